What follows belongs to an exercise in optimizing a design on an open flow for a short achievable clock period and few clock cycles; a production flow would make more cautious choices. The RTL was checked by simulation tests, not by an equivalence proof against the original design. Order is by start time. A run may have started before the one above it ended, and the first run may already hold edits. Some runs may be left out. An edit can pass the tests and still lose a function that they never use. Power figures rest on the tool's default switching activity, not on a simulated workload.

$ cat flow/run.sh
#!/bin/bash
# synth_recipe.tcl (not shown) runs the flow's synth.tcl, then flattens the netlist and writes it again
# the make line also repeats each setting of config.mk as NAME=value (left out here)
make -C /OpenROAD-flow-scripts/flow DESIGN_CONFIG=/design/flow/config.mk WORK_HOME=/design/flow/orfs CLKGATE_MAP_FILE= SYNTH_SCRIPT=/design/flow/synth_recipe.tcl finish
$ cat flow/config.mk
export PLATFORM = sky130hd
export DESIGN_NAME = RV32ICore
export DESIGN_NICKNAME = RV32ICore
export VERILOG_FILES = /design/flow/design.v
export SDC_FILE = /design/flow/constraint.sdc
export NUM_CORES = 4
export LEC_CHECK = 0
export CAP_MARGIN = 20
export CORE_MARGIN = 2
export CORE_UTILIZATION = 40
export SLEW_MARGIN = 20
$ cat flow/constraint.sdc
create_clock -name core_clock -period 10.0 [get_ports {CPU_CLK}]
set_input_delay 2.0000 -clock core_clock [delete_from_list [all_inputs] [get_ports {CPU_CLK}]]
set_output_delay 2.0000 -clock core_clock [all_outputs]
set_load 0.01 [all_outputs]
$ cat flow/design.v
`timescale 1ns / 1ps
`timescale 1ns / 1ps
 `timescale 1ns / 1ps
module ALU(
    input wire [31:0] op1,
    input wire [31:0] op2,
    input wire [3:0] ALU_func,
    output reg [31:0] ALU_out
    );
    always @ (*)
        begin
            case (ALU_func)
                4'd0:   ALU_out <= op1 << op2[4:0];
                4'd1:   ALU_out <= op1 >> op2[4:0];
                4'd2:   ALU_out <= $signed(op1) >>> op2[4:0];
                4'd3:   ALU_out <= op1 + op2;
                4'd4:   ALU_out <= op1 - op2;
                4'd5:   ALU_out <= op1 ^ op2;
                4'd6:    ALU_out <= op1 | op2;
                4'd7:   ALU_out <= op1 & op2;
                4'd8:   ALU_out <= $signed(op1) < $signed(op2) ? 32'd1 : 32'd0;
                4'd9:  ALU_out <= $unsigned(op1) < $unsigned(op2) ? 32'd1 : 32'd0;
                4'd10:   ALU_out <= {op2[31:12], 12'd0};
                default:    ALU_out <= 32'd0;
            endcase
        end
endmodule
`timescale 1ns / 1ps
 `timescale 1ns / 1ps
module BranchDecision(
    input wire [31:0] reg1, reg2,
    input wire [2:0] br_type,
    output reg br
    );
    always @ (*)
        begin
            case(br_type)
                3'd0:  br <= 1'b0;
                3'd1:       br <= (reg1 == reg2);
                3'd2:       br <= (reg1 != reg2);
                3'd3:       br <= ($signed(reg1) < $signed(reg2));
                3'd4:      br <= ($unsigned(reg1) < $unsigned(reg2));
                3'd5:       br <= ($signed(reg1) >= $signed(reg2));
                3'd6:      br <= ($unsigned(reg1) >= $unsigned(reg2));
                default:    br <= 1'b0;
            endcase
        end
endmodule
`timescale 1ns / 1ps
 `timescale 1ns / 1ps
module ControllerDecoder(
    input wire [31:0] inst,
    output wire jal,
    output wire jalr,
    output wire op2_src,
    output reg [3:0] ALU_func,
    output reg [2:0] br_type,
    output wire load_npc,
    output wire wb_select,
    output reg [2:0] load_type,
    output reg [1:0] src_reg_en,
    output reg reg_write_en,
    output reg [3:0] cache_write_en,
    output wire alu_src1,
    output wire [1:0] alu_src2,
    output reg [2:0] imm_type, 
    output reg csrreg_write_en, 
    output reg [2:0] csrALU_func, 
    output wire csrwb_select
    );
    wire [6:0] Op, Fn7;
    wire [2:0] Fn3;
    wire [4:0] Rs2, Rs1, RD;
    assign {Fn7, Rs2, Rs1, Fn3, RD, Op} = inst;
    localparam ALUR_OP = 7'b011_0011; 
    localparam ALUI_OP = 7'b001_0011; 
    localparam LUI_OP = 7'b011_0111; 
    localparam AUIPC_OP = 7'b001_0111; 
    localparam JALR_OP = 7'b110_0111; 
    localparam JAL_OP = 7'b110_1111; 
    localparam BR_OP = 7'b110_0011; 
    localparam LOAD_OP = 7'b000_0011; 
    localparam STORE_OP = 7'b010_0011; 
    localparam CSR_OP = 7'b111_0011;
    wire SLLI, SRLI, SRAI, SLL;
    assign SLLI = (Op == ALUI_OP) && (Fn3 == 3'b001) && (Fn7 == 7'b000_0000);
    assign SRLI = (Op == ALUI_OP) && (Fn3 == 3'b101) && (Fn7 == 7'b000_0000);
    assign SRAI = (Op == ALUI_OP) && (Fn3 == 3'b101) && (Fn7 == 7'b010_0000);
    assign SLL = (Op == ALUR_OP) && (Fn3 == 3'b001) && (Fn7 == 7'b000_0000);
    assign SRL = (Op == ALUR_OP) && (Fn3 == 3'b101) && (Fn7 == 7'b000_0000);
    assign SRA = (Op == ALUR_OP) && (Fn3 == 3'b101) && (Fn7 == 7'b010_0000);
    wire ADD, SUB, ADDI;
    assign ADD = (Op == ALUR_OP) && (Fn3 == 3'b000) && (Fn7 == 7'b000_0000);
    assign SUB = (Op == ALUR_OP) && (Fn3 == 3'b000) && (Fn7 == 7'b010_0000);
    assign ADDI = (Op == ALUI_OP) && (Fn3 == 3'b000);
    wire SLT, SLTU, SLTI, SLTIU;
    assign SLT = (Op == ALUR_OP) && (Fn3 == 3'b010) && (Fn7 == 7'b000_0000);
    assign SLTU = (Op == ALUR_OP) && (Fn3 == 3'b011) && (Fn7 == 7'b000_0000);
    assign SLTI = (Op == ALUI_OP) && (Fn3 == 3'b010);
    assign SLTIU = (Op == ALUI_OP) && (Fn3 == 3'b011);
    wire XOR, OR, AND, XORI, ORI, ANDI;
    assign XOR = (Op == ALUR_OP) && (Fn3 == 3'b100) && (Fn7 == 7'b000_0000);
    assign OR = (Op == ALUR_OP) && (Fn3 == 3'b110) && (Fn7 == 7'b000_0000);
    assign AND = (Op == ALUR_OP) && (Fn3 == 3'b111) && (Fn7 == 7'b000_0000);
    assign XORI = (Op == ALUI_OP) && (Fn3 == 3'b100);
    assign ORI = (Op == ALUI_OP) && (Fn3 == 3'b110);
    assign ANDI = (Op == ALUI_OP) && (Fn3 == 3'b111);
    wire LUI, AUIPC;
    assign LUI = (Op == LUI_OP);
    assign AUIPC = (Op == AUIPC_OP);
    wire JALR, JAL, BEQ, BNE, BLT, BGE, BLTU, BGEU;
    assign JALR = (Op == JALR_OP);
    assign JAL = (Op == JAL_OP);
    assign BEQ = (Op == BR_OP) && (Fn3 == 3'b000);
    assign BNE = (Op == BR_OP) && (Fn3 == 3'b001);
    assign BLT = (Op == BR_OP) && (Fn3 == 3'b100);
    assign BGE = (Op == BR_OP) && (Fn3 == 3'b101);
    assign BLTU = (Op == BR_OP) && (Fn3 == 3'b110);
    assign BGEU = (Op == BR_OP) && (Fn3 == 3'b111);
    wire LB, LH, LW, LBU, LHU;
    assign LB = (Op == LOAD_OP) && (Fn3 == 3'b000);
    assign LH = (Op == LOAD_OP) && (Fn3 == 3'b001);
    assign LW = (Op == LOAD_OP) && (Fn3 == 3'b010);
    assign LBU = (Op == LOAD_OP) && (Fn3 == 3'b100);
    assign LHU = (Op == LOAD_OP) && (Fn3 == 3'b101);
    wire SB, SH, SW;
    assign SB = (Op == STORE_OP) && (Fn3 == 3'b000);
    assign SH = (Op == STORE_OP) && (Fn3 == 3'b001);
    assign SW = (Op == STORE_OP) && (Fn3 == 3'b010);
    wire CSRW, CSRS, CSRC, CSRWI, CSRSI, CSRCI; 
    assign CSRW = (Op == CSR_OP) && (Fn3 == 3'b001); 
    assign CSRS = (Op == CSR_OP) && (Fn3 == 3'b010); 
    assign CSRC = (Op == CSR_OP) && (Fn3 == 3'b011); 
    assign CSRWI = (Op == CSR_OP) && (Fn3 == 3'b101); 
    assign CSRSI = (Op == CSR_OP) && (Fn3 == 3'b110); 
    assign CSRCI = (Op == CSR_OP) && (Fn3 == 3'b111);
    assign jal = JAL;
    assign jalr = JALR;
    assign op2_src = SLLI || SRLI || SRAI || ADDI || SLTI || SLTIU || XORI || ORI || ANDI || LUI || AUIPC || JALR || JAL || BEQ || BNE || BLT || BGE || BLTU || BGEU || LB || LH || LW || LBU || LHU || SB || SH || SW;
    always @ (*)
        begin
            if (SLL || SLLI)        ALU_func <= 4'd0;
            else if (SRL || SRLI)   ALU_func <= 4'd1;
            else if (SRA || SRAI)   ALU_func <= 4'd2;
            else if (ADD || ADDI || AUIPC || JALR || Op == LOAD_OP || Op == STORE_OP)   
                                    ALU_func <= 4'd3;
            else if (SUB)           ALU_func <= 4'd4;
            else if (XOR || XORI)   ALU_func <= 4'd5;
            else if (OR || ORI)     ALU_func <= 4'd6;
            else if (AND || ANDI)   ALU_func <= 4'd7;
            else if (SLT || SLTI)   ALU_func <= 4'd8;
            else if (SLTU || SLTIU) ALU_func <= 4'd9;
            else if (LUI)           ALU_func <= 4'd10;
            else                    ALU_func <= 4'b1111;
        end
    always @ (*)
        begin
            if (BEQ)        br_type <= 3'd1;
            else if (BNE)   br_type <= 3'd2;
            else if (BLT)   br_type <= 3'd3;
            else if (BLTU)  br_type <= 3'd4;
            else if (BGE)   br_type <= 3'd5;
            else if (BGEU)  br_type <= 3'd6;
            else            br_type <= 3'd0;  
        end
    assign load_npc = JAL || JALR;
    wire RegWD_NL = LUI || AUIPC || (Op == ALUR_OP) || (Op == ALUI_OP) || JAL || JALR;
    wire RegWD_L = LB || LH || LW || LBU || LHU;
    assign wb_select = RegWD_NL ? 1'b0 : (RegWD_L ? 1'b1 : 1'b0);
    always @ (*)
        begin
            if (LB)         load_type <= 3'd1;
            else if (LH)    load_type <= 3'd2;
            else if (LW)    load_type <= 3'd3;
            else if (LBU)   load_type <= 3'd4;
            else if (LHU)   load_type <= 3'd5;
            else            load_type <= 3'b0;
        end
    always @ (*)
        begin
            src_reg_en[0] <= (Op == ALUR_OP) || (Op == BR_OP) || (Op == STORE_OP);
            src_reg_en[1] <= (Op == ALUI_OP) || (Op == ALUR_OP) || (Op == LOAD_OP) || (Op == STORE_OP) || (Op == BR_OP) || JALR;
        end
    always @ (*)
        begin 
            if(RegWD_NL || RegWD_L || CSRW || CSRS || CSRC || CSRWI || CSRSI || CSRCI) reg_write_en <= 1'b1;
            else reg_write_en <= 1'b0; 
        end
    always @ (*)
        begin
            if (SB)         cache_write_en <= 4'b0001;
            else if (SH)    cache_write_en <= 4'b0011;
            else if (SW)    cache_write_en <= 4'b1111;
            else            cache_write_en <= 4'b0000;
        end
    always @ (*)
        begin
            if (Op == ALUR_OP)          imm_type <= 3'd0;
            else if (Op == ALUI_OP || Op == LOAD_OP || JALR)   imm_type <= 3'd1;
            else if (LUI || AUIPC)      imm_type <= 3'd4;
            else if (JAL)               imm_type <= 3'd5;
            else if (Op == BR_OP)       imm_type <= 3'd3;
            else if (Op == STORE_OP)    imm_type <= 3'd2;
            else                        imm_type <= 3'b111;
        end
    assign alu_src1 = AUIPC;
    assign alu_src2 = (SLLI || SRLI || SRAI) ? 2'b01 : ((Op == ALUR_OP || Op == BR_OP) ? 2'b00 : 2'b10);
    always @ (*)
        begin 
            if(CSRW || CSRS || CSRC || CSRWI || CSRCI || CSRSI ) csrreg_write_en <= 1'b1;
            else csrreg_write_en <= 1'b0; 
        end
    always @ (*)
        begin
            if (CSRW)       csrALU_func <= 3'd0;
            else if (CSRS)  csrALU_func <= 3'd1;
            else if (CSRC)  csrALU_func <= 3'd2; 
            else if (CSRWI) csrALU_func <= 3'd3;
            else if (CSRSI) csrALU_func <= 3'd4;
            else if (CSRCI) csrALU_func <= 3'd5;
            else            csrALU_func <= 3'b111;
        end
    assign csrwb_select = (CSRW || CSRS || CSRC || CSRWI || CSRSI || CSRCI) ? 1'b1 : 1'b0;
endmodule
`timescale 1ns / 1ps
 `timescale 1ns / 1ps
module csrALU(
    input wire [31:0] op1,
    input wire [31:0] op2,
    input wire [4:0] op3,
    input wire [2:0] csrALU_func,
    output reg [31:0] ALU_out
    );
    always @ (*)
        begin
            case (csrALU_func)
                3'd0:     ALU_out <= op1 ;
                3'd1:     ALU_out <= op1 | op2;
                3'd2:     ALU_out <= (~op1) & op2;
                3'd3:    ALU_out <= {27'd0, op3};
                3'd4:    ALU_out <= op2 | {27'd0, op3};
                3'd5:    ALU_out <= op2 & ~{27'd0, op3};
                default:    ALU_out <= 32'd0;
            endcase
        end
endmodule
`timescale 1ns / 1ps
module CSRRegisterFile(
    input wire clk, 
    input wire rst, 
    input wire write_en, 
    input wire [11:0] addr, wb_addr, 
    input wire [31:0] wb_data, 
    output wire [31:0] csrreg
);
reg [31:0] csr_reg_file[3:0];
integer i;
    always@(posedge clk) 
    begin 
        if (rst)
            for (i = 0; i < 4; i = i + 1) 
                csr_reg_file[i][31:0] <= 32'b0;
        else if(write_en)
            csr_reg_file[wb_addr[1:0]] <= wb_data;   
    end
    assign csrreg = (write_en && (wb_addr[1:0] == addr[1:0])) ? wb_data : csr_reg_file[addr[1:0]];
endmodule
`timescale 1ns / 1ps
 `timescale 1ns / 1ps
module DataExtend(
    input wire [31:0] data,
    input wire [1:0] addr,
    input wire [2:0] load_type,
    output reg [31:0] dealt_data
    );
    always @ (*)
        begin
            case (load_type)
                3'b0:    dealt_data <= 32'b0;
                3'd1:    
                    begin
                        case(addr)
                            2'b00:  dealt_data <= {{24{data[7]}}, data[7:0]};
                            2'b01:  dealt_data <= {{24{data[15]}}, data[15:8]};
                            2'b10:  dealt_data <= {{24{data[23]}}, data[23:16]};
                            2'b11:  dealt_data <= {{24{data[31]}}, data[31:24]};
                            default:    dealt_data <= 32'b0;
                        endcase
                    end
                3'd2:
                    begin
                        casex(addr)
                            2'b00:  dealt_data <= {{16{data[15]}}, data[15:0]};
                            2'b01:  dealt_data <= {{16{data[23]}}, data[23:8]};
                            2'b10:  dealt_data <= {{16{data[31]}}, data[31:16]};
                            default:    dealt_data <= 32'b0;
                        endcase
                    end
                3'd3:    dealt_data <= data;
                3'd4:   
                    begin
                        case(addr)
                            2'b00:  dealt_data <= {24'b0, data[7:0]};
                            2'b01:  dealt_data <= {24'b0, data[15:8]};
                            2'b10:  dealt_data <= {24'b0, data[23:16]};
                            2'b11:  dealt_data <= {24'b0, data[31:24]};
                            default: dealt_data <= 32'b0;
                        endcase
                    end
                3'd5:
                    begin
                        casex(addr)
                            2'b00:  dealt_data <= {16'b0, data[15:0]};
                            2'b01:  dealt_data <= {16'b0, data[23:8]};
                            2'b10:  dealt_data <= {16'b0, data[31:16]};
                            default:    dealt_data <= 32'b0;
                        endcase
                    end
                default:    dealt_data <= 32'b0;
            endcase
        end
endmodule
`timescale 1ns / 1ps
module RegisterFile(
    input wire clk,
    input wire rst,
    input wire write_en,
    input wire [4:0] addr1, addr2, wb_addr,
    input wire [31:0] wb_data,
    output wire [31:0] reg1, reg2
    );
    reg [31:0] reg_file[31:1];
    integer i;
    always@(posedge clk) 
    begin 
        if (rst)
            for (i = 1; i < 32; i = i + 1) 
                reg_file[i][31:0] <= 32'b0;
        else if(write_en && (wb_addr != 5'h0))
            reg_file[wb_addr] <= wb_data;   
    end
    assign reg1 = (addr1 == 5'b0) ? 32'h0 :
                  (write_en && (wb_addr == addr1)) ? wb_data : reg_file[addr1];
    assign reg2 = (addr2 == 5'b0) ? 32'h0 :
                  (write_en && (wb_addr == addr2)) ? wb_data : reg_file[addr2];
endmodule
`timescale 1ns / 1ps
module HarzardUnit(
    input wire rst,
    input wire [4:0] reg1_srcD, reg2_srcD, reg1_srcE, reg2_srcE, reg_dstE, reg_dstM, reg_dstW,
    input wire br, jalr, jal,
    input wire [1:0] src_reg_en,
    input wire wb_select,
    input wire reg_write_en_EX,
    input wire reg_write_en_MEM,
    input wire reg_write_en_WB,
    input wire cache_write_en_EX,
    input wire alu_src1,
    input wire [1:0] alu_src2,
    output reg flushF, bubbleF, flushD, bubbleD, flushE, bubbleE, flushM, bubbleM, flushW, bubbleW,
    output reg [1:0] op1_sel, op2_sel, reg2_sel
    );
    always @ (*)
        begin
            if(rst)
                begin
                    flushF <= 1'b1; bubbleF <= 1'b0;
                    flushD <= 1'b1; bubbleD <= 1'b0;
                    flushE <= 1'b1; bubbleE <= 1'b0;
                    flushM <= 1'b1; bubbleM <= 1'b0;
                    flushW <= 1'b1; bubbleW <= 1'b0;
                end
            else if (wb_select && ((reg_dstE == reg1_srcD) || (reg_dstE == reg2_srcD) && reg_dstE != 5'b0 ))
                begin
                    flushF <= 1'b0; bubbleF <= 1'b1;
                    flushD <= 1'b0; bubbleD <= 1'b1;
                    flushE <= 1'b1; bubbleE <= 1'b0;
                    flushM <= 1'b0; bubbleM <= 1'b0;
                    flushW <= 1'b0; bubbleW <= 1'b0;
                end
            else if (br || jalr)
                begin
                    flushF <= 1'b0; bubbleF <= 1'b0;
                    flushD <= 1'b1; bubbleD <= 1'b0;
                    flushE <= 1'b1; bubbleE <= 1'b0;
                    flushM <= 1'b0; bubbleM <= 1'b0;
                    flushW <= 1'b0; bubbleW <= 1'b0;                    
                end
            else if (jal)
                begin
                    flushF <= 1'b0; bubbleF <= 1'b0;
                    flushD <= 1'b1; bubbleD <= 1'b0;
                    flushE <= 1'b0; bubbleE <= 1'b0;
                    flushM <= 1'b0; bubbleM <= 1'b0;
                    flushW <= 1'b0; bubbleW <= 1'b0;                    
                end
            else 
                begin
                    flushF <= 1'b0; bubbleF <= 1'b0;
                    flushD <= 1'b0; bubbleD <= 1'b0;
                    flushE <= 1'b0; bubbleE <= 1'b0;
                    flushM <= 1'b0; bubbleM <= 1'b0;
                    flushW <= 1'b0; bubbleW <= 1'b0;                    
                end
        end
    always @ (*)
        begin
            if ((src_reg_en[1] == 1'b1) && (reg_write_en_MEM) && (reg_dstM != 5'b0) && (reg1_srcE == reg_dstM))
                op1_sel <= 2'b00;
            else if ((src_reg_en[1] == 1'b1) && (reg_write_en_WB) && (reg_dstW != 5'b0) && (reg1_srcE == reg_dstW) )
                op1_sel <= 2'b01;
            else if (alu_src1 == 1'b0)
                op1_sel <= 2'b11;
            else
                op1_sel <= 2'b10;
        end
    always @ (*)
        begin
            if ((src_reg_en[0] == 1'b1) && (reg_write_en_MEM) && (reg_dstM != 5'b0) && (reg2_srcE == reg_dstM) && !cache_write_en_EX)
                op2_sel <= 2'b00;
            else if ((src_reg_en[0] == 1'b1) && (reg_write_en_WB) && (reg_dstW != 5'b0) && (reg2_srcE == reg_dstW) && !cache_write_en_EX)
                op2_sel <= 2'b01;
            else if (alu_src2 == 2'b00 || alu_src2 == 2'b10)
                op2_sel <= 2'b11;
            else
                op2_sel <= 2'b10;
        end
    always @ (*)
        begin
            if ((src_reg_en[0] == 1'b1) && (reg_write_en_MEM) && (reg_dstM != 5'b0) && (reg2_srcE == reg_dstM))
                reg2_sel <= 2'b00;
            else if ((src_reg_en[0] == 1'b1) && (reg_write_en_WB) && (reg_dstW != 5'b0) && (reg2_srcE == reg_dstW))
                reg2_sel <= 2'b01;
            else 
                reg2_sel <= 2'b10;
        end
endmodule
`timescale 1ns / 1ps
 `timescale 1ns / 1ps
module ImmExtend(
    input wire [31:7] inst,
    input wire [2:0] imm_type,
    output reg [31:0] imm
    );
    always@(*)
    begin
        case(imm_type)
            3'd1: imm <= {{21{inst[31]}}, inst[30:20]};
            3'd0: imm <= 32'b0;
            3'd2: imm <= {{21{inst[31]}}, inst[30:25], inst[11:7]};
            3'd3: imm <= {{20{inst[31]}}, inst[7], inst[30:25], inst[11:8], 1'b0};
            3'd4: imm <= {inst[31:12], 12'b0};
            3'd5: imm <= {{12{inst[31]}}, inst[19:12], inst[20], inst[30:21], 1'b0};
            default: imm <= 32'h00000000;
        endcase
    end
endmodule
`timescale 1ns / 1ps
module NPC_Generator(
    input wire [31:0] PC, jal_target, jalr_target, br_target,
    input wire jal, jalr, br,
    output reg [31:0] NPC
    );
    always@(*)
        begin
            if(jalr) NPC <= jalr_target;
            else if(br) NPC <= br_target;
            else if(jal) NPC <= jal_target;
            else NPC <= PC;
        end
endmodule
`timescale 1ns / 1ps
module PC_IF(
    input wire clk, bubbleF, flushF,
    input wire [31:0] NPC,
    output reg [31:0] PC
    );
    always@(posedge clk)
        if (!bubbleF) 
        begin
            if (flushF)
                PC <= 0;
            else 
                PC <= NPC;
        end
endmodule
`timescale 1ns / 1ps
module PC_ID(
    input wire clk, bubbleD, flushD,
    input wire [31:0] PC_IF,
    output reg [31:0] PC_ID
    );
    always@(posedge clk)
        if (!bubbleD) 
        begin
            if (flushD)
                PC_ID <= 0;
            else 
                PC_ID <= PC_IF;
        end
endmodule
`timescale 1ns / 1ps
module IR_ID(
    input wire clk, bubbleD, flushD,
    input wire [31:0] inst_ID_raw,
    output wire [31:0] inst_ID
    );
    reg bubble_ff;
    reg flush_ff;
    reg [31:0] inst_ID_old;
    always@(posedge clk)
    begin
        bubble_ff <= bubbleD;
        flush_ff <= flushD;
        inst_ID_old <= inst_ID_raw;
    end
    assign inst_ID = bubble_ff ? inst_ID_old : (flush_ff ? 32'b0 : inst_ID_raw);
endmodule
`timescale 1ns / 1ps
module Addr_EX(
    input wire clk, bubbleE, flushE,
    input wire [4:0] reg1_src_ID, reg2_src_ID, reg_dest_ID,
    output reg [4:0] reg1_src_EX, reg2_src_EX, reg_dest_EX
    );
    always@(posedge clk)
        if (!bubbleE) 
        begin
            if (flushE)
            begin
                reg1_src_EX <= 0;
                reg2_src_EX <= 0;
                reg_dest_EX <= 0;
            end
            else
            begin
                reg1_src_EX <= reg1_src_ID;
                reg2_src_EX <= reg2_src_ID;
                reg_dest_EX <= reg_dest_ID;
            end
        end
endmodule
`timescale 1ns / 1ps
module BR_Target_EX(
    input wire clk, bubbleE, flushE,
    input wire [31:0] address,
    output reg [31:0] address_EX
    );
    always@(posedge clk)
        if (!bubbleE) 
        begin
            if (flushE)
                address_EX <= 0;
            else 
                address_EX <= address;
        end
endmodule
`timescale 1ns / 1ps
module Ctrl_EX(
    input wire clk, bubbleE, flushE,
    input wire jalr_ID,
    input wire [3:0] ALU_func_ID,
    input wire [2:0] br_type_ID,
    input wire load_npc_ID,
    input wire wb_select_ID,
    input wire [2:0] load_type_ID,
    input wire [1:0] src_reg_en_ID,
    input wire reg_write_en_ID,
    input wire [3:0] cache_write_en_ID,
    input wire alu_src1_ID,
    input wire [1:0] alu_src2_ID,
    input wire csrreg_write_en_ID,
    input wire [2:0] csrALU_func_ID, 
    input wire csrwb_select_ID, 
    output reg jalr_EX,
    output reg [3:0] ALU_func_EX,
    output reg [2:0] br_type_EX,
    output reg load_npc_EX,
    output reg wb_select_EX,
    output reg [2:0] load_type_EX,
    output reg [2:0] src_reg_en_EX,
    output reg reg_write_en_EX,
    output reg [3:0] cache_write_en_EX,
    output reg alu_src1_EX,
    output reg [1:0] alu_src2_EX, 
    output reg csrreg_write_en_EX, 
    output reg [2:0] csrALU_func_EX, 
    output reg csrwb_select_EX
    );
    always@(posedge clk)
        if (!bubbleE) 
        begin
            if (flushE)
            begin
                jalr_EX <= 0;
                ALU_func_EX <= 4'h0;
                br_type_EX <= 3'h0;
                load_npc_EX <= 0;
                wb_select_EX <= 0;
                load_type_EX <= 2'h0;
                src_reg_en_EX <= 2'h0;
                reg_write_en_EX <= 0;
                cache_write_en_EX <= 3'h0;
                alu_src1_EX <= 0;
                alu_src2_EX <= 2'b0;
                csrreg_write_en_EX = 0;
                csrALU_func_EX = 3'b0;
                csrwb_select_EX = 0;
            end
            else
            begin
                jalr_EX <= jalr_ID;
                ALU_func_EX <= ALU_func_ID;
                br_type_EX <= br_type_ID;
                load_npc_EX <= load_npc_ID;
                wb_select_EX <= wb_select_ID;
                load_type_EX <= load_type_ID;
                src_reg_en_EX <= src_reg_en_ID;
                reg_write_en_EX <= reg_write_en_ID;
                cache_write_en_EX <= cache_write_en_ID;
                alu_src1_EX <= alu_src1_ID;
                alu_src2_EX <= alu_src2_ID;
                csrreg_write_en_EX <= csrreg_write_en_ID;
                csrALU_func_EX <= csrALU_func_ID;
                csrwb_select_EX <= csrwb_select_ID;
            end
        end
endmodule
`timescale 1ns / 1ps
module Op1_EX(
    input wire clk, bubbleE, flushE,
    input wire [31:0] reg1,
    output reg [31:0] reg1_EX
    );
    always@(posedge clk)
        if (!bubbleE) 
        begin
            if (flushE)
                reg1_EX <= 0;
            else 
                reg1_EX <= reg1;
        end
endmodule
`timescale 1ns / 1ps
module Op2_EX(
    input wire clk, bubbleE, flushE,
    input wire [31:0] op2,
    output reg [31:0] reg_or_imm
    );
    always@(posedge clk)
        if (!bubbleE) 
        begin
            if (flushE)
                reg_or_imm <= 0;
            else 
                reg_or_imm <= op2;
        end
endmodule
`timescale 1ns / 1ps
module PC_EX(
    input wire clk, bubbleE, flushE,
    input wire [31:0] PC_ID,
    output reg [31:0] PC_EX
    );
    always@(posedge clk)
        if (!bubbleE) 
        begin
            if (flushE)
                PC_EX <= 0;
            else 
                PC_EX <= PC_ID;
        end
endmodule
`timescale 1ns / 1ps
module Reg2_EX(
    input wire clk, bubbleE, flushE,
    input wire [31:0] reg2,
    output reg [31:0] reg2_EX
    );
    always@(posedge clk)
        if (!bubbleE) 
        begin
            if (flushE)
                reg2_EX <= 0;
            else 
                reg2_EX <= reg2;
        end
endmodule
`timescale 1ns / 1ps
module csrAddrid(
    input wire clk, bubbleE, flushE, 
    input wire [11:0] csrAid, 
    output reg [11:0] csrAex    
);
always @ (posedge clk)
    if(!bubbleE)
    begin
        if(flushE)
            csrAex <= 0;
        else 
            csrAex <= csrAid;
    end
endmodule
`timescale 1ns / 1ps
module csrDid(
    input wire clk, bubbleE, flushE, 
    input wire [31:0] csrRegid, 
    output reg [31:0] csrRegex    
);
always @ (posedge clk)
    if(!bubbleE)
    begin
        if(flushE)
            csrRegex <= 0;
        else 
            csrRegex <= csrRegid;
    end
endmodule
`timescale 1ns / 1ps
module Addr_MEM(
    input wire clk, bubbleM, flushM,
    input wire [4:0] reg_dest_EX,
    output reg [4:0] reg_dest_MEM
    );
    always@(posedge clk)
        if (!bubbleM) 
        begin
            if (flushM)
                reg_dest_MEM <= 0;
            else 
                reg_dest_MEM <= reg_dest_EX;
        end
endmodule
`timescale 1ns / 1ps
module Ctrl_MEM(
    input wire clk, bubbleM, flushM,
    input wire wb_select_EX,
    input wire [2:0] load_type_EX,
    input wire reg_write_en_EX,
    input wire [3:0] cache_write_en_EX,
    input wire csrwb_select_EX, 
    input wire csrreg_write_en_EX,
    output reg wb_select_MEM,
    output reg [2:0] load_type_MEM,
    output reg reg_write_en_MEM,
    output reg [3:0] cache_write_en_MEM,
    output reg csrwb_select_MEM, 
    output reg csrreg_write_en_MEM
    );
    always@(posedge clk)
        if (!bubbleM) 
        begin
            if (flushM)
            begin
                wb_select_MEM <= 0;
                load_type_MEM <= 2'h0;
                reg_write_en_MEM <= 0;
                cache_write_en_MEM <= 3'h0;
                csrwb_select_MEM = 0;
                csrreg_write_en_MEM = 0;
            end
            else
            begin
                wb_select_MEM <= wb_select_EX;
                load_type_MEM <= load_type_EX;
                reg_write_en_MEM <= reg_write_en_EX;
                cache_write_en_MEM <= cache_write_en_EX;
                csrwb_select_MEM <= csrwb_select_EX; 
                csrreg_write_en_MEM <= csrreg_write_en_EX;
            end
        end
endmodule
`timescale 1ns / 1ps
module Reg2_MEM(
    input wire clk, bubbleM, flushM,
    input wire [31:0] reg2_EX,
    output reg [31:0] reg2_MEM
    );
    always@(posedge clk)
        if (!bubbleM) 
        begin
            if (flushM)
                reg2_MEM <= 0;
            else 
                reg2_MEM <= reg2_EX;
        end
endmodule
`timescale 1ns / 1ps
module Result_MEM(
    input wire clk, bubbleM, flushM,
    input wire [31:0] result,
    output reg [31:0] result_MEM
    );
    always@(posedge clk)
        if (!bubbleM) 
        begin
            if (flushM)
                result_MEM <= 32'h0;
            else 
                result_MEM <= result;
        end
endmodule
`timescale 1ns / 1ps
module csrAddrex(
    input wire clk, bubbleM, flushM,
    input wire [11:0] csrAex,
    output reg [11:0] csrAmem
    );
    always@(posedge clk)
        if (!bubbleM) 
        begin
            if (flushM)
                csrAmem <= 0;
            else 
                csrAmem <= csrAex;
        end
endmodule
`timescale 1ns / 1ps
module csrDex(
    input wire clk, bubbleM, flushM,
    input wire [31:0] csrALU_out,
    output reg [31:0] csrRegmem2
    );
    always@(posedge clk)
        if (!bubbleM) 
        begin
            if (flushM)
                csrRegmem2 <= 0;
            else 
                csrRegmem2 <= csrALU_out;
        end
endmodule
`timescale 1ns / 1ps
module csrex(
    input wire clk, bubbleM, flushM,
    input wire [31:0] csrRegex,
    output reg [31:0] csrRegmem1
    );
    always@(posedge clk)
        if (!bubbleM) 
        begin
            if (flushM)
                csrRegmem1 <= 0;
            else 
                csrRegmem1 <= csrRegex;
        end
endmodule
`timescale 1ns / 1ps
module Addr_WB(
    input wire clk, bubbleW, flushW,
    input wire [4:0] reg_dest_MEM,
    output reg [4:0] reg_dest_WB
    );
    always@(posedge clk)
        if (!bubbleW) 
        begin
            if (flushW)
                reg_dest_WB <= 4'h0;
            else 
                reg_dest_WB <= reg_dest_MEM;
        end
endmodule
`timescale 1ns / 1ps
module Ctrl_WB(
    input wire clk, bubbleW, flushW,
    input wire reg_write_en_MEM,
    input wire csrreg_write_en_MEM,
    output reg reg_write_en_WB,
    output reg csrreg_write_en_WB
    );
    always@(posedge clk)
        if (!bubbleW) 
        begin
            if (flushW)
                begin
                reg_write_en_WB <= 0;
                csrreg_write_en_WB <= 0;
                end
            else
                begin
                reg_write_en_WB <= reg_write_en_MEM;
                csrreg_write_en_WB <= csrreg_write_en_MEM;
                end
        end
endmodule
`timescale 1ns / 1ps
module WB_Data_WB(
    input wire clk, bubbleW, flushW,
    input wire wb_select, csrwb_select,
    input wire [2:0] load_type,
    input  [3:0] write_en,
    input  [31:0] addr,
    input  [31:0] in_data,
    input [31:0] csrRegmem1,
    input wire [31:0] data_raw,
    output wire [3:0] mem_write_en,
    output wire [31:0] mem_in_data,
    output wire [31:0] data_WB
    );
    wire [31:0] data_WB_raw;
    assign mem_write_en = write_en << addr[1:0];
    assign mem_in_data = in_data << (8 * addr[1:0]);
    reg bubble_ff;
    reg flush_ff;
    reg wb_select_old;
    reg csrwb_select_old;
    reg [31:0] data_WB_old;
    reg [31:0] csrRegmem1_old;
    reg [31:0] addr_old;
    reg [2:0] load_type_old;
    DataExtend DataExtend1(
        .data(data_raw),
        .addr(addr_old[1:0]),
        .load_type(load_type_old),
        .dealt_data(data_WB_raw)
    );
    always@(posedge clk)
    begin
        bubble_ff <= bubbleW;
        flush_ff <= flushW;
        data_WB_old <= data_WB;
        addr_old <= addr;
        wb_select_old <= wb_select;
        csrwb_select_old <= csrwb_select;
        load_type_old <= load_type;
        csrRegmem1_old <= csrRegmem1;
    end
    wire [31:0] data_WB_first;
    assign data_WB_first = bubble_ff ? data_WB_old :
                                 (flush_ff ? 32'b0 : 
                                             (wb_select_old ? data_WB_raw :
                                                          addr_old));
    assign data_WB = csrwb_select_old ? csrRegmem1_old : data_WB_first;
endmodule
`timescale 1ns / 1ps
module csrAddrwb(
    input wire clk, bubbleW, flushW,
    input wire [31:0] csrAmem,
    output reg [31:0] csrAwb
    );
    always@(posedge clk)
        if (!bubbleW) 
        begin
            if (flushW)
                csrAwb <= 0;
            else 
                csrAwb <= csrAmem;
        end
endmodule
`timescale 1ns / 1ps
module csrDwb(
    input wire clk, bubbleW, flushW,
    input wire [31:0] csrRegmem2,
    output reg [31:0] csrRegwb
    );
    always@(posedge clk)
        if (!bubbleW) 
        begin
            if (flushW)
                csrRegwb <= 0;
            else 
                csrRegwb <= csrRegmem2;
        end
endmodule
`timescale 1ns / 1ps
module RV32ICore(
    input wire CPU_CLK,
    input wire CPU_RST,
    output wire [31:0] imem_addr,
    input wire [31:0] imem_rdata,
    output wire [31:0] dmem_addr,
    output wire [3:0] dmem_we,
    output wire [31:0] dmem_wdata,
    input wire [31:0] dmem_rdata
    );
    wire bubbleF, flushF, bubbleD, flushD, bubbleE, flushE, bubbleM, flushM, bubbleW, flushW;
    wire [31:0] jal_target, br_target;
    wire jal, br;
    wire jalr_ID, jalr_EX;
    wire [31:0] NPC, PC_IF, PC_4, PC_ID, PC_EX;
    wire [31:0] inst_ID;
    wire reg_write_en_ID, reg_write_en_EX, reg_write_en_MEM, reg_write_en_WB;
    wire [4:0] reg1_src_EX;
    wire [4:0] reg2_src_EX;
    wire [4:0] reg_dest_EX, reg_dest_MEM, reg_dest_WB;
    wire [31:0] data_WB;
    wire [31:0] reg1, reg1_EX;
    wire [31:0] reg2, reg2_EX, reg2_MEM;
    wire [31:0] op2;
    wire [31:0] reg_or_imm;
    wire op2_src;
    wire [3:0] ALU_func_ID, ALU_func_EX;
    wire [2:0] br_type_ID, br_type_EX;
    wire load_npc_ID, load_npc_EX;
    wire wb_select_ID, wb_select_EX, wb_select_MEM;
    wire [2:0] load_type_ID, load_type_EX, load_type_MEM;
    wire [1:0] src_reg_en_ID, src_reg_en_EX;
    wire [3:0] cache_write_en_ID, cache_write_en_EX, cache_write_en_MEM;
    wire alu_src1_ID, alu_src1_EX;
    wire [1:0] alu_src2_ID, alu_src2_EX;
    wire [2:0] imm_type;
    wire [31:0] imm;
    wire [31:0] ALU_op1, ALU_op2, ALU_out;
    wire [31:0] dealt_reg2;
    wire [31:0] result, result_MEM;
    wire [1:0] op1_sel, op2_sel, reg2_sel;
    wire csrreg_write_en_ID, csrreg_write_en_EX, csrreg_write_en_MEM, csrreg_write_en_WB;
    wire [2:0] csrALU_func_ID, csrALU_func_EX;
    wire csrwb_select_ID, csrwb_select_EX, csrwb_select_MEM;
    wire [31:0] csrRegid, csrRegex, csrRegmem1, csrRegmem2, csrRegwb, csrALU_out; 
    wire [11:0] csrAex, csrAmem, csrAwb;
    assign imem_addr = PC_IF;
    assign dmem_addr = result_MEM;
    assign PC_4 = PC_IF + 4;
    assign op2 = op2_src ? imm : reg2;
    assign jal_target = PC_ID + op2 - 4;
    assign ALU_op1 = (op1_sel == 2'h0) ? result_MEM :
                                         ((op1_sel == 2'h1) ? data_WB :
                                                              (op1_sel == 2'h2) ? (PC_EX - 4) :
                                                                                  reg1_EX);
    assign ALU_op2 = (op2_sel == 2'h0) ? result_MEM :
                                         ((op2_sel == 2'h1) ? data_WB :
                                                              ((op2_sel == 2'h2) ? reg2_src_EX :
                                                                                   reg_or_imm));
    assign dealt_reg2 = (reg2_sel == 2'h0) ? result_MEM :
                                            ((reg2_sel == 2'h1) ? data_WB : reg2_EX);
    assign result = load_npc_EX ? PC_EX : ALU_out;
    NPC_Generator NPC_Generator1(
        .PC(PC_4),
        .jal_target(jal_target),
        .jalr_target(ALU_out),
        .br_target(br_target),
        .jal(jal),
        .jalr(jalr_EX),
        .br(br),
        .NPC(NPC)
    );
    PC_IF PC_IF1(
        .clk(CPU_CLK),
        .bubbleF(bubbleF),
        .flushF(flushF),
        .NPC(NPC),
        .PC(PC_IF)
    );
    PC_ID PC_ID1(
        .clk(CPU_CLK),
        .bubbleD(bubbleD),
        .flushD(flushD),
        .PC_IF(PC_4),
        .PC_ID(PC_ID)
    );
    IR_ID IR_ID1(
        .clk(CPU_CLK),
        .bubbleD(bubbleD),
        .flushD(flushD),
        .inst_ID_raw(imem_rdata),
        .inst_ID(inst_ID)
    );
    RegisterFile RegisterFile1(
        .clk(CPU_CLK),
        .rst(CPU_RST),
        .write_en(reg_write_en_WB),
        .addr1(inst_ID[19:15]),
        .addr2(inst_ID[24:20]),
        .wb_addr(reg_dest_WB),
        .wb_data(data_WB),
        .reg1(reg1),
        .reg2(reg2)
    );
    CSRRegisterFile CSRRegisterFile1(
        .clk(CPU_CLK), 
        .rst(CPU_RST), 
        .write_en(csrreg_write_en_WB), 
        .addr(inst_ID[31:20]), 
        .wb_addr(csrAwb),
        .wb_data(csrRegwb), 
        .csrreg(csrRegid) 
    );
    ControllerDecoder ControllerDecoder1(
        .inst(inst_ID),
        .jal(jal),
        .jalr(jalr_ID),
        .op2_src(op2_src),
        .ALU_func(ALU_func_ID),
        .br_type(br_type_ID),
        .load_npc(load_npc_ID),
        .wb_select(wb_select_ID),
        .load_type(load_type_ID),
        .src_reg_en(src_reg_en_ID),
        .reg_write_en(reg_write_en_ID),
        .cache_write_en(cache_write_en_ID),
        .alu_src1(alu_src1_ID),
        .alu_src2(alu_src2_ID),
        .imm_type(imm_type), 
        .csrreg_write_en(csrreg_write_en_ID), 
        .csrALU_func(csrALU_func_ID), 
        .csrwb_select(csrwb_select_ID)
    );
    ImmExtend ImmExtend1(
        .inst(inst_ID[31:7]),
        .imm_type(imm_type),
        .imm(imm)
    );
    PC_EX PC_EX1(
        .clk(CPU_CLK),
        .bubbleE(bubbleE),
        .flushE(flushE),
        .PC_ID(PC_ID),
        .PC_EX(PC_EX)
    );
    BR_Target_EX BR_Target_EX1(
        .clk(CPU_CLK),
        .bubbleE(bubbleE),
        .flushE(flushE),
        .address(jal_target),
        .address_EX(br_target)
    );
    Op1_EX Op1_EX1(
        .clk(CPU_CLK),
        .bubbleE(bubbleE),
        .flushE(flushE),
        .reg1(reg1),
        .reg1_EX(reg1_EX)
    );
    Op2_EX Op2_EX1(
        .clk(CPU_CLK),
        .bubbleE(bubbleE),
        .flushE(flushE),
        .op2(op2),
        .reg_or_imm(reg_or_imm)
    );
    Reg2_EX Reg2_EX1(
        .clk(CPU_CLK),
        .bubbleE(bubbleE),
        .flushE(flushE),
        .reg2(reg2),
        .reg2_EX(reg2_EX)
    );
    Addr_EX Addr_EX1(
        .clk(CPU_CLK),
        .bubbleE(bubbleE),
        .flushE(flushE),
        .reg1_src_ID(inst_ID[19:15]),
        .reg2_src_ID(inst_ID[24:20]),
        .reg_dest_ID(inst_ID[11:7]),
        .reg1_src_EX(reg1_src_EX),
        .reg2_src_EX(reg2_src_EX),
        .reg_dest_EX(reg_dest_EX)
    );
    csrDid csrDid1(
        .clk(CPU_CLK), 
        .bubbleE(bubbleE), 
        .flushE(flushE), 
        .csrRegid(csrRegid), 
        .csrRegex(csrRegex)
    );
    csrAddrid csrAddrid1(
        .clk(CPU_CLK), 
        .bubbleE(bubbleE), 
        .flushE(flushE), 
        .csrAid(inst_ID[31:20]), 
        .csrAex(csrAex)
    );
    Ctrl_EX Ctrl_EX1(
        .clk(CPU_CLK),
        .bubbleE(bubbleE),
        .flushE(flushE),
        .jalr_ID(jalr_ID),
        .ALU_func_ID(ALU_func_ID),
        .br_type_ID(br_type_ID),
        .load_npc_ID(load_npc_ID),
        .wb_select_ID(wb_select_ID),
        .load_type_ID(load_type_ID),
        .src_reg_en_ID(src_reg_en_ID),
        .reg_write_en_ID(reg_write_en_ID),
        .cache_write_en_ID(cache_write_en_ID),
        .alu_src1_ID(alu_src1_ID),
        .alu_src2_ID(alu_src2_ID),
        .csrreg_write_en_ID(csrreg_write_en_ID),
        .csrALU_func_ID(csrALU_func_ID),
        .csrwb_select_ID(csrwb_select_ID),
        .jalr_EX(jalr_EX),
        .ALU_func_EX(ALU_func_EX),
        .br_type_EX(br_type_EX),
        .load_npc_EX(load_npc_EX),
        .wb_select_EX(wb_select_EX),
        .load_type_EX(load_type_EX),
        .src_reg_en_EX(src_reg_en_EX),
        .reg_write_en_EX(reg_write_en_EX),
        .cache_write_en_EX(cache_write_en_EX),
        .alu_src1_EX(alu_src1_EX),
        .alu_src2_EX(alu_src2_EX), 
        .csrreg_write_en_EX(csrreg_write_en_EX),
        .csrALU_func_EX(csrALU_func_EX), 
        .csrwb_select_EX(csrwb_select_EX)
    );
    ALU ALU1(
        .op1(ALU_op1),
        .op2(ALU_op2),
        .ALU_func(ALU_func_EX),
        .ALU_out(ALU_out)
    );
    csrALU csrALU1(
        .op1(reg1_EX), 
        .op2(csrRegex), 
        .op3(reg1_src_EX), 
        .csrALU_func(csrALU_func_EX), 
        .ALU_out(csrALU_out)
    );
    BranchDecision BranchDecision1(
        .reg1(ALU_op1),
        .reg2(dealt_reg2),
        .br_type(br_type_EX),
        .br(br)
    );
    Result_MEM Result_MEM1(
        .clk(CPU_CLK),
        .bubbleM(bubbleM),
        .flushM(flushM),
        .result(result),
        .result_MEM(result_MEM)
    );
    Reg2_MEM Reg2_MEM1(
        .clk(CPU_CLK),
        .bubbleM(bubbleM),
        .flushM(flushM),
        .reg2_EX(dealt_reg2),
        .reg2_MEM(reg2_MEM)
    );
    Addr_MEM Addr_MEM1(
        .clk(CPU_CLK),
        .bubbleM(bubbleM),
        .flushM(flushM),
        .reg_dest_EX(reg_dest_EX),
        .reg_dest_MEM(reg_dest_MEM)
    );
    csrex csrex1(
        .clk(CPU_CLK), 
        .bubbleM(bubbleM), 
        .flushM(flushM), 
        .csrRegex(csrRegex), 
        .csrRegmem1(csrRegmem1)
    );
    csrDex csrDex1(
        .clk(CPU_CLK), 
        .bubbleM(bubbleM), 
        .flushM(flushM), 
        .csrALU_out(csrALU_out),
        .csrRegmem2(csrRegmem2) 
    );
    csrAddrex csrAddrex1(
        .clk(CPU_CLK), 
        .bubbleM(bubbleM), 
        .flushM(flushM), 
        .csrAex(csrAex), 
        .csrAmem(csrAmem)
    );
    Ctrl_MEM Ctrl_MEM1(
        .clk(CPU_CLK),
        .bubbleM(bubbleM),
        .flushM(flushM),
        .wb_select_EX(wb_select_EX),
        .load_type_EX(load_type_EX),
        .reg_write_en_EX(reg_write_en_EX),
        .cache_write_en_EX(cache_write_en_EX),
        .csrwb_select_EX(csrwb_select_EX), 
        .csrreg_write_en_EX(csrreg_write_en_EX),
        .wb_select_MEM(wb_select_MEM),
        .load_type_MEM(load_type_MEM),
        .reg_write_en_MEM(reg_write_en_MEM),
        .cache_write_en_MEM(cache_write_en_MEM),
        .csrwb_select_MEM(csrwb_select_MEM),
        .csrreg_write_en_MEM(csrreg_write_en_MEM)
    );
    WB_Data_WB WB_Data_WB1(
        .clk(CPU_CLK),
        .bubbleW(bubbleW),
        .flushW(flushW),
        .wb_select(wb_select_MEM),
        .csrwb_select(csrwb_select_MEM),
        .load_type(load_type_MEM),
        .write_en(cache_write_en_MEM),
        .addr(result_MEM),
        .in_data(reg2_MEM),
        .csrRegmem1(csrRegmem1),
        .data_raw(dmem_rdata),
        .mem_write_en(dmem_we),
        .mem_in_data(dmem_wdata),
        .data_WB(data_WB)
    );
    Addr_WB Addr_WB1(
        .clk(CPU_CLK),
        .bubbleW(bubbleW),
        .flushW(flushW),
        .reg_dest_MEM(reg_dest_MEM),
        .reg_dest_WB(reg_dest_WB)
    );
    csrDwb csrDwb1(
        .clk(CPU_CLK), 
        .bubbleW(bubbleW), 
        .flushW(flushW), 
        .csrRegmem2(csrRegmem2), 
        .csrRegwb(csrRegwb)
    );
    csrAddrwb csrAddrwb1(
        .clk(CPU_CLK), 
        .bubbleW(bubbleW), 
        .flushW(flushW), 
        .csrAmem(csrAmem),
        .csrAwb(csrAwb)
    );
    Ctrl_WB Ctrl_WB1(
        .clk(CPU_CLK),
        .bubbleW(bubbleW),
        .flushW(flushW),
        .reg_write_en_MEM(reg_write_en_MEM),
        .csrreg_write_en_MEM(csrreg_write_en_MEM),
        .reg_write_en_WB(reg_write_en_WB),
        .csrreg_write_en_WB(csrreg_write_en_WB)
    );
    HarzardUnit HarzardUnit1(
        .rst(CPU_RST),
        .reg1_srcD(inst_ID[19:15]),
        .reg2_srcD(inst_ID[24:20]),
        .reg1_srcE(reg1_src_EX),
        .reg2_srcE(reg2_src_EX),
        .reg_dstE(reg_dest_EX),
        .reg_dstM(reg_dest_MEM),
        .reg_dstW(reg_dest_WB),
        .br(br),
        .jalr(jalr_EX),
        .jal(jal),
        .src_reg_en(src_reg_en_EX),
        .wb_select(wb_select_EX),
        .reg_write_en_EX(reg_write_en_EX),
        .reg_write_en_MEM(reg_write_en_MEM),
        .reg_write_en_WB(reg_write_en_WB),
        .cache_write_en_EX(cache_write_en_EX),
        .alu_src1(alu_src1_EX),
        .alu_src2(alu_src2_EX),
        .flushF(flushF),
        .bubbleF(bubbleF),
        .flushD(flushD),
        .bubbleD(bubbleD),
        .flushE(flushE),
        .bubbleE(bubbleE),
        .flushM(flushM),
        .bubbleM(bubbleM),
        .flushW(flushW),
        .bubbleW(bubbleW),
        .op1_sel(op1_sel),
        .op2_sel(op2_sel),
        .reg2_sel(reg2_sel)
    );  
endmodule
==> flow_metrics.env, run 1 <==
export IMPL_routed_wirelength_mm=449
export IMPL_synth_top_area_cell="edfxtp_1"
export IMPL_area_growth_pct=12.6
export IMPL_rsz0062_at_grt="false"
export IMPL_dr_first_iter_drc_count=13500
export IMPL_grt_usage=0.347
export IMPL_initial_utilization=0.403
export IMPL_synth_edf_count=1216
export IMPL_die_area_sq_um=249000
export IMPL_worst_slack_ns=1.20
export IMPL_synth_cell_types=115
export IMPL_synth_area_sq_um=98100
export IMPL_maxSlewViolCount=0
export IMPL_final_core_util=0.453
export IMPL_drtAntennaViolNets=0
export IMPL_drt_first_pass_iters=7
export IMPL_tightest_slew_ns=1.32
export IMPL_ioPinCount=166
export IMPL_hold_violations=0
export IMPL_dieWidth_um=499
export IMPL_hpwl_mm=300
export IMPL_finalCritPeriodShare=0.880
export IMPL_end_kind="flip-flop"
export IMPL_finalCriticalPeriod_ns=8.80
export IMPL_cts_max_level=4
export IMPL_grt_pass1_vias=87200
export IMPL_clock_latency_ns=0.88
export IMPL_holdBufCountCts=0
export IMPL_post_cts_buffers=0
export IMPL_grt_max_degree=132
export IMPL_layout_drive_gt1_share=0.0844
export IMPL_die_h_um=499
export IMPL_fin_worst_skew_ns=0.0699
export IMPL_clock_sinks=1739
export IMPL_grt_first_pass_wirelength_mm=635
export IMPL_antenna_found_initial=15
export IMPL_synthFlopType="edfxtp_1"
export IMPL_port_buffers=165
export IMPL_synthesis_instances=11400
export IMPL_vias=92900
export IMPL_async_flop_share=0
export IMPL_critPathKind="in2reg"
export IMPL_regMostFlops="RegisterFile1.reg_file"
export IMPL_wire_per_inst_um=30.7
export IMPL_final_area_sq_um=110000
export IMPL_worstSetupStartpointType="input port"
export IMPL_ys_seq_elements=1739
export IMPL_via_per_inst=6.37
export IMPL_place_ws_ns=0.701
export IMPL_cts_buffers=187
export IMPL_overflow=0
export IMPL_cts_root_buf="clkbuf_16"
export IMPL_avgSynthCellArea_sq_um=8.59
export IMPL_placed_cell_area_sq_um=104000
export IMPL_synth_area_top_cells="edfxtp_1, dfxtp_1, nand2_1, nor2_1, nand3_1"
export IMPL_powerDensity_nw_per_um2=173
export IMPL_cp_arrival_ns=9.60
export IMPL_worst_hold_path_type="reg2reg"
export IMPL_total_power_mw=19.2
export IMPL_cts_tree="done"
export IMPL_yosys_top_cells_count="nand2_1, nor2_1, edfxtp_1"
export IMPL_clockBufferDepth=3
export IMPL_place_inst=14200
export IMPL_synth_seq_area_share=0.479
export IMPL_yosys_warnings=40
export IMPL_leakagePower_nw=40.8
export IMPL_synth_top_area_frac=0.372
export IMPL_fin_tns_setup_ns=0
export IMPL_clk_pin_slew_ns=0.06
export IMPL_largest_reg_flops=1024
export IMPL_maxSlewHeadroom=0.117
export IMPL_setup_viol=0
export IMPL_finalNetCount=11500
export IMPL_cp_data_required_time_ns=10.81
export IMPL_reg_top3="RegisterFile1.reg_file (1024), CSRRegisterFile1.csr_reg_file (128)"
export IMPL_route_detailed_drc=0
export IMPL_max_vdd_ir_drop_mv=0.158
export IMPL_cts_resized=0
export IMPL_fmax_ghz=0.114
export IMPL_drv_cap=0
export IMPL_final_cell_count_no_fill=14600
export IMPL_worstPathMaxFanout=33
export IMPL_hold_ws_ns=0.326
export IMPL_place_gp_congestion=1.06
export IMPL_status="no timing/DRC/antenna violations"
export IMPL_coreArea_sq_um=244000
export IMPL_synth_most_common_cell="nand2_1"
export IMPL_num_rows=181
-- path summary, 6_finish.rpt --
path | startpoint | slack, ns | cells after the start | to
worst max-delay path | dmem_rdata[23] | 1.20 | 23 | Ctrl_EX1.cache_write_en_EX[2]
worst min-delay path | csrex1.csrRegmem1[19] | 0.33 | 0 | WB_Data_WB1.csrRegmem1_old[19]
worst max register to register | Addr_WB1.reg_dest_WB[2] | 1.39 | 20 | PC_IF1.PC[12]
worst min register to register | csrex1.csrRegmem1[19] | 0.33 | 0 | WB_Data_WB1.csrRegmem1_old[19]
-- logic make-up (layout without fill, tap and decap cells) --
group | count (synthesis) | in the layout | synth area share
flip-flops | 1739 | 1739 | 0.479
adder cells (fa/ha/maj) | 195 | 195 | 0.0251
XOR/XNOR | 112 | 112 | 0.00999
buffers and inverters | 1264 | 1187 | 0.0496
multiplexers | 280 | 280 | 0.0306
AND/OR/NAND/NOR | 5755 | 5755 | 0.255
AO/OA/AOI/OAI | 2080 | 2080 | 0.151
other | 1 | 44 | 0.0000382
-- critical path, cell delays in order --
cell and delay [ns]:
clkdlybuf4s50_1 0.60, mux4_2 0.28, or3b_1 0.41, nor2_1 0.43, a221o_1 0.34, a221oi_4 0.10, buf_4 0.30, a211oi_1 0.65
a21oi_1 0.25, ha_1 0.40, a211oi_1 0.23, o21ai_0 0.12, a211oi_1 0.29, o211ai_1 0.33, or4b_2 0.69, a21oi_1 0.20
a2111oi_2 0.10, buf_12 0.19, a211oi_4 0.37, buf_4 0.24, nand2_1 0.11, nor4_1 0.72, buf_4 0.24
-- cell type report --
cell class              instances  area [sq um]
fillers                     23200        133000
multi-input cells            8454         47100
flip-flops and latches       1739         47000
clock buffers                 245          5170
repair buffers                571          5130
well taps                    3202          4010
clock inverters               103          1060
inverters                     268          1010
diodes                         12          30.0
-- metal layers --
metal	track usage	share of wire
met5	0	0.000047
met4	0.207	0.069
met3	0.0769	0.12
met2	0.531	0.43
met1	0.448	0.38
-- cell usage in the layout (no fill, tap or decap), drive strengths merged, types with 24 or more instances in the layout --
cell and n:
a211o 30, a211oi 236, a21o 45, a21oi 362, a221o 24, a221oi 48
a22o 32, a22oi 94, a311o 35, a311oi 255, a31oi 281, and2 208
and3 282, buf 406, clkbuf 246, clkdlybuf4s50 164, clkinv 71, conb 32
dfxtp 523, edfxtp 1216, ha 192, inv 279, mux2 58, mux2i 213
nand2 2530, nand2b 68, nand3 637, nand4 32, nor2 1576, nor2b 129
nor3 122, nor4 46, o211ai 102, o21a 31, o21ai 190, o22ai 52
o31ai 31, or2 25, xnor2 66, xor2 46
-- where the power goes --
| part | internal, mW | total (mW) | switching (mW) |
|---|---|---|---|
| clock | 4.01 | 7.14 | 3.13 |
| combinational | 1.18 | 3.70 | 2.51 |
| sequential | 8.02 | 8.32 | 0.298 |
Testbench counts, summed over its fixed seeds: cycles 134,879.
==> run 2: changes to the inputs <==
==> flow/design.v (replaced) <==
`timescale 1ns / 1ps
module RV32ICore(
    input wire CPU_CLK,
    input wire CPU_RST,
    output wire [31:0] imem_addr,
    input wire [31:0] imem_rdata,
    output wire [31:0] dmem_addr,
    output wire [3:0] dmem_we,
    output wire [31:0] dmem_wdata,
    input wire [31:0] dmem_rdata
    );
    localparam BTB_BITS = 5;
    localparam BTB_N = 1 << BTB_BITS;
    localparam TAG_LO = BTB_BITS + 2;
    localparam TAG_HI = 13;
    localparam OP_LUI = 7'b0110111, OP_AUIPC = 7'b0010111, OP_JAL = 7'b1101111,
               OP_JALR = 7'b1100111, OP_BR = 7'b1100011, OP_LOAD = 7'b0000011,
               OP_STORE = 7'b0100011, OP_IMM = 7'b0010011, OP_REG = 7'b0110011,
               OP_SYS = 7'b1110011;
    localparam A_ADD = 4'd0, A_SUB = 4'd1, A_SLL = 4'd2, A_SLT = 4'd3, A_SLTU = 4'd4,
               A_XOR = 4'd5, A_SRL = 4'd6, A_SRA = 4'd7, A_OR = 4'd8, A_AND = 4'd9,
               A_LINK = 4'd10, A_CSR = 4'd11;
    wire rst = CPU_RST;
    wire clk = CPU_CLK;
    reg [31:0] pc_f;
    reg        d_valid, d_use_hold;
    reg [31:0] d_pc, d_hold, d_pred_tgt, d_btb_tgt;
    reg        d_pred_taken, d_hit;
    reg [1:0]  d_ctr;
    reg        r_valid;
    reg [31:0] r_pc, r_inst, r_pred_tgt, r_btb_tgt;
    reg        r_pred_taken, r_hit;
    reg [1:0]  r_ctr;
    reg        e_valid;
    reg [31:0] e_pc, e_pc4, e_av, e_bv, e_sd, e_br_target, e_jcmp, e_pred_tgt, e_btb_tgt;
    reg        e_pred_taken, e_hit;
    reg [1:0]  e_ctr;
    reg [2:0]  e_fa, e_fb, e_fs;        
    reg [3:0]  e_alu;
    reg        e_rwe, e_load, e_store, e_br, e_jal, e_jalr, e_csr;
    reg [4:0]  e_rd, e_zimm;
    reg [2:0]  e_f3;
    reg [1:0]  e_csr_idx;
    reg [31:0] m_result, m_wdata;
    reg [3:0]  m_we;
    reg        m_rwe, m_load;
    reg [4:0]  m_rd;
    reg [2:0]  m_f3;
    reg [31:0] w_result;
    reg        w_rwe, w_load;
    reg [4:0]  w_rd;
    reg [2:0]  w_f3;
    reg [31:0] x_value;
    reg        x_rwe;
    reg [4:0]  x_rd;
    reg [31:0] rf [1:31];
    reg [31:0] csr [0:3];
    reg              btb_v   [0:BTB_N-1];
    reg              btb_unc [0:BTB_N-1];
    reg [1:0]        btb_ctr [0:BTB_N-1];
    reg [TAG_HI:TAG_LO] btb_tag [0:BTB_N-1];
    reg [31:0]       btb_tgt [0:BTB_N-1];
    reg        u_en, u_v, u_unc;
    reg [1:0]  u_ctr;
    reg [BTB_BITS-1:0] u_idx;
    reg [TAG_HI:TAG_LO] u_tag;
    reg [31:0] u_tgt;
    assign imem_addr = pc_f;
    assign dmem_addr = m_result;
    assign dmem_we = m_we;
    assign dmem_wdata = m_wdata;
    wire [BTB_BITS-1:0] f_idx = pc_f[BTB_BITS+1:2];
    wire        f_hit = btb_v[f_idx] && (btb_tag[f_idx] == pc_f[TAG_HI:TAG_LO]);
    wire [1:0]  f_ctr = btb_ctr[f_idx];
    wire [31:0] f_tgt = btb_tgt[f_idx];
    wire        f_pred = f_hit && (btb_unc[f_idx] || f_ctr[1]);
    wire [31:0] f_npc = f_pred ? f_tgt : (pc_f + 32'd4);
    wire [31:0] d_inst = d_use_hold ? d_hold : imem_rdata;
    wire [6:0] r_op = r_inst[6:0];
    wire [2:0] r_f3 = r_inst[14:12];
    wire [4:0] r_rd = r_inst[11:7];
    wire [4:0] r_rs1 = r_inst[19:15];
    wire [4:0] r_rs2 = r_inst[24:20];
    wire r_lui = r_op == OP_LUI;
    wire r_auipc = r_op == OP_AUIPC;
    wire r_jal = r_op == OP_JAL;
    wire r_jalr = r_op == OP_JALR;
    wire r_brn = r_op == OP_BR;
    wire r_load = r_op == OP_LOAD;
    wire r_store = r_op == OP_STORE;
    wire r_opimm = r_op == OP_IMM;
    wire r_opreg = r_op == OP_REG;
    wire r_csr = (r_op == OP_SYS) && (r_f3[1:0] != 2'b00);
    wire r_use1 = r_jalr | r_brn | r_load | r_store | r_opimm | r_opreg | (r_csr & ~r_f3[2]);
    wire r_use2 = r_brn | r_store | r_opreg;
    wire r_wr = (r_lui | r_auipc | r_jal | r_jalr | r_load | r_opimm | r_opreg | r_csr) && (r_rd != 5'd0);
    wire [31:0] r_imm_i = {{20{r_inst[31]}}, r_inst[31:20]};
    wire [31:0] r_imm_s = {{20{r_inst[31]}}, r_inst[31:25], r_inst[11:7]};
    wire [31:0] r_imm_u = {r_inst[31:12], 12'b0};
    wire [31:0] r_imm_b = {{20{r_inst[31]}}, r_inst[7], r_inst[30:25], r_inst[11:8], 1'b0};
    wire [31:0] r_imm_j = {{12{r_inst[31]}}, r_inst[19:12], r_inst[20], r_inst[30:21], 1'b0};
    wire [31:0] r_imm = r_store ? r_imm_s : ((r_lui | r_auipc) ? r_imm_u : r_imm_i);
    reg [3:0] r_alu;
    always @(*) begin
        if (r_jal | r_jalr) r_alu = A_LINK;
        else if (r_csr) r_alu = A_CSR;
        else if (r_opimm | r_opreg)
            case (r_f3)
                3'd0: r_alu = (r_opreg & r_inst[30]) ? A_SUB : A_ADD;
                3'd1: r_alu = A_SLL;
                3'd2: r_alu = A_SLT;
                3'd3: r_alu = A_SLTU;
                3'd4: r_alu = A_XOR;
                3'd5: r_alu = r_inst[30] ? A_SRA : A_SRL;
                3'd6: r_alu = A_OR;
                default: r_alu = A_AND;
            endcase
        else r_alu = A_ADD;
    end
    wire [31:0] r_rv1 = (r_rs1 == 5'd0) ? 32'd0 :
                        (x_rwe && x_rd == r_rs1) ? x_value : rf[r_rs1];
    wire [31:0] r_rv2 = (r_rs2 == 5'd0) ? 32'd0 :
                        (x_rwe && x_rd == r_rs2) ? x_value : rf[r_rs2];
    wire h1e = e_valid && e_rwe && e_rd == r_rs1;
    wire h1m = m_rwe && m_rd == r_rs1;
    wire h1w = w_rwe && w_rd == r_rs1;
    wire h2e = e_valid && e_rwe && e_rd == r_rs2;
    wire h2m = m_rwe && m_rd == r_rs2;
    wire h2w = w_rwe && w_rd == r_rs2;
    wire [2:0] fsel1 = h1e ? 3'b001 : h1m ? 3'b010 : h1w ? 3'b100 : 3'b000;
    wire [2:0] fsel2 = h2e ? 3'b001 : h2m ? 3'b010 : h2w ? 3'b100 : 3'b000;
    wire stall = r_valid && ((r_use1 && ((h1e && e_load) || (!h1e && h1m && m_load))) ||
                             (r_use2 && ((h2e && e_load) || (!h2e && h2m && m_load))));
    wire [31:0] a = e_fa[0] ? m_result : e_fa[1] ? w_result : e_fa[2] ? x_value : e_av;
    wire [31:0] b = e_fb[0] ? m_result : e_fb[1] ? w_result : e_fb[2] ? x_value : e_bv;
    wire [31:0] sd = e_fs[0] ? m_result : e_fs[1] ? w_result : e_fs[2] ? x_value : e_sd;
    wire [31:0] sum = a + b;
    wire [31:0] diff = a - b;
    wire lt = $signed(a) < $signed(b);
    wire ltu = a < b;
    wire eq = a == b;
    wire [31:0] csr_old = csr[e_csr_idx];
    wire [31:0] csr_src = e_f3[2] ? {27'd0, e_zimm} : a;
    reg  [31:0] csr_new;
    always @(*) begin
        case (e_f3[1:0])
            2'b01: csr_new = csr_src;
            2'b10: csr_new = csr_old | csr_src;
            default: csr_new = csr_old & ~csr_src;
        endcase
    end
    reg [31:0] e_res;
    always @(*) begin
        case (e_alu)
            A_ADD:  e_res = sum;
            A_SUB:  e_res = diff;
            A_SLL:  e_res = a << b[4:0];
            A_SLT:  e_res = {31'd0, lt};
            A_SLTU: e_res = {31'd0, ltu};
            A_XOR:  e_res = a ^ b;
            A_SRL:  e_res = a >> b[4:0];
            A_SRA:  e_res = $signed(a) >>> b[4:0];
            A_OR:   e_res = a | b;
            A_AND:  e_res = a & b;
            A_LINK: e_res = e_pc4;
            default: e_res = csr_old;
        endcase
    end
    reg cond;
    always @(*) begin
        case (e_f3)
            3'b000: cond = eq;
            3'b001: cond = ~eq;
            3'b100: cond = lt;
            3'b101: cond = ~lt;
            3'b110: cond = ltu;
            3'b111: cond = ~ltu;
            default: cond = 1'b0;
        endcase
    end
    wire taken = e_jal | e_jalr | (e_br & cond);
    wire tgt_ok = e_jalr ? (a == e_jcmp) : (e_pred_tgt == e_br_target);
    wire redir = e_valid && (taken ? !(e_pred_taken && tgt_ok) : e_pred_taken);
    wire [31:0] act_tgt = e_jalr ? sum : e_br_target;
    wire [31:0] redir_tgt = taken ? act_tgt : e_pc4;
    wire [1:0] lo = sum[1:0];
    reg [3:0] be;
    always @(*) begin
        case (e_f3[1:0])
            2'b00: be = 4'b0001 << lo;
            2'b01: be = lo[1] ? 4'b1100 : 4'b0011;
            default: be = 4'b1111;
        endcase
    end
    wire [31:0] wdata = (e_f3[1:0] == 2'b00) ? {4{sd[7:0]}} :
                        (e_f3[1:0] == 2'b01) ? {2{sd[15:0]}} : sd;
    wire [1:0] w_lo = w_result[1:0];
    wire [7:0] ld_b = w_lo[1] ? (w_lo[0] ? dmem_rdata[31:24] : dmem_rdata[23:16])
                              : (w_lo[0] ? dmem_rdata[15:8] : dmem_rdata[7:0]);
    wire [15:0] ld_h = w_lo[1] ? dmem_rdata[31:16] : dmem_rdata[15:0];
    reg [31:0] ld_val;
    always @(*) begin
        case (w_f3)
            3'b000: ld_val = {{24{ld_b[7]}}, ld_b};
            3'b001: ld_val = {{16{ld_h[15]}}, ld_h};
            3'b100: ld_val = {24'd0, ld_b};
            3'b101: ld_val = {16'd0, ld_h};
            default: ld_val = dmem_rdata;
        endcase
    end
    integer i;
    always @(posedge clk) begin
        if (rst) pc_f <= 32'd0;
        else if (redir) pc_f <= redir_tgt;
        else if (!stall) pc_f <= f_npc;
        if (rst || redir) begin
            d_valid <= 1'b0;
            d_use_hold <= 1'b0;
        end else if (stall) begin
            d_use_hold <= 1'b1;
            d_hold <= d_inst;
        end else begin
            d_valid <= 1'b1;
            d_use_hold <= 1'b0;
            d_pc <= pc_f;
            d_pred_taken <= f_pred;
            d_pred_tgt <= f_npc;
            d_hit <= f_hit;
            d_ctr <= f_ctr;
            d_btb_tgt <= f_tgt;
        end
        if (rst || redir) r_valid <= 1'b0;
        else if (!stall) begin
            r_valid <= d_valid;
            r_inst <= d_inst;
            r_pc <= d_pc;
            r_pred_taken <= d_pred_taken;
            r_pred_tgt <= d_pred_tgt;
            r_hit <= d_hit;
            r_ctr <= d_ctr;
            r_btb_tgt <= d_btb_tgt;
        end
        if (rst || redir || stall || !r_valid) begin
            e_valid <= 1'b0;
            e_rwe <= 1'b0;
            e_load <= 1'b0;
            e_store <= 1'b0;
            e_br <= 1'b0;
            e_jal <= 1'b0;
            e_jalr <= 1'b0;
            e_csr <= 1'b0;
            e_pred_taken <= 1'b0;
            e_hit <= 1'b0;
        end else begin
            e_valid <= 1'b1;
            e_rwe <= r_wr;
            e_load <= r_load;
            e_store <= r_store;
            e_br <= r_brn;
            e_jal <= r_jal;
            e_jalr <= r_jalr;
            e_csr <= r_csr;
            e_pred_taken <= r_pred_taken;
            e_hit <= r_hit;
        end
        e_pc <= r_pc;
        e_pc4 <= r_pc + 32'd4;
        e_br_target <= r_pc + (r_jal ? r_imm_j : r_imm_b);
        e_jcmp <= r_pred_tgt - r_imm_i;
        e_pred_tgt <= r_pred_tgt;
        e_btb_tgt <= r_btb_tgt;
        e_ctr <= r_ctr;
        e_alu <= r_alu;
        e_rd <= r_rd;
        e_zimm <= r_rs1;
        e_f3 <= r_f3;
        e_csr_idx <= r_inst[21:20];
        e_av <= r_lui ? 32'd0 : (r_auipc ? r_pc : r_rv1);
        e_bv <= (r_opreg | r_brn) ? r_rv2 : r_imm;
        e_sd <= r_rv2;
        e_fa <= (r_lui | r_auipc) ? 3'b000 : fsel1;
        e_fb <= (r_opreg | r_brn) ? fsel2 : 3'b000;
        e_fs <= fsel2;
        m_result <= e_res;
        m_wdata <= wdata;
        if (rst) begin
            m_we <= 4'd0;
            m_rwe <= 1'b0;
            m_load <= 1'b0;
        end else begin
            m_we <= e_store ? be : 4'd0;
            m_rwe <= e_rwe;
            m_load <= e_load;
        end
        m_rd <= e_rd;
        m_f3 <= e_f3;
        w_result <= m_result;
        w_rwe <= rst ? 1'b0 : m_rwe;
        w_load <= m_load;
        w_rd <= m_rd;
        w_f3 <= m_f3;
        x_value <= w_load ? ld_val : w_result;
        x_rwe <= rst ? 1'b0 : w_rwe;
        x_rd <= w_rd;
        if (rst) begin
            for (i = 1; i < 32; i = i + 1) rf[i] <= 32'd0;
        end else if (x_rwe) begin
            rf[x_rd] <= x_value;
        end
        if (rst) begin
            for (i = 0; i < 4; i = i + 1) csr[i] <= 32'd0;
        end else if (e_csr) begin
            csr[e_csr_idx] <= csr_new;
        end
        if (rst) u_en <= 1'b0;
        else u_en <= e_valid && ((e_br && (taken || e_hit)) || e_jal || e_jalr || (e_hit && !(e_br || e_jal || e_jalr)));
        u_v <= e_br | e_jal | e_jalr;
        u_unc <= e_jal | e_jalr;
        u_idx <= e_pc[BTB_BITS+1:2];
        u_tag <= e_pc[TAG_HI:TAG_LO];
        u_tgt <= taken ? act_tgt : e_btb_tgt;
        u_ctr <= !e_hit ? 2'b11 :
                 taken ? ((e_ctr == 2'b11) ? 2'b11 : e_ctr + 2'b01)
                       : ((e_ctr == 2'b00) ? 2'b00 : e_ctr - 2'b01);
        if (rst) begin
            for (i = 0; i < BTB_N; i = i + 1) btb_v[i] <= 1'b0;
        end else if (u_en) begin
            btb_v[u_idx] <= u_v;
            btb_unc[u_idx] <= u_unc;
            btb_ctr[u_idx] <= u_ctr;
            btb_tag[u_idx] <= u_tag;
            btb_tgt[u_idx] <= u_tgt;
        end
    end
endmodule
==> flow_metrics.env, run 2 <==
export IMPL_status="no timing/DRC/antenna violations"
export IMPL_maxSlewViolCount=0
export IMPL_area_growth_pct=12.7
export IMPL_grt_max_degree=139
export IMPL_reg_top3="btb_tgt (1024), rf (1024), btb_tag (224)"
export IMPL_fillers=34000
export IMPL_fin_worst_skew_ns=0.0915
export IMPL_async_flop_share=0
export IMPL_seq_area_sq_um=95200
export IMPL_cts_buffers=362
export IMPL_clock_latency_ns=1.00
export IMPL_place_gp_congestion=0.999
export IMPL_slowest_stage="and2_4"
export IMPL_synth_seq_area_share=0.610
export IMPL_via_per_inst=6.19
export IMPL_cp_arrival_ns=7.95
export IMPL_yosys_area_share_xor_xnor=0.0147
export IMPL_worst_hold_path_type="reg2reg"
export IMPL_grt_pass1_vias=98100
export IMPL_synth_most_common_cell="edfxtp_1"
export IMPL_antenna_found_initial=65
export IMPL_end_kind="flip-flop"
export IMPL_holdBufCountCts=0
export IMPL_synth_area_top_cells="edfxtp_1, mux4_2, dfxtp_1, and2_1, mux2i_1"
export IMPL_total_power_mw=36.2
export IMPL_ys_seq_elements=3356
export IMPL_maxSlewHeadroom=0.0881
export IMPL_synth_top_family_by_area="multiplexers"
export IMPL_setup_viol=0
export IMPL_synth_top_area_frac=0.537
export IMPL_synth_top_area_cell="edfxtp_1"
export IMPL_port_buffers=165
export IMPL_fin_tns_setup_ns=0
export IMPL_synthFlopType="edfxtp_1"
export IMPL_worst_slack_ns=2.65
export IMPL_die_h_um=629
export IMPL_dr_first_iter_drc_count=14700
export IMPL_cts_tree="done"
export IMPL_hold_violations=0
export IMPL_worstSetupStartpointType="flip-flop"
export IMPL_cp_num_buf_inv=4
export IMPL_ioPinCount=166
export IMPL_crit_path_frequent_cell="buf_4"
export IMPL_worstPathMaxFanout=88
export IMPL_cts_root_buf="clkbuf_16"
export IMPL_cts_max_level=5
export IMPL_final_cell_count_no_fill=16000
export IMPL_yosys_top_cells_count="edfxtp_1, mux4_2, and2_1"
export IMPL_drt_first_pass_iters=25
export IMPL_clockBufferDepth=4
export IMPL_placed_cell_area_sq_um=164000
export IMPL_clock_sinks=3356
export IMPL_synth_area_sq_um=156000
export IMPL_final_common_cell="edfxtp_1"
export IMPL_routed_wirelength_mm=594
export IMPL_synth_fa_ha_area_frac=0.0137
export IMPL_fmax_ghz=0.136
export IMPL_post_cts_buffers=0
export IMPL_final_core_util=0.452
export IMPL_layout_common_cells="edfxtp_1, mux4_2, and2_1, nor2_1, dfxtp_1"
export IMPL_hold_ws_ns=0.325
export IMPL_place_inst=15300
export IMPL_synth_compound_area_frac=0.0585
export IMPL_layout_drive_gt1_share=0.210
export IMPL_avgSynthCellArea_sq_um=14.9
export IMPL_grt_usage=0.295
export IMPL_final_area_sq_um=176000
export IMPL_coreArea_sq_um=389000
export IMPL_wire_per_inst_um=37.1
export IMPL_finalNetCount=10700
export IMPL_vias=99200
export IMPL_max_vdd_ir_drop_mv=0.162
export IMPL_multi_input_area_sq_um=57300
export IMPL_yosys_mux_area_fraction=0.183
export IMPL_hpwl_mm=384
export IMPL_initial_utilization=0.401
export IMPL_dieWidth_um=629
export IMPL_cp_slowest_stage_delay_ns=0.73
export IMPL_drv_cap=0
export IMPL_yosys_warnings=1
export IMPL_critPathKind="reg2reg"
export IMPL_synth_cell_types=98
export IMPL_cts_resized=0
export IMPL_clk_pin_slew_ns=0.06
export IMPL_finalCritPeriodShare=0.735
export IMPL_yosys_area_share_simple=0.0930
export IMPL_route_detailed_drc=0
export IMPL_grt_first_pass_wirelength_mm=809
export IMPL_synth_edf_count=2792
export IMPL_place_ws_ns=2.66
export IMPL_die_area_sq_um=395000
export IMPL_tightest_slew_ns=1.37
export IMPL_drtAntennaViolNets=0
export IMPL_finalCriticalPeriod_ns=7.35
export IMPL_powerDensity_nw_per_um2=206
export IMPL_crit_chain="buf_4 -> inv_1 -> buf_4 -> a211oi_1 -> a21oi_1 -> ha_1 -> or4_4 -> nor4b_4 -> nand3_1 -> mux2i_1 -> a21boi_0 -> a21o_4 -> a21oi_4 -> and2_4 -> buf_12"
export IMPL_leakagePower_nw=60.5
export IMPL_cp_data_required_time_ns=10.59
export IMPL_rsz0062_at_grt="false"
export IMPL_synthesis_instances=10500
export IMPL_num_rows=229
export IMPL_overflow=0
export IMPL_path_delay_family="compound AO/OA/AOI/OAI gates"
[run 2: final cells by class]
type                            instances  share of cell area
Clock inverter                        178             0.00923
Clock buffer                          487              0.0575
Tap cell                             5197              0.0370
Antenna cell                           26            0.000370
Timing Repair Buffer                  480              0.0235
Inverter                              218             0.00468
Multi-Input combinational cell       6081               0.326
Sequential cell                      3356               0.542
[run 2: path summary, 6_finish.rpt]
kind / from / end / slack [ns] / cells after the start
setup / recovery: e_fa[1] / d_pc[25] / 2.65 / 15
hold / removal: m_f3[0] / w_f3[0] / 0.32 / 0
setup reg to reg: e_fa[1] / d_pc[25] / 2.65 / 15
hold reg to reg: m_f3[0] / w_f3[0] / 0.32 / 0
[run 2: cell families after synthesis]
family | after synthesis
compound gates | 1392
xor+xnor | 261
fa+ha+maj | 168
buf+inv | 1043
flops | 3356
mux | 1510
simple gates | 2750
[run 2: routing by layer]
layer | GRT usage | routed length (um) | up-vias
met5 | 0 | 118 | -
met4 | 0.160 | 37200 | 20
met3 | 0.0593 | 59700 | 1182
met2 | 0.448 | 265000 | 5959
met1 | 0.400 | 232000 | 51800
li1 | - | - | 40300
[run 2: report_power, final]
part / internal, mW / leakage [nW] / switching [mW]
Clock: 7.67 / 5.76 / 5.73
Combinational: 2.04 / 23.1 / 3.86
Sequential: 15.8 / 31.7 / 1.05
Total: 25.5 / 60.5 / 10.6
Testbench counts for the RTL of run 2, summed over its fixed seeds: cycles 115,342.
==> run 3: changes to the inputs <==
--- a/flow/design.v
+++ b/flow/design.v
@@ -24,18 +24,22 @@
     wire clk = CPU_CLK;
     reg [31:0] pc_f;
+    reg        redir_r;      
     reg        d_valid, d_use_hold;
-    reg [31:0] d_pc, d_hold, d_pred_tgt, d_btb_tgt;
+    reg [31:0] d_pc, d_hold, d_pred_tgt;
+    reg [13:2] d_btb_tgt;
     reg        d_pred_taken, d_hit;
     reg [1:0]  d_ctr;
     reg        r_valid;
-    reg [31:0] r_pc, r_inst, r_pred_tgt, r_btb_tgt;
+    reg [31:0] r_pc, r_inst, r_pred_tgt;
+    reg [13:2] r_btb_tgt;
     reg        r_pred_taken, r_hit;
     reg [1:0]  r_ctr;
     reg        e_valid;
-    reg [31:0] e_pc, e_pc4, e_av, e_bv, e_sd, e_br_target, e_jcmp, e_pred_tgt, e_btb_tgt;
+    reg [31:0] e_pc, e_pc4, e_av, e_bv, e_sd, e_br_target, e_jcmp, e_pred_tgt;
+    reg [13:2] e_btb_tgt;
     reg        e_pred_taken, e_hit;
     reg [1:0]  e_ctr;
-    reg [2:0]  e_fa, e_fb, e_fs;        
-    reg [3:0]  e_alu;
+    reg        e_fa, e_fb, e_fs;        
+    reg [11:0] e_alu;       
     reg        e_rwe, e_load, e_store, e_br, e_jal, e_jalr, e_csr;
     reg [4:0]  e_rd, e_zimm;
@@ -60,10 +64,10 @@
     reg [1:0]        btb_ctr [0:BTB_N-1];
     reg [TAG_HI:TAG_LO] btb_tag [0:BTB_N-1];
-    reg [31:0]       btb_tgt [0:BTB_N-1];
+    reg [13:2]       btb_tgt [0:BTB_N-1];
     reg        u_en, u_v, u_unc;
     reg [1:0]  u_ctr;
     reg [BTB_BITS-1:0] u_idx;
     reg [TAG_HI:TAG_LO] u_tag;
-    reg [31:0] u_tgt;
+    reg [13:2] u_tgt;
     assign imem_addr = pc_f;
     assign dmem_addr = m_result;
@@ -73,8 +77,22 @@
     wire        f_hit = btb_v[f_idx] && (btb_tag[f_idx] == pc_f[TAG_HI:TAG_LO]);
     wire [1:0]  f_ctr = btb_ctr[f_idx];
-    wire [31:0] f_tgt = btb_tgt[f_idx];
+    wire [13:2] f_tgt = btb_tgt[f_idx];
     wire        f_pred = f_hit && (btb_unc[f_idx] || f_ctr[1]);
-    wire [31:0] f_npc = f_pred ? f_tgt : (pc_f + 32'd4);
+    wire [31:0] f_npc = f_pred ? {pc_f[31:14], f_tgt, 2'b00} : (pc_f + 32'd4);
     wire [31:0] d_inst = d_use_hold ? d_hold : imem_rdata;
+    wire [1:0] w_lo = w_result[1:0];
+    wire [7:0] ld_b = w_lo[1] ? (w_lo[0] ? dmem_rdata[31:24] : dmem_rdata[23:16])
+                              : (w_lo[0] ? dmem_rdata[15:8] : dmem_rdata[7:0]);
+    wire [15:0] ld_h = w_lo[1] ? dmem_rdata[31:16] : dmem_rdata[15:0];
+    reg [31:0] ld_val;
+    always @(*) begin
+        case (w_f3)
+            3'b000: ld_val = {{24{ld_b[7]}}, ld_b};
+            3'b001: ld_val = {{16{ld_h[15]}}, ld_h};
+            3'b100: ld_val = {24'd0, ld_b};
+            3'b101: ld_val = {16'd0, ld_h};
+            default: ld_val = dmem_rdata;
+        endcase
+    end
     wire [6:0] r_op = r_inst[6:0];
     wire [2:0] r_f3 = r_inst[14:12];
@@ -102,4 +120,5 @@
     wire [31:0] r_imm = r_store ? r_imm_s : ((r_lui | r_auipc) ? r_imm_u : r_imm_i);
     reg [3:0] r_alu;
+    wire [11:0] r_alu_oh = 12'd1 << r_alu;
     always @(*) begin
         if (r_jal | r_jalr) r_alu = A_LINK;
@@ -118,21 +137,22 @@
         else r_alu = A_ADD;
     end
-    wire [31:0] r_rv1 = (r_rs1 == 5'd0) ? 32'd0 :
-                        (x_rwe && x_rd == r_rs1) ? x_value : rf[r_rs1];
-    wire [31:0] r_rv2 = (r_rs2 == 5'd0) ? 32'd0 :
-                        (x_rwe && x_rd == r_rs2) ? x_value : rf[r_rs2];
     wire h1e = e_valid && e_rwe && e_rd == r_rs1;
     wire h1m = m_rwe && m_rd == r_rs1;
     wire h1w = w_rwe && w_rd == r_rs1;
+    wire h1x = x_rwe && x_rd == r_rs1;
     wire h2e = e_valid && e_rwe && e_rd == r_rs2;
     wire h2m = m_rwe && m_rd == r_rs2;
     wire h2w = w_rwe && w_rd == r_rs2;
-    wire [2:0] fsel1 = h1e ? 3'b001 : h1m ? 3'b010 : h1w ? 3'b100 : 3'b000;
-    wire [2:0] fsel2 = h2e ? 3'b001 : h2m ? 3'b010 : h2w ? 3'b100 : 3'b000;
-    wire stall = r_valid && ((r_use1 && ((h1e && e_load) || (!h1e && h1m && m_load))) ||
+    wire h2x = x_rwe && x_rd == r_rs2;
+    wire [31:0] w_value = w_load ? ld_val : w_result;
+    wire [31:0] r_rv1 = (r_rs1 == 5'd0) ? 32'd0 : h1m ? m_result : h1w ? w_value :
+                        h1x ? x_value : rf[r_rs1];
+    wire [31:0] r_rv2 = (r_rs2 == 5'd0) ? 32'd0 : h2m ? m_result : h2w ? w_value :
+                        h2x ? x_value : rf[r_rs2];
+    wire stall = r_valid && !redir_r && ((r_use1 && ((h1e && e_load) || (!h1e && h1m && m_load))) ||
                              (r_use2 && ((h2e && e_load) || (!h2e && h2m && m_load))));
-    wire [31:0] a = e_fa[0] ? m_result : e_fa[1] ? w_result : e_fa[2] ? x_value : e_av;
-    wire [31:0] b = e_fb[0] ? m_result : e_fb[1] ? w_result : e_fb[2] ? x_value : e_bv;
-    wire [31:0] sd = e_fs[0] ? m_result : e_fs[1] ? w_result : e_fs[2] ? x_value : e_sd;
+    wire [31:0] a = e_fa ? m_result : e_av;
+    wire [31:0] b = e_fb ? m_result : e_bv;
+    wire [31:0] sd = e_fs ? m_result : e_sd;
     wire [31:0] sum = a + b;
     wire [31:0] diff = a - b;
@@ -150,21 +170,17 @@
         endcase
     end
-    reg [31:0] e_res;
-    always @(*) begin
-        case (e_alu)
-            A_ADD:  e_res = sum;
-            A_SUB:  e_res = diff;
-            A_SLL:  e_res = a << b[4:0];
-            A_SLT:  e_res = {31'd0, lt};
-            A_SLTU: e_res = {31'd0, ltu};
-            A_XOR:  e_res = a ^ b;
-            A_SRL:  e_res = a >> b[4:0];
-            A_SRA:  e_res = $signed(a) >>> b[4:0];
-            A_OR:   e_res = a | b;
-            A_AND:  e_res = a & b;
-            A_LINK: e_res = e_pc4;
-            default: e_res = csr_old;
-        endcase
-    end
+    wire [31:0] sra_v = $signed(a) >>> b[4:0];
+    wire [31:0] srl_v = a >> b[4:0];
+    wire [31:0] shr = e_alu[A_SRA] ? sra_v : srl_v;
+    wire [31:0] e_other = ({32{e_alu[A_SLL]}} & (a << b[4:0])) |
+                        ({32{e_alu[A_SLT]}} & {31'd0, lt}) |
+                        ({32{e_alu[A_SLTU]}} & {31'd0, ltu}) |
+                        ({32{e_alu[A_XOR]}} & (a ^ b)) |
+                        ({32{e_alu[A_SRL] | e_alu[A_SRA]}} & shr) |
+                        ({32{e_alu[A_OR]}} & (a | b)) |
+                        ({32{e_alu[A_AND]}} & (a & b)) |
+                        ({32{e_alu[A_LINK]}} & e_pc4) |
+                        ({32{e_alu[A_CSR]}} & csr_old);
+    wire [31:0] e_res = e_alu[A_ADD] ? sum : e_alu[A_SUB] ? diff : e_other;
     reg cond;
     always @(*) begin
@@ -181,5 +197,6 @@
     wire taken = e_jal | e_jalr | (e_br & cond);
     wire tgt_ok = e_jalr ? (a == e_jcmp) : (e_pred_tgt == e_br_target);
-    wire redir = e_valid && (taken ? !(e_pred_taken && tgt_ok) : e_pred_taken);
+    wire e_live = e_valid && !redir_r;    
+    wire redir = e_live && (taken ? !(e_pred_taken && tgt_ok) : e_pred_taken);
     wire [31:0] act_tgt = e_jalr ? sum : e_br_target;
     wire [31:0] redir_tgt = taken ? act_tgt : e_pc4;
@@ -195,32 +212,16 @@
     wire [31:0] wdata = (e_f3[1:0] == 2'b00) ? {4{sd[7:0]}} :
                         (e_f3[1:0] == 2'b01) ? {2{sd[15:0]}} : sd;
-    wire [1:0] w_lo = w_result[1:0];
-    wire [7:0] ld_b = w_lo[1] ? (w_lo[0] ? dmem_rdata[31:24] : dmem_rdata[23:16])
-                              : (w_lo[0] ? dmem_rdata[15:8] : dmem_rdata[7:0]);
-    wire [15:0] ld_h = w_lo[1] ? dmem_rdata[31:16] : dmem_rdata[15:0];
-    reg [31:0] ld_val;
-    always @(*) begin
-        case (w_f3)
-            3'b000: ld_val = {{24{ld_b[7]}}, ld_b};
-            3'b001: ld_val = {{16{ld_h[15]}}, ld_h};
-            3'b100: ld_val = {24'd0, ld_b};
-            3'b101: ld_val = {16'd0, ld_h};
-            default: ld_val = dmem_rdata;
-        endcase
-    end
+    reg rst_r;
     integer i;
     always @(posedge clk) begin
+        rst_r <= rst;
         if (rst) pc_f <= 32'd0;
         else if (redir) pc_f <= redir_tgt;
         else if (!stall) pc_f <= f_npc;
-        if (rst || redir) begin
-            d_valid <= 1'b0;
-            d_use_hold <= 1'b0;
-        end else if (stall) begin
-            d_use_hold <= 1'b1;
-            d_hold <= d_inst;
-        end else begin
-            d_valid <= 1'b1;
-            d_use_hold <= 1'b0;
+        if (rst) d_valid <= 1'b0;
+        else if (!stall) d_valid <= 1'b1;
+        d_use_hold <= stall;
+        if (stall) d_hold <= d_inst;
+        if (!stall) begin
             d_pc <= pc_f;
             d_pred_taken <= f_pred;
@@ -230,7 +231,7 @@
             d_btb_tgt <= f_tgt;
         end
-        if (rst || redir) r_valid <= 1'b0;
-        else if (!stall) begin
-            r_valid <= d_valid;
+        if (rst) r_valid <= 1'b0;
+        else if (!stall) r_valid <= d_valid && !redir_r;
+        if (!stall) begin
             r_inst <= d_inst;
             r_pc <= d_pc;
@@ -241,5 +242,6 @@
             r_btb_tgt <= d_btb_tgt;
         end
-        if (rst || redir || stall || !r_valid) begin
+        redir_r <= !rst && redir;
+        if (rst || redir_r || stall || !r_valid) begin
             e_valid <= 1'b0;
             e_rwe <= 1'b0;
@@ -271,5 +273,5 @@
         e_btb_tgt <= r_btb_tgt;
         e_ctr <= r_ctr;
-        e_alu <= r_alu;
+        e_alu <= r_alu_oh;
         e_rd <= r_rd;
         e_zimm <= r_rs1;
@@ -279,7 +281,7 @@
         e_bv <= (r_opreg | r_brn) ? r_rv2 : r_imm;
         e_sd <= r_rv2;
-        e_fa <= (r_lui | r_auipc) ? 3'b000 : fsel1;
-        e_fb <= (r_opreg | r_brn) ? fsel2 : 3'b000;
-        e_fs <= fsel2;
+        e_fa <= h1e && !(r_lui | r_auipc);
+        e_fb <= h2e && (r_opreg | r_brn);
+        e_fs <= h2e;
         m_result <= e_res;
         m_wdata <= wdata;
@@ -289,7 +291,7 @@
             m_load <= 1'b0;
         end else begin
-            m_we <= e_store ? be : 4'd0;
-            m_rwe <= e_rwe;
-            m_load <= e_load;
+            m_we <= (e_store && !redir_r) ? be : 4'd0;
+            m_rwe <= e_rwe && !redir_r;
+            m_load <= e_load && !redir_r;
         end
         m_rd <= e_rd;
@@ -303,28 +305,30 @@
         x_rwe <= rst ? 1'b0 : w_rwe;
         x_rd <= w_rd;
-        if (rst) begin
+        if (rst_r) begin
             for (i = 1; i < 32; i = i + 1) rf[i] <= 32'd0;
         end else if (x_rwe) begin
             rf[x_rd] <= x_value;
         end
-        if (rst) begin
+        if (rst_r) begin
             for (i = 0; i < 4; i = i + 1) csr[i] <= 32'd0;
-        end else if (e_csr) begin
+        end else if (e_csr && !redir_r) begin
             csr[e_csr_idx] <= csr_new;
         end
         if (rst) u_en <= 1'b0;
-        else u_en <= e_valid && ((e_br && (taken || e_hit)) || e_jal || e_jalr || (e_hit && !(e_br || e_jal || e_jalr)));
+        else u_en <= e_live && ((e_br && (taken || e_hit)) || e_jal || e_jalr || (e_hit && !(e_br || e_jal || e_jalr)));
         u_v <= e_br | e_jal | e_jalr;
         u_unc <= e_jal | e_jalr;
         u_idx <= e_pc[BTB_BITS+1:2];
         u_tag <= e_pc[TAG_HI:TAG_LO];
-        u_tgt <= taken ? act_tgt : e_btb_tgt;
+        u_tgt <= taken ? act_tgt[13:2] : e_btb_tgt;
         u_ctr <= !e_hit ? 2'b11 :
                  taken ? ((e_ctr == 2'b11) ? 2'b11 : e_ctr + 2'b01)
                        : ((e_ctr == 2'b00) ? 2'b00 : e_ctr - 2'b01);
-        if (rst) begin
+        if (rst_r) begin
             for (i = 0; i < BTB_N; i = i + 1) btb_v[i] <= 1'b0;
         end else if (u_en) begin
             btb_v[u_idx] <= u_v;
+        end
+        if (u_en) begin
             btb_unc[u_idx] <= u_unc;
             btb_ctr[u_idx] <= u_ctr;
==> flow/flow/run.sh (new file) <==
#!/bin/bash
set -euo pipefail
bash standard.sh SETUP_SLACK_MARGIN=7 finish > standard.log 2>&1
==> flow/standard.sh (new file) <==
#!/bin/bash
# synth_recipe.tcl (not shown) runs the flow's synth.tcl, then flattens the netlist and writes it again
# the make line also repeats each setting of config.mk as NAME=value (left out here)
make -C /OpenROAD-flow-scripts/flow DESIGN_CONFIG=/design/flow/config.mk WORK_HOME=/design/flow/orfs CLKGATE_MAP_FILE= SYNTH_SCRIPT=/design/flow/synth_recipe.tcl "${@:-finish}"
--- a/flow/config.mk
+++ b/flow/config.mk
@@ -6,6 +6,8 @@
 export NUM_CORES = 4
 export LEC_CHECK = 0
+export ABC_CLOCK_PERIOD_IN_PS = 2500
 export CAP_MARGIN = 20
 export CORE_MARGIN = 2
 export CORE_UTILIZATION = 40
+export SETUP_SLACK_MARGIN = 5
 export SLEW_MARGIN = 20
removed: flow/run.sh
==> flow_metrics.env, run 3 <==
export IMPL_status="no timing/DRC/antenna violations"
export IMPL_cp_slowest_stage_delay_ns=0.52
export IMPL_num_rows=207
export IMPL_clock_latency_ns=0.96
export IMPL_yosys_area_share_simple=0.106
export IMPL_maxSlewHeadroom=0.0672
export IMPL_layout_drive_gt1_share=0.365
export IMPL_crit_path_frequent_cell="buf_6"
export IMPL_synthFlopType="edfxtp_1"
export IMPL_synth_top_family_by_area="multiplexers"
export IMPL_holdBufCountCts=0
export IMPL_fin_tns_setup_ns=0
export IMPL_wire_per_inst_um=37.8
export IMPL_yosys_warnings=1
export IMPL_synth_seq_area_share=0.581
export IMPL_vias=89200
export IMPL_area_growth_pct=26.5
export IMPL_cts_tree="done"
export IMPL_cp_num_buf_inv=7
export IMPL_cts_buffers=300
export IMPL_cts_max_level=5
export IMPL_drtAntennaViolNets=0
export IMPL_synth_cell_types=91
export IMPL_die_area_sq_um=323000
export IMPL_timing_rr_end="pc_f[18]"
export IMPL_avgSynthCellArea_sq_um=14.0
export IMPL_ff2ff_path_depth=20
export IMPL_leakagePower_nw=57.2
export IMPL_yosys_area_share_xor_xnor=0.0179
export IMPL_grt_max_degree=70
export IMPL_hp_start="m_f3[1]"
export IMPL_synth_area_top_cells="edfxtp_1, mux4_2, dfxtp_1, and2_1, mux2i_1"
export IMPL_antenna_found_initial=48
export IMPL_seq_power_share=0.449
export IMPL_cp_data_required_time_ns=10.80
export IMPL_synth_area_sq_um=127000
export IMPL_synth_fa_ha_area_frac=0.0167
export IMPL_end_kind="flip-flop"
export IMPL_finalCriticalPeriod_ns=4.66
export IMPL_r2r_start="e_fa"
export IMPL_drt_first_pass_iters=6
export IMPL_fin_worst_skew_ns=0.121
export IMPL_dieWidth_um=568
export IMPL_worst_hold_path_type="reg2reg"
export IMPL_power_switching_share=0.295
export IMPL_dr_first_iter_drc_count=12500
export IMPL_drv_cap=0
export IMPL_clkPwrFrac=0.369
export IMPL_ioPinCount=166
export IMPL_p_int_mw=20.7
export IMPL_synth_top_area_cell="edfxtp_1"
export IMPL_hpwl_mm=342
export IMPL_critPathKind="reg2reg"
export IMPL_synth_most_common_cell="edfxtp_1"
export IMPL_hold_violations=0
export IMPL_worstPathMaxFanout=14
export IMPL_min_to="w_f3[1]"
export IMPL_grt_first_pass_wirelength_mm=724
export IMPL_rrSetupSlack_ns=5.34
export IMPL_place_gp_congestion=1.00
export IMPL_coreArea_sq_um=317000
export IMPL_clock_sinks=2640
export IMPL_overflow=0
export IMPL_total_power_mw=29.4
export IMPL_synthesis_instances=9118
export IMPL_finalNetCount=10100
export IMPL_port_buffers=165
export IMPL_maxSlewViolCount=0
export IMPL_comb_power_share=0.182
export IMPL_yosys_top_cells_count="edfxtp_1, and2_1, mux4_2"
export IMPL_layout_common_cells="edfxtp_1, and2_1, mux4_2, buf_4, nor2_1"
export IMPL_ys_seq_elements=2640
export IMPL_routed_wirelength_mm=540
export IMPL_final_common_cell="edfxtp_1"
export IMPL_setup_viol=0
export IMPL_yosys_mux_area_fraction=0.182
export IMPL_cp_arrival_ns=5.46
export IMPL_route_detailed_drc=0
export IMPL_max_vdd_ir_drop_mv=0.181
export IMPL_slowest_stage="a2111o_2"
export IMPL_largest_reg_flops=1024
export IMPL_die_h_um=568
export IMPL_hold_path_depth=0
export IMPL_grt_pass1_vias=85900
export IMPL_initial_utilization=0.401
export IMPL_worstSetupStartpointType="flip-flop"
export IMPL_synth_top_area_frac=0.498
export IMPL_clk_pin_slew_ns=0.06
export IMPL_fmax_ghz=0.215
export IMPL_reg_top3="rf (1024), btb_tgt (384), btb_tag (224)"
export IMPL_switchingPower_mw=8.69
export IMPL_synth_edf_count=2112
export IMPL_grt_usage=0.325
export IMPL_synth_compound_area_frac=0.0676
export IMPL_cts_root_buf="clkbuf_16"
export IMPL_regMostFlops="rf"
export IMPL_tightest_slew_ns=1.40
export IMPL_rsz0062_at_grt="true"
export IMPL_via_per_inst=6.23
export IMPL_clockBufferDepth=4
export IMPL_crit_chain="buf_12 -> buf_6 -> buf_6 -> mux2i_4 -> ha_4 -> or2_4 -> or3_4 -> o221ai_4 -> a2111oi_4 -> buf_6 -> nor3_4 -> nor4_4 -> mux2i_4 -> buf_6 -> a31o_4 -> a2111o_2 -> buf_12 -> buf_12 -> a211oi_2 -> a211oi_1"
export IMPL_powerDensity_nw_per_um2=183
export IMPL_finalCritPeriodShare=0.466
export IMPL_path_delay_family="compound AO/OA/AOI/OAI gates"
export IMPL_async_flop_share=0
[run 3: cell types whose count changed after synthesis, moves of 43 or more]
cell,change
buf_2,-43
nor2_1,-53
edfxtp_1,-680
mux2i_1,-81
a21oi_1,-91
nand2_1,+58
nor2b_1,-61
mux4_2,-198
o21ai_0,+58
[run 3: timing repair]
action / CTS / global route
setup buffers: 389 / 262
pin swaps: 212 / 285
gates resized for setup: 1846 / 647
cloned: 73 / 24
setup endpoints to repair: 1382 / 704
[run 3: area by class of cell]
type                       instances  area, sq um
timing repair buffer            1157        14000
sequential                      2640        74400
fill                           26300       156000
multi-input combinational       5552        56900
clock buffer                     396         8210
clock inverter                   150         1410
tap                             4180         5230
antenna                           14         35.0
inverter                         216          911
[run 3: power groups by stage]
| stage | sequential, mW | clock, mW | combinational [mW] |
|---|---|---|---|
| after global placement | 13.5 | 0 | 3.74 |
| after detailed placement | 13.5 | 0 | 3.71 |
| after CTS | 13.2 | 10.9 | 4.75 |
| after floorplan | 12.9 | 0 | 2.30 |
| final | 13.2 | 10.9 | 5.35 |
| after global routing | 13.3 | 11.4 | 5.46 |
[run 3: through the flow]
step | setup slack, ns | hold WS, ns | cells | instance area, sq um | util
after global routing | 5.27 | 0.275 | 14300 | 161000 | 0.508
after CTS | 5.32 | 0.259 | 14000 | 155000 | 0.490
after floorplan | 5.85 | 0.310 | 9118 | 129000 | -
final | 5.34 | 0.261 | 14300 | 161000 | 0.508
after detailed placement | 3.34 | 0.312 | 13000 | 135000 | 0.426
after global placement | 3.38 | 0.315 | 13000 | 135000 | 0.426
[run 3: how the worst max path moves through the flow]
stage / endpoint / startpoint / cells after the start / slack (ns)
after detailed placement: pc_f[28] / e_fa / 14 / 3.34
after floorplan: pc_f[18] / r_inst[20] / 12 / 5.85
after global routing: pc_f[6] / e_fa / 21 / 5.27
final: pc_f[18] / e_fa / 20 / 5.34
after CTS: pc_f[14] / e_fa / 19 / 5.32
after global placement: pc_f[29] / e_fa / 14 / 3.38
[run 3: worst reg2reg max path: cells and delay by family (launching register included)]
family / cells / cell delay, ns
buf+inv: 7 / 0.98
compound gates: 6 / 1.47
flops: 1 / 0.46
fa+ha+maj: 1 / 0.25
simple gates: 4 / 0.89
mux: 2 / 0.52
[run 3: layer usage]
| metal | wire length (um) | track usage | vias up |
|---|---|---|---|
| li1 | - | - | 36300 |
| met1 | 212000 | 0.444 | 46600 |
| met5 | 273 | 0 | - |
| met3 | 51900 | 0.0607 | 993 |
| met4 | 35100 | 0.171 | 10 |
| met2 | 241000 | 0.494 | 5216 |
[run 3: cells by family (layout without fill, tap and decap cells)]
logic type,after synthesis,in the layout
flip-flops,2640,2640
multiplexers,1216,1216
AO/OA/AOI/OAI,1303,1305
adder cells (fa/ha/maj),168,168
other,0,14
buffers and inverters,933,1919
AND/OR/NAND/NOR,2598,2603
XOR/XNOR,260,260
Testbench counts for the RTL of run 3, summed over its fixed seeds: cycles 115,342.
==> run 4: changes to the inputs <==
==> flow/design.v (replaced) <==
`timescale 1ns / 1ps
module RV32ICore(
    input wire CPU_CLK,
    input wire CPU_RST,
    output wire [31:0] imem_addr,
    input wire [31:0] imem_rdata,
    output wire [31:0] dmem_addr,
    output wire [3:0] dmem_we,
    output wire [31:0] dmem_wdata,
    input wire [31:0] dmem_rdata
    );
    localparam BTB_BITS = 5;
    localparam BTB_N = 1 << BTB_BITS;
    localparam TAG_LO = BTB_BITS + 2;
    localparam TAG_HI = 11;
    localparam OP_LUI = 7'b0110111, OP_AUIPC = 7'b0010111, OP_JAL = 7'b1101111,
               OP_JALR = 7'b1100111, OP_BR = 7'b1100011, OP_LOAD = 7'b0000011,
               OP_STORE = 7'b0100011, OP_IMM = 7'b0010011, OP_REG = 7'b0110011,
               OP_SYS = 7'b1110011;
    localparam A_ADD = 4'd0, A_SUB = 4'd1, A_SLL = 4'd2, A_SLT = 4'd3, A_SLTU = 4'd4,
               A_XOR = 4'd5, A_SRL = 4'd6, A_SRA = 4'd7, A_OR = 4'd8, A_AND = 4'd9,
               A_LINK = 4'd10, A_CSR = 4'd11;
    wire rst = CPU_RST;
    wire clk = CPU_CLK;
    reg [31:0] pc_f;
    reg        redir_r;      
    reg        d_valid, d_use_hold;
    reg [31:0] d_pc, d_hold, d_pred_tgt;
    reg [13:2] d_btb_tgt;
    reg        d_pred_taken, d_hit;
    reg [1:0]  d_ctr;
    reg        e_valid;
    reg [31:0] e_pc, e_pc4, e_av, e_bv, e_sd, e_bjimm, e_off, e_jcmp;
    reg [13:2] e_btb_tgt;
    reg        e_pred_taken, e_hit;
    reg [1:0]  e_ctr;
    reg        e_fa, e_fb, e_fs;        
    reg [11:0] e_alu;       
    reg        e_rwe, e_load, e_store, e_br, e_jal, e_jalr, e_csr;
    reg [4:0]  e_rd, e_zimm;
    reg [2:0]  e_f3;
    reg [1:0]  e_csr_idx;
    reg [31:0] m_result, m_wdata;
    reg [3:0]  m_we;
    reg        m_rwe, m_load;
    reg [4:0]  m_rd;
    reg [2:0]  m_f3;
    reg [31:0] w_result;
    reg        w_rwe, w_load;
    reg [4:0]  w_rd;
    reg [2:0]  w_f3;
    reg [31:0] x_value;
    reg        x_rwe;
    reg [4:0]  x_rd;
    reg [31:0] rf [1:31];
    reg [31:0] csr [0:3];
    reg              btb_v   [0:BTB_N-1];
    reg              btb_unc [0:BTB_N-1];
    reg [1:0]        btb_ctr [0:BTB_N-1];
    reg [TAG_HI:TAG_LO] btb_tag [0:BTB_N-1];
    reg [13:2]       btb_tgt [0:BTB_N-1];
    reg        c_live, c_taken, c_br, c_jal, c_jalr, c_hit;
    reg [1:0]  c_ctr;
    reg [BTB_BITS-1:0] c_idx;
    reg [TAG_HI:TAG_LO] c_tag;
    reg [13:2] c_act_tgt, c_btb_tgt;
    wire       c_cti = c_br | c_jal | c_jalr;
    wire       u_en = c_live && ((c_br && (c_taken || c_hit)) || c_jal || c_jalr || (c_hit && !c_cti));
    wire       u_v = c_cti;
    wire       u_unc = c_jal | c_jalr;
    wire [BTB_BITS-1:0] u_idx = c_idx;
    wire [TAG_HI:TAG_LO] u_tag = c_tag;
    wire [13:2] u_tgt = c_taken ? c_act_tgt : c_btb_tgt;
    wire [1:0] u_ctr = !c_hit ? 2'b11 :
                       c_taken ? ((c_ctr == 2'b11) ? 2'b11 : c_ctr + 2'b01)
                               : ((c_ctr == 2'b00) ? 2'b00 : c_ctr - 2'b01);
    reg [31:0] ia_n, ma;
    assign imem_addr = ~ia_n;
    assign dmem_addr = ma;
    assign dmem_we = m_we;
    assign dmem_wdata = m_wdata;
    wire [BTB_BITS-1:0] f_idx = pc_f[BTB_BITS+1:2];
    wire [BTB_N-1:0] f_sel = {{(BTB_N-1){1'b0}}, 1'b1} << f_idx;
    reg  [BTB_N-1:0] f_match, f_take;
    integer k;
    always @(*) begin
        for (k = 0; k < BTB_N; k = k + 1) begin
            f_match[k] = btb_v[k] && (btb_tag[k] == pc_f[TAG_HI:TAG_LO]);
            f_take[k] = btb_unc[k] || btb_ctr[k][1];
        end
    end
    wire        f_hit = |(f_sel & f_match);
    wire        f_pred = |(f_sel & f_match & f_take);
    wire [1:0]  f_ctr = btb_ctr[f_idx];
    wire [13:2] f_tgt = btb_tgt[f_idx];
    wire [31:0] f_pc4 = pc_f + 32'd4;
    wire [31:0] f_btbt = {pc_f[31:14], f_tgt, 2'b00};
    wire [31:0] f_npc = f_pred ? f_btbt : f_pc4;
    wire [31:0] d_inst = d_use_hold ? d_hold : imem_rdata;
    wire [6:0] d_op = d_inst[6:0];
    wire [9:0] d_cls = {(d_op == OP_SYS) && (d_inst[13:12] != 2'b00), d_op == OP_REG, d_op == OP_IMM,
                        d_op == OP_STORE, d_op == OP_LOAD, d_op == OP_BR, d_op == OP_JALR,
                        d_op == OP_JAL, d_op == OP_AUIPC, d_op == OP_LUI};
    wire [1:0] w_lo = w_result[1:0];
    wire [7:0] ld_b = w_lo[1] ? (w_lo[0] ? dmem_rdata[31:24] : dmem_rdata[23:16])
                              : (w_lo[0] ? dmem_rdata[15:8] : dmem_rdata[7:0]);
    wire [15:0] ld_h = w_lo[1] ? dmem_rdata[31:16] : dmem_rdata[15:0];
    reg [31:0] ld_val;
    always @(*) begin
        case (w_f3)
            3'b000: ld_val = {{24{ld_b[7]}}, ld_b};
            3'b001: ld_val = {{16{ld_h[15]}}, ld_h};
            3'b100: ld_val = {24'd0, ld_b};
            3'b101: ld_val = {16'd0, ld_h};
            default: ld_val = dmem_rdata;
        endcase
    end
    wire [2:0] d_f3 = d_inst[14:12];
    wire [4:0] d_rd = d_inst[11:7];
    wire [4:0] d_rs1 = d_inst[19:15];
    wire [4:0] d_rs2 = d_inst[24:20];
    wire d_lui = d_cls[0];
    wire d_auipc = d_cls[1];
    wire d_jal = d_cls[2];
    wire d_jalr = d_cls[3];
    wire d_brn = d_cls[4];
    wire d_load = d_cls[5];
    wire d_store = d_cls[6];
    wire d_opimm = d_cls[7];
    wire d_opreg = d_cls[8];
    wire d_csr = d_cls[9];
    wire d_use1 = d_jalr | d_brn | d_load | d_store | d_opimm | d_opreg | (d_csr & ~d_f3[2]);
    wire d_use2 = d_brn | d_store | d_opreg;
    wire d_wr = (d_lui | d_auipc | d_jal | d_jalr | d_load | d_opimm | d_opreg | d_csr) && (d_rd != 5'd0);
    wire [31:0] d_imm_i = {{20{d_inst[31]}}, d_inst[31:20]};
    wire [31:0] d_imm_s = {{20{d_inst[31]}}, d_inst[31:25], d_inst[11:7]};
    wire [31:0] d_imm_u = {d_inst[31:12], 12'b0};
    wire [31:0] d_imm_b = {{20{d_inst[31]}}, d_inst[7], d_inst[30:25], d_inst[11:8], 1'b0};
    wire [31:0] d_imm_j = {{12{d_inst[31]}}, d_inst[19:12], d_inst[20], d_inst[30:21], 1'b0};
    wire [31:0] d_imm = d_store ? d_imm_s : ((d_lui | d_auipc) ? d_imm_u : d_imm_i);
    reg [3:0] d_alu;
    wire [11:0] d_alu_oh = 12'd1 << d_alu;
    always @(*) begin
        if (d_jal | d_jalr) d_alu = A_LINK;
        else if (d_csr) d_alu = A_CSR;
        else if (d_opimm | d_opreg)
            case (d_f3)
                3'd0: d_alu = (d_opreg & d_inst[30]) ? A_SUB : A_ADD;
                3'd1: d_alu = A_SLL;
                3'd2: d_alu = A_SLT;
                3'd3: d_alu = A_SLTU;
                3'd4: d_alu = A_XOR;
                3'd5: d_alu = d_inst[30] ? A_SRA : A_SRL;
                3'd6: d_alu = A_OR;
                default: d_alu = A_AND;
            endcase
        else d_alu = A_ADD;
    end
    wire h1e = e_valid && e_rwe && e_rd == d_rs1;
    wire h1m = m_rwe && m_rd == d_rs1;
    wire h1w = w_rwe && w_rd == d_rs1;
    wire h1x = x_rwe && x_rd == d_rs1;
    wire h2e = e_valid && e_rwe && e_rd == d_rs2;
    wire h2m = m_rwe && m_rd == d_rs2;
    wire h2w = w_rwe && w_rd == d_rs2;
    wire h2x = x_rwe && x_rd == d_rs2;
    wire [31:0] w_value = w_load ? ld_val : w_result;
    wire [31:0] d_rv1 = (d_rs1 == 5'd0) ? 32'd0 : h1m ? m_result : h1w ? w_value :
                        h1x ? x_value : rf[d_rs1];
    wire [31:0] d_rv2 = (d_rs2 == 5'd0) ? 32'd0 : h2m ? m_result : h2w ? w_value :
                        h2x ? x_value : rf[d_rs2];
    wire stall = d_valid && !redir_r && ((d_use1 && ((h1e && e_load) || (!h1e && h1m && m_load))) ||
                             (d_use2 && ((h2e && e_load) || (!h2e && h2m && m_load))));
    wire [31:0] a = e_fa ? m_result : e_av;
    wire [31:0] b = e_fb ? m_result : e_bv;
    wire [31:0] sd = e_fs ? m_result : e_sd;
    wire [31:0] sum_00 = e_av + e_bv;
    wire [31:0] sum_10 = m_result + e_bv;
    wire [31:0] sum_01 = e_av + m_result;
    wire [31:0] sum_11 = m_result + m_result;
    wire [31:0] sum = e_fa ? (e_fb ? sum_11 : sum_10) : (e_fb ? sum_01 : sum_00);
    wire [31:0] diff_00 = e_av - e_bv;
    wire [31:0] diff_10 = m_result - e_bv;
    wire [31:0] diff_01 = e_av - m_result;
    wire [31:0] diff = e_fa ? (e_fb ? 32'd0 : diff_10) : (e_fb ? diff_01 : diff_00);
    wire eq_00 = e_av == e_bv, eq_10 = m_result == e_bv, eq_01 = e_av == m_result;
    wire lt_00 = $signed(e_av) < $signed(e_bv), lt_10 = $signed(m_result) < $signed(e_bv),
         lt_01 = $signed(e_av) < $signed(m_result);
    wire ltu_00 = e_av < e_bv, ltu_10 = m_result < e_bv, ltu_01 = e_av < m_result;
    wire eq = e_fa ? (e_fb ? 1'b1 : eq_10) : (e_fb ? eq_01 : eq_00);
    wire lt = e_fa ? (e_fb ? 1'b0 : lt_10) : (e_fb ? lt_01 : lt_00);
    wire ltu = e_fa ? (e_fb ? 1'b0 : ltu_10) : (e_fb ? ltu_01 : ltu_00);
    wire [31:0] csr_old = csr[e_csr_idx];
    wire [31:0] csr_src = e_f3[2] ? {27'd0, e_zimm} : a;
    reg  [31:0] csr_new;
    always @(*) begin
        case (e_f3[1:0])
            2'b01: csr_new = csr_src;
            2'b10: csr_new = csr_old | csr_src;
            default: csr_new = csr_old & ~csr_src;
        endcase
    end
    wire [31:0] sra_v = $signed(a) >>> b[4:0];
    wire [31:0] srl_v = a >> b[4:0];
    wire [31:0] shr = e_alu[A_SRA] ? sra_v : srl_v;
    wire [31:0] e_other = ({32{e_alu[A_SLL]}} & (a << b[4:0])) |
                        ({32{e_alu[A_SLT]}} & {31'd0, lt}) |
                        ({32{e_alu[A_SLTU]}} & {31'd0, ltu}) |
                        ({32{e_alu[A_XOR]}} & (a ^ b)) |
                        ({32{e_alu[A_SRL] | e_alu[A_SRA]}} & shr) |
                        ({32{e_alu[A_OR]}} & (a | b)) |
                        ({32{e_alu[A_AND]}} & (a & b)) |
                        ({32{e_alu[A_LINK]}} & e_pc4) |
                        ({32{e_alu[A_CSR]}} & csr_old);
    wire [31:0] e_res = e_alu[A_ADD] ? sum : e_alu[A_SUB] ? diff : e_other;
    reg cond;
    always @(*) begin
        case (e_f3)
            3'b000: cond = eq;
            3'b001: cond = ~eq;
            3'b100: cond = lt;
            3'b101: cond = ~lt;
            3'b110: cond = ltu;
            3'b111: cond = ~ltu;
            default: cond = 1'b0;
        endcase
    end
    wire taken = e_jal | e_jalr | (e_br & cond);
    wire [31:0] e_tgt = e_pc + e_bjimm;
    wire st_ok = e_off == e_bjimm;
    wire j_ok = e_fa ? (m_result == e_jcmp) : (e_av == e_jcmp);
    wire tgt_ok = e_jalr ? j_ok : st_ok;
    wire e_live = e_valid && !redir_r;    
    wire redir = e_live && (taken ? !(e_pred_taken && tgt_ok) : e_pred_taken);
    wire [31:0] act_tgt = e_jalr ? sum : e_tgt;
    wire        rd_other = e_live && !e_br && !e_jalr &&
                           (e_jal ? !(e_pred_taken && st_ok) : e_pred_taken);
    wire        rd_br1 = e_live && !(e_pred_taken && st_ok);
    wire        rd_br0 = e_live && e_pred_taken;
    wire        j_bad = e_live && !(e_pred_taken && j_ok);
    wire        redirect = e_br ? (cond ? rd_br1 : rd_br0) : (e_jalr ? j_bad : rd_other);
    wire [31:0] rtgt = e_br ? (cond ? e_tgt : e_pc4) :
                       (e_jalr ? sum : (e_jal ? e_tgt : e_pc4));
    wire        hold = rst || stall;
    wire [31:0] alt = rst ? 32'd0 : (stall ? pc_f : f_pc4);
    wire        use_btb = f_pred && !hold;
    wire [31:0] pc_next = (use_btb && !redirect) ? f_btbt : (redirect ? rtgt : alt);
    wire [1:0] lo = sum[1:0];
    reg [3:0] be;
    always @(*) begin
        case (e_f3[1:0])
            2'b00: be = 4'b0001 << lo;
            2'b01: be = lo[1] ? 4'b1100 : 4'b0011;
            default: be = 4'b1111;
        endcase
    end
    wire [31:0] wdata = (e_f3[1:0] == 2'b00) ? {4{sd[7:0]}} :
                        (e_f3[1:0] == 2'b01) ? {2{sd[15:0]}} : sd;
    reg rst_r;
    integer i;
    always @(posedge clk) begin
        rst_r <= rst;
        pc_f <= pc_next;
        ia_n <= ~pc_next;
        if (rst) d_valid <= 1'b0;
        else if (!stall) d_valid <= 1'b1;
        d_use_hold <= stall;
        if (stall) d_hold <= d_inst;
        if (!stall) begin
            d_pc <= pc_f;
            d_pred_taken <= f_pred;
            d_pred_tgt <= f_npc;
            d_hit <= f_hit;
            d_ctr <= f_ctr;
            d_btb_tgt <= f_tgt;
        end
        redir_r <= !rst && redir;
        if (rst || redir_r || stall || !d_valid) begin
            e_valid <= 1'b0;
            e_rwe <= 1'b0;
            e_load <= 1'b0;
            e_store <= 1'b0;
            e_br <= 1'b0;
            e_jal <= 1'b0;
            e_jalr <= 1'b0;
            e_csr <= 1'b0;
            e_pred_taken <= 1'b0;
            e_hit <= 1'b0;
        end else begin
            e_valid <= 1'b1;
            e_rwe <= d_wr;
            e_load <= d_load;
            e_store <= d_store;
            e_br <= d_brn;
            e_jal <= d_jal;
            e_jalr <= d_jalr;
            e_csr <= d_csr;
            e_pred_taken <= d_pred_taken;
            e_hit <= d_hit;
        end
        e_pc <= d_pc;
        e_pc4 <= d_pc + 32'd4;
        e_bjimm <= d_jal ? d_imm_j : d_imm_b;
        e_off <= d_pred_tgt - d_pc;
        e_jcmp <= d_pred_tgt - d_imm_i;
        e_btb_tgt <= d_btb_tgt;
        e_ctr <= d_ctr;
        e_alu <= d_alu_oh;
        e_rd <= d_rd;
        e_zimm <= d_rs1;
        e_f3 <= d_f3;
        e_csr_idx <= d_inst[21:20];
        e_av <= d_lui ? 32'd0 : (d_auipc ? d_pc : d_rv1);
        e_bv <= (d_opreg | d_brn) ? d_rv2 : d_imm;
        e_sd <= d_rv2;
        e_fa <= h1e && !(d_lui | d_auipc);
        e_fb <= h2e && (d_opreg | d_brn);
        e_fs <= h2e;
        m_result <= e_res;
        ma <= sum;
        m_wdata <= wdata;
        if (rst) begin
            m_we <= 4'd0;
            m_rwe <= 1'b0;
            m_load <= 1'b0;
        end else begin
            m_we <= (e_store && !redir_r) ? be : 4'd0;
            m_rwe <= e_rwe && !redir_r;
            m_load <= e_load && !redir_r;
        end
        m_rd <= e_rd;
        m_f3 <= e_f3;
        w_result <= m_result;
        w_rwe <= rst ? 1'b0 : m_rwe;
        w_load <= m_load;
        w_rd <= m_rd;
        w_f3 <= m_f3;
        x_value <= w_load ? ld_val : w_result;
        x_rwe <= rst ? 1'b0 : w_rwe;
        x_rd <= w_rd;
        if (rst_r) begin
            for (i = 1; i < 32; i = i + 1) rf[i] <= 32'd0;
        end else if (x_rwe) begin
            rf[x_rd] <= x_value;
        end
        if (rst_r) begin
            for (i = 0; i < 4; i = i + 1) csr[i] <= 32'd0;
        end else if (e_csr && !redir_r) begin
            csr[e_csr_idx] <= csr_new;
        end
        c_live <= !rst && e_live;
        c_taken <= taken;
        c_br <= e_br;
        c_jal <= e_jal;
        c_jalr <= e_jalr;
        c_hit <= e_hit;
        c_ctr <= e_ctr;
        c_idx <= e_pc[BTB_BITS+1:2];
        c_tag <= e_pc[TAG_HI:TAG_LO];
        c_act_tgt <= act_tgt[13:2];
        c_btb_tgt <= e_btb_tgt;
        if (rst_r) begin
            for (i = 0; i < BTB_N; i = i + 1) btb_v[i] <= 1'b0;
        end else if (u_en) begin
            btb_v[u_idx] <= u_v;
        end
        if (u_en) begin
            btb_unc[u_idx] <= u_unc;
            btb_ctr[u_idx] <= u_ctr;
            btb_tag[u_idx] <= u_tag;
            btb_tgt[u_idx] <= u_tgt;
        end
    end
endmodule
--- a/flow/config.mk
+++ b/flow/config.mk
@@ -9,5 +9,5 @@
 export CAP_MARGIN = 20
 export CORE_MARGIN = 2
-export CORE_UTILIZATION = 40
+export CORE_UTILIZATION = 60
 export SETUP_SLACK_MARGIN = 5
 export SLEW_MARGIN = 20
==> flow_metrics.env, run 4 <==
export IMPL_yosys_top_cells_count="nand2_1, edfxtp_1, nand3_1"
export IMPL_synth_most_common_cell="nand2_1"
export IMPL_overflow=73
export IMPL_avgSynthCellArea_sq_um=10.0
export IMPL_place_gp_congestion=1.11
export IMPL_dieWidth_um=476
export IMPL_hpwl_mm=374
export IMPL_synth_area_sq_um=134000
export IMPL_cts_root_buf="clkbuf_16"
export IMPL_die_h_um=476
export IMPL_ioPinCount=166
export IMPL_tool_error="[ERROR GRT-0232] Routing congestion too high. Check the congestion heatmap in the GUI."
export IMPL_initial_utilization=0.603
export IMPL_synth_area_top_cells="edfxtp_1, dfxtp_1, nand2_1, and2_1, nand3_1"
export IMPL_grt_usage=0.697
export IMPL_cts_max_level=5
export IMPL_synthFlopType="edfxtp_1"
export IMPL_synth_cell_types=98
export IMPL_num_rows=173
export IMPL_port_buffers=165
export IMPL_clock_sinks=2532
export IMPL_yosys_warnings=1
export IMPL_synth_top_area_cell="edfxtp_1"
export IMPL_synthesis_instances=13300
export IMPL_synth_edf_count=1936
export IMPL_status="stopped before the end"
export IMPL_async_flop_share=0
export IMPL_failed_stage="global routing (5_1_grt)"
export IMPL_clockBufferDepth=4
export IMPL_synth_top_area_frac=0.435
export IMPL_synth_seq_area_share=0.524
export IMPL_grt_max_degree=93
export IMPL_ys_seq_elements=2532
export IMPL_cts_buffers=286
run 4: changes by cell type after synthesis, sizes merged, moves of 143 or more:
| cell | change |
|---|---|
| nand2 | +1989 |
| xnor2 | +143 |
| edfxtp | -176 |
| a21oi | +200 |
| inv | +210 |
| a311oi | +212 |
| nand3 | +968 |
| clkbuf | +213 |
| mux4 | -674 |
run 4: cell families after synthesis:
family / count (synthesis) / synth area share
xor+xnor: 501 / 0.0328
mux: 568 / 0.0625
simple gates: 5891 / 0.206
buf+inv: 1416 / 0.0414
fa+ha+maj: 271 / 0.0258
compound gates: 2146 / 0.108
flops: 2532 / 0.524
run 4: per-stage QoR:
step           setup WS, ns  area, sq um  power [mW]  cells   util
2_1_floorplan          4.85       137000        15.9  13300      -
3_3_place_gp           2.86       140000        18.6  15800  0.632
3_5_place_dp           2.82       140000        18.7  15800  0.632
4_1_cts                5.60       170000        30.9  17200  0.765
run 4: what timing repair did:
item	4_1_cts
pin swaps	637
resized for setup	2695
gates cloned	186
hold buffers	0
setup endpoints to repair	1497
buffers inserted	724
run 4: per-layer routing:
layer,GRT overflow,GRT usage
met3,2,0.505
met4,38,0.685
met1,3,0.720
met2,30,0.865
met5,0,0.285
run 4: worst max-delay path by stage:
stage                         startpoint    endpoint  slack, ns
after detailed placement  imem_rdata[23]    ia_n[26]       2.82
after CTS                           e_fa    pc_f[28]       5.60
after global placement    imem_rdata[23]    ia_n[24]       2.86
after floorplan           imem_rdata[20]  e_jcmp[30]       4.85
run 4: power by group through the flow:
stage	registers [mW]	logic, mW	clock network, mW
after CTS	12.7	7.68	10.5
after detailed placement	12.9	5.80	0
after global placement	12.9	5.76	0
after floorplan	12.5	3.43	0
Testbench counts for the RTL of run 4, summed over its fixed seeds: cycles 112,213.
==> run 5: changes to the inputs <==
--- a/flow/design.v
+++ b/flow/design.v
@@ -60,5 +60,8 @@
     reg [TAG_HI:TAG_LO] btb_tag [0:BTB_N-1];
     reg [13:2]       btb_tgt [0:BTB_N-1];
-    reg        c_live, c_taken, c_br, c_jal, c_jalr, c_hit;
+    reg              btb_loop [0:BTB_N-1];
+    reg [4:0]        btb_trip [0:BTB_N-1];
+    reg [4:0]        btb_iter [0:BTB_N-1];
+    reg        c_live, c_taken, c_br, c_jal, c_jalr, c_hit, c_back;
     reg [1:0]  c_ctr;
     reg [BTB_BITS-1:0] c_idx;
@@ -72,4 +75,10 @@
     wire [TAG_HI:TAG_LO] u_tag = c_tag;
     wire [13:2] u_tgt = c_taken ? c_act_tgt : c_btb_tgt;
+    wire [4:0] c_iter = btb_iter[c_idx];
+    wire       u_lp = c_hit ? btb_loop[c_idx] : c_back;
+    wire [4:0] u_iter = !c_hit ? 5'd1 :
+                        c_taken ? ((c_iter == 5'd31) ? 5'd31 : c_iter + 5'd1) : 5'd0;
+    wire [4:0] u_trip = !c_hit ? 5'd0 :
+                        c_taken ? btb_trip[c_idx] : ((c_iter == 5'd31) ? 5'd0 : c_iter);
     wire [1:0] u_ctr = !c_hit ? 2'b11 :
                        c_taken ? ((c_ctr == 2'b11) ? 2'b11 : c_ctr + 2'b01)
@@ -87,5 +96,7 @@
         for (k = 0; k < BTB_N; k = k + 1) begin
             f_match[k] = btb_v[k] && (btb_tag[k] == pc_f[TAG_HI:TAG_LO]);
-            f_take[k] = btb_unc[k] || btb_ctr[k][1];
+            f_take[k] = btb_unc[k] ||
+                        ((btb_loop[k] && btb_trip[k] != 5'd0) ? (btb_iter[k] != btb_trip[k])
+                                                              : btb_ctr[k][1]);
         end
     end
@@ -355,4 +366,5 @@
         c_jalr <= e_jalr;
         c_hit <= e_hit;
+        c_back <= e_bjimm[31];
         c_ctr <= e_ctr;
         c_idx <= e_pc[BTB_BITS+1:2];
@@ -368,4 +380,7 @@
             btb_unc[u_idx] <= u_unc;
             btb_ctr[u_idx] <= u_ctr;
+            btb_loop[u_idx] <= u_lp;
+            btb_iter[u_idx] <= u_iter;
+            btb_trip[u_idx] <= u_trip;
             btb_tag[u_idx] <= u_tag;
             btb_tgt[u_idx] <= u_tgt;
--- a/flow/config.mk
+++ b/flow/config.mk
@@ -9,5 +9,5 @@
 export CAP_MARGIN = 20
 export CORE_MARGIN = 2
-export CORE_UTILIZATION = 60
+export CORE_UTILIZATION = 45
 export SETUP_SLACK_MARGIN = 5
 export SLEW_MARGIN = 20
==> flow_metrics.env, run 5 <==
export IMPL_wire_per_inst_um=35.1
export IMPL_grt_first_pass_wirelength_mm=951
export IMPL_avgSynthCellArea_sq_um=10.3
export IMPL_maxSlewHeadroom=0.179
export IMPL_drt_first_pass_iters=13
export IMPL_largest_reg_flops=1024
export IMPL_powerDensity_nw_per_um2=178
export IMPL_port_buffers=165
export IMPL_route_detailed_drc=0
export IMPL_layout_drive_gt1_share=0.281
export IMPL_rrSetupSlack_ns=5.66
export IMPL_holdBufCountCts=0
export IMPL_synth_area_top_cells="edfxtp_1, dfxtp_1, nand2_1, nand3_1, and2_1"
export IMPL_cts_buffers=321
export IMPL_synth_edf_count=2288
export IMPL_finalNetCount=15900
export IMPL_ys_seq_elements=2885
export IMPL_fmax_ghz=0.218
export IMPL_end_kind="flip-flop"
export IMPL_synth_area_sq_um=148000
export IMPL_clk_pin_slew_ns=0.06
export IMPL_crit_path_frequent_cell="buf_12"
export IMPL_drtAntennaViolNets=0
export IMPL_dieWidth_um=577
export IMPL_critPathKind="in2reg"
export IMPL_cts_root_buf="clkbuf_16"
export IMPL_die_area_sq_um=333000
export IMPL_final_cell_count_no_fill=20200
export IMPL_setup_viol=0
export IMPL_die_h_um=577
export IMPL_area_growth_pct=33.1
export IMPL_fin_worst_skew_ns=0.0806
export IMPL_fin_tns_setup_ns=0
export IMPL_finalCriticalPeriod_ns=4.58
export IMPL_vias=133000
export IMPL_max_vdd_ir_drop_mv=0.168
export IMPL_worstSetupStartpointType="input port"
export IMPL_clock_sinks=2885
export IMPL_hold_violations=0
export IMPL_async_flop_share=0
export IMPL_synth_top_area_cell="edfxtp_1"
export IMPL_antenna_found_initial=67
export IMPL_hold_ws_ns=0.317
export IMPL_cp_data_required_time_ns=10.86
export IMPL_yosys_warnings=1
export IMPL_worst_hold_path_type="reg2reg"
export IMPL_cts_max_level=5
export IMPL_layout_common_cells="nand2_1, edfxtp_1, nand3_1, and2_1, buf_4"
export IMPL_synth_most_common_cell="nand2_1"
export IMPL_regMostFlops="rf"
export IMPL_drv_cap=0
export IMPL_final_common_cell="nand2_1"
export IMPL_ff2ff_path_depth=19
export IMPL_cp_arrival_ns=5.44
export IMPL_crit_chain="buf_12 -> mux2i_4 -> buf_12 -> buf_16 -> buf_12 -> buf_12 -> nand2_2 -> and3_4 -> a311oi_4 -> a311oi_2 -> a311oi_4 -> a31oi_4 -> a21oi_4 -> a21oi_2 -> nor2_1 -> a21oi_2 -> o31ai_1"
export IMPL_status="no timing/DRC/antenna violations"
export IMPL_reg_top3="rf (1024), btb_tgt (384)"
export IMPL_dr_first_iter_drc_count=23900
export IMPL_num_rows=210
export IMPL_slowest_stage="a311oi_4"
export IMPL_synth_seq_area_share=0.547
export IMPL_rsz0062_at_grt="true"
export IMPL_synth_cell_types=98
export IMPL_grt_max_degree=67
export IMPL_place_gp_congestion=1.03
export IMPL_maxSlewViolCount=0
export IMPL_cts_tree="done"
export IMPL_worstPathMaxFanout=6
export IMPL_hold_path_depth=0
export IMPL_hpwl_mm=376
export IMPL_cp_slowest_stage_delay_ns=0.66
export IMPL_yosys_top_cells_count="nand2_1, edfxtp_1, nand3_1"
export IMPL_clockBufferDepth=4
export IMPL_finalCritPeriodShare=0.458
export IMPL_initial_utilization=0.452
export IMPL_grt_usage=0.406
export IMPL_grt_pass1_vias=122000
export IMPL_tightest_slew_ns=1.23
export IMPL_synth_top_area_frac=0.466
export IMPL_ioPinCount=166
export IMPL_via_per_inst=6.58
export IMPL_clock_latency_ns=0.98
export IMPL_coreArea_sq_um=327000
export IMPL_synthFlopType="edfxtp_1"
export IMPL_routed_wirelength_mm=710
export IMPL_overflow=0
export IMPL_place_inst=18200
export IMPL_leakagePower_nw=73.4
export IMPL_synthesis_instances=14400
## run 5: changes by cell type after synthesis, moves of 42 or more
cell	delta
nor2_1	+52
buf_2	-42
nand2_1	+143
clkbuf_1	+88
nor3_1	-57
o21ai_0	+44
edfxtp_1	+352
mux2i_1	-92
xor2_1	+62
a21oi_1	+83
nand3_1	+252
inv_1	+44
a22oi_1	+47
xnor2_1	+102
## run 5: worst max-delay path: cells and delay by family
kind            cells  cell delay, ns
compound gates      8            2.18
buf+inv             5            0.68
simple gates        3            0.36
mux                 1            0.16
## run 5: layout make-up
cell class | instances | area (sq um)
Antenna cell | 39 | 97.6
Clock buffer | 439 | 8980
Clock inverter | 152 | 1560
Fill cell | 25600 | 130000
Inverter | 470 | 2020
Multi-Input combinational cell | 10000 | 73000
Sequential cell | 2885 | 81000
Tap cell | 4346 | 5440
Timing Repair Buffer | 1831 | 24000
Timing Repair inverter | 27 | 448
## run 5: layer usage
metal,wire length [um],track usage,vias to the layer above
met5,1010,0.0103,-
met4,63600,0.290,43
met3,115000,0.167,3164
met2,286000,0.566,11400
met1,244000,0.507,64400
li1,-,-,54100
## run 5: cell families (layout without fill, tap and decap cells)
| family | Yosys count | count (layout) | share of synthesized area |
|---|---|---|---|
| AND/OR/NAND/NOR | 6326 | 6342 | 0.200 |
| flip-flops | 2885 | 2885 | 0.547 |
| AO/OA/AOI/OAI | 2255 | 2255 | 0.0998 |
| buffers and inverters | 1490 | 2919 | 0.0388 |
| XOR/XNOR | 665 | 665 | 0.0395 |
| multiplexers | 487 | 488 | 0.0518 |
| adder cells (fa/ha/maj) | 272 | 272 | 0.0234 |
| other | 0 | 39 | 0 |
## run 5: worst paths after layout
check / start / to
min reg2reg: d_ctr[1] / e_ctr[1]
max: imem_rdata[20] / e_bv[16]
max reg2reg: e_bv[27] / ia_n[6]
min: d_ctr[1] / e_ctr[1]
## run 5: timing repair
| item | in CTS | in global routing |
|---|---|---|
| pin swaps | 710 | 495 |
| setup buffers | 803 | 302 |
| endpoints found under the setup margin | 2060 | 1507 |
| cloned | 226 | 35 |
| gates resized for setup | 2784 | 864 |
## run 5: per-stage QoR
| step | setup slack, ns | total power, mW | util | cell area, sq um |
|---|---|---|---|---|
| global placement | 2.45 | 20.1 | 0.477 | 156000 |
| finish | 5.42 | 35.0 | 0.601 | 197000 |
| global route | 5.38 | 35.6 | 0.601 | 196000 |
| detailed placement | 2.88 | 20.1 | 0.477 | 156000 |
| CTS | 5.79 | 33.8 | 0.579 | 189000 |
| floorplan | 4.96 | 17.6 | - | 150000 |
## run 5: report_power, final
part | switching [mW] | internal (mW)
registers | 0.703 | 13.6
clock network | 5.22 | 6.94
logic | 5.32 | 3.26
Testbench counts for the RTL of run 5, summed over its fixed seeds: cycles 110,003.
==> run 6: changes to the inputs <==
--- a/flow/config.mk
+++ b/flow/config.mk
@@ -9,5 +9,5 @@
 export CAP_MARGIN = 20
 export CORE_MARGIN = 2
-export CORE_UTILIZATION = 45
+export CORE_UTILIZATION = 40
 export SETUP_SLACK_MARGIN = 5
 export SLEW_MARGIN = 20
==> flow_metrics.env, run 6 <==
export IMPL_status="no timing/DRC/antenna violations"
export IMPL_synth_edf_count=2288
export IMPL_largest_reg_flops=1024
export IMPL_timing_rr_end="ia_n[30]"
export IMPL_initial_utilization=0.401
export IMPL_fin_tns_setup_ns=0
export IMPL_layout_common_cells="nand2_1, edfxtp_1, nand3_1, and2_1, buf_4"
export IMPL_maxSlewHeadroom=0.146
export IMPL_regMostFlops="rf"
export IMPL_grt_first_pass_wirelength_mm=937
export IMPL_top_layer="met5"
export IMPL_synth_compound_area_frac=0.0998
export IMPL_cp_data_required_time_ns=10.84
export IMPL_yosys_warnings=1
export IMPL_num_rows=223
export IMPL_leakagePower_nw=72.5
export IMPL_rsz0062_at_grt="true"
export IMPL_ys_seq_elements=2885
export IMPL_finalCritPeriodShare=0.449
export IMPL_wl_met3_mm=107
export IMPL_fmax_ghz=0.223
export IMPL_drt_met1_wl_mm=243
export IMPL_hold_path_depth=0
export IMPL_end_kind="flip-flop"
export IMPL_place_gp_congestion=1.02
export IMPL_ioPinCount=166
export IMPL_yosys_top_cells_count="nand2_1, edfxtp_1, nand3_1"
export IMPL_critPathKind="in2reg"
export IMPL_ff2ff_path_depth=17
export IMPL_synth_fa_ha_area_frac=0.0234
export IMPL_clk_pin_slew_ns=0.06
export IMPL_final_common_cell="nand2_1"
export IMPL_cts_max_level=5
export IMPL_yosys_area_share_simple=0.200
export IMPL_synth_top_area_cell="edfxtp_1"
export IMPL_async_flop_share=0
export IMPL_coreArea_sq_um=368000
export IMPL_fillers=30500
export IMPL_min_to="c_btb_tgt[13]"
export IMPL_synth_area_sq_um=148000
export IMPL_dieWidth_um=611
export IMPL_fin_worst_skew_ns=0.102
export IMPL_synthFlopType="edfxtp_1"
export IMPL_area_growth_pct=32.2
export IMPL_die_area_sq_um=374000
export IMPL_cts_root_buf="clkbuf_16"
export IMPL_powerDensity_nw_per_um2=179
export IMPL_routed_wirelength_mm=695
export IMPL_drv_cap=0
export IMPL_port_buffers=165
export IMPL_die_h_um=611
export IMPL_worst_hold_path_type="reg2reg"
export IMPL_final_cell_count_no_fill=20600
export IMPL_reg_top3="rf (1024), btb_tgt (384)"
export IMPL_maxSlewViolCount=0
export IMPL_overflow=0
export IMPL_multi_input_area_sq_um=72700
export IMPL_drtAntennaViolNets=0
export IMPL_rrSetupSlack_ns=5.61
export IMPL_wire_per_inst_um=33.8
export IMPL_r2r_start="e_av[17]"
export IMPL_worstSetupStartpointType="input port"
export IMPL_cp_arrival_ns=5.33
export IMPL_setup_viol=0
export IMPL_layout_drive_gt1_share=0.273
export IMPL_hold_violations=0
export IMPL_grt_usage=0.354
export IMPL_worstPathMaxFanout=5
export IMPL_antenna_found_initial=70
export IMPL_finalNetCount=15800
export IMPL_grt_pass1_vias=120000
export IMPL_hp_start="e_btb_tgt[13]"
export IMPL_synth_most_common_cell="nand2_1"
export IMPL_route_detailed_drc=0
export IMPL_synth_seq_area_share=0.547
export IMPL_synth_area_top_cells="edfxtp_1, dfxtp_1, nand2_1, nand3_1, and2_1"
export IMPL_synth_top_area_frac=0.466
export IMPL_vias=132000
export IMPL_max_vdd_ir_drop_mv=0.143
export IMPL_hpwl_mm=375
export IMPL_tightest_slew_ns=1.28
export IMPL_dr_first_iter_drc_count=24000
export IMPL_yosys_area_share_xor_xnor=0.0395
export IMPL_clockBufferDepth=4
export IMPL_synth_cell_types=98
export IMPL_yosys_mux_area_fraction=0.0518
export IMPL_place_inst=18700
export IMPL_clock_sinks=2885
export IMPL_via_per_inst=6.40
export IMPL_clock_latency_ns=1.02
export IMPL_synth_top_family_by_area="simple AND/OR/NAND/NOR gates"
export IMPL_cts_tree="done"
export IMPL_cts_buffers=322
export IMPL_seq_area_sq_um=81000
export IMPL_drt_first_pass_iters=10
export IMPL_synthesis_instances=14400
export IMPL_avgSynthCellArea_sq_um=10.3
export IMPL_grt_max_degree=73
export IMPL_met2_length_mm=284
export IMPL_finalCriticalPeriod_ns=4.49
-- run 6: cell counts after synthesis --
No cell type changed its count.
-- run 6: how the worst max path moves through the flow --
stage | cells after the start | slack [ns] | from | to
after detailed placement | 15 | 2.66 | imem_rdata[16] | e_av[24]
final | 18 | 5.51 | imem_rdata[20] | e_bv[22]
after global placement | 16 | 2.68 | imem_rdata[17] | ia_n[14]
after floorplan | 20 | 4.96 | imem_rdata[20] | e_jcmp[30]
after global routing | 17 | 5.52 | imem_rdata[20] | e_bv[24]
after CTS | 20 | 5.81 | imem_rdata[20] | e_jcmp[28]
-- run 6: kinds of logic (layout without fill, tap and decap cells) --
logic type / count (synthesis) / count (layout)
simple gates: 6326 / 6334
flops: 2885 / 2885
compound gates: 2255 / 2256
buf+inv: 1490 / 2801
xor+xnor: 665 / 665
mux: 487 / 488
fa+ha+maj: 272 / 272
other cells: 0 / 37
-- run 6: repair_timing --
action | 4_1_cts | 5_1_grt
gates resized for setup | 2646 | 914
hold buffers | 0 | 0
hold endpoints to repair | 0 | 0
pin swaps | 565 | 555
setup buffers | 704 | 304
gates cloned | 205 | 17
endpoints found under the setup margin | 2197 | 1138
-- run 6: metrics by stage --
stage / util / instance area [sq um] / setup slack, ns / total power [mW] / hold WS [ns]
floorplan: - / 150000 / 4.96 / 17.6 / 0.310
global placement: 0.425 / 156000 / 2.68 / 20.2 / 0.310
detailed placement: 0.425 / 156000 / 2.66 / 20.2 / 0.312
CTS: 0.511 / 188000 / 5.81 / 33.8 / 0.326
global route: 0.530 / 195000 / 5.52 / 35.5 / 0.329
finish: 0.530 / 195000 / 5.51 / 34.9 / 0.325
-- run 6: final cells by class --
class,instances,share of cell area
repair buffers,1713,0.114
repair inverters,27,0.00262
inverters,470,0.0103
diodes,37,0.000474
well taps,4837,0.0310
flip-flops and latches,2885,0.415
clock buffers,437,0.0459
clock inverters,154,0.00844
multi-input cells,10000,0.372
-- run 6: routing by layer --
layer  up-vias  track usage
met4        32        0.247
met5         -      0.00220
met3      3020        0.140
met2     11000        0.502
met1     63800        0.440
li1      53700            -
-- run 6: power breakdown --
part           leakage (nW)  switching, mW  internal (mW)
Sequential             26.7          0.504           13.6
Clock                  5.17           5.19           7.04
Combinational          40.7           5.45           3.13
Total                  72.5           11.1           23.7
-- run 6: worst max-delay path, stage by stage --
cell and delay (ns):
buf_12 0.12, mux2i_4 0.18, buf_12 0.16, buf_6 0.11
buf_12 0.17, buf_16 0.20, buf_6 0.13, nand2_1 0.04
and3_1 0.17, a311oi_2 0.21, a311oi_2 0.07, a311oi_2 0.57
a31oi_4 0.28, a21oi_2 0.30, a21oi_2 0.08, nor2_1 0.15
a21oi_2 0.06, o31ai_1 0.26

==> afterwards: timing with drivers on the ports <==
The flow's constraints put no driver on any port. The routed layouts listed below were extracted and timed again, unchanged, in two steps. Step 1, drivers: a clkbuf_16 drives CPU_CLK and a buf_2 each remaining input, both assumed. Step 2 times the ports against the registers' clock, not the clock port: input delays grow and output delays shrink by t, the midpoint of the rising clock arrivals with the driver on. a / b / c = no drivers / after step 1 / after step 2; a / b = the first two.
run	t (ns)	setup WS [ns]	hold WS [ns]	clock arrival spread, ns	worst data-port slew with drivers (ns)
run 1	0.939	1.203 / 1.265 / 0.326	0.326 / 0.326 / 0.326	0.070 / 0.070	0.08
run 2	1.084	2.649 / 2.649 / 2.649	0.325 / 0.325 / 0.325	0.091 / 0.092	0.05
run 3	1.003	5.345 / 5.345 / 5.345	0.261 / 0.261 / 0.261	0.123 / 0.122	0.22
run 5	1.049	5.416 / 5.470 / 4.421	0.317 / 0.317 / 0.317	0.085 / 0.084	0.24
run 6	1.067	5.511 / 5.540 / 4.473	0.325 / 0.325 / 0.325	0.111 / 0.111	0.11
After both steps setup and hold are still met in every run listed. For run 6, which loses most, drivers alone change the setup slack by +0.029 ns; drivers and shift together by -1.038 ns.
